This design comes from an exercise in tuning for small area on the open sky130 flow, not from production work. Where RTL was checked, it was by simulation tests only, not by an equivalence proof against the original. Order is by start time. A run may have started before the one above it ended, and the first run may already hold edits. Some runs may be left out. An edit can pass the tests and still lose a function that they never use. Function not checked in run 2: the RTL went through the layout flow alone. Power and IR drop assume default switching activity.

==> flow/design.v <==
`timescale 1ns / 1ps
module Oled_C(input basys_clock, input [12:0] pixel_index, input [3:0] song_state, output reg [15:0] oled_colour
    );
    wire [6:0] x;
    wire [6:0] y;
    pix_convert convert0 (pixel_index, x, y);
    always @ (posedge basys_clock) begin
        if ( y == 11 && ((x>=1 && x<=3) || (x == 6 || x == 10) || (x>=13 && x<=15) || (x>=18 && x<=21) || (x>=24 && x<=26)
             || (x>=30 && x<=32) || (x==36||x==37) || (x==41) || (x==53 || x== 57) || (x==61 || x==62) || (x>=66 && x<=68)
             || (x==73 || x==74) || (x==78 || x==81))) begin
            oled_colour <= 16'b 11111_111111_11111;
          end
        else if (y == 12 && ((x==2) || (x==6||x==7) || (x==9 || x==10) || (x==13 || x==16) || (x==18) || (x==24 || x==27) 
             || (x==31) || (x==35 || x==38) || (x==41) || (x==53 || x==54) || (x==56 || x==57) || (x==60 || x==63) || 
             (x==66 || x==69) || (x==72 || x==75) || (x==78 || x==81))) begin
             oled_colour <= 16'b 11111_111111_11111;
            end
        else if (y == 13 && ((x==2) || (x==6||x==8||x==10) || (x>=13 && x<=15) || (x>=18 && x<=20) || (x>=24 && x<=26) 
             || (x==31) || (x>=35 && x<=38) || (x==41) || (x==53 || x==55 || x==57) || (x>=60 && x<=63) || 
             (x>=66 && x<=68) || (x==72) || (x>=78 && x<=81))) begin
             oled_colour <= 16'b 11111_111111_11111;
            end
        else if (y == 14 && ((x==2) || (x==6||x==10) || (x==13) || (x==18) || (x==24 || x==26) 
             || (x==31) || (x==35 || x==38) || (x==41) || (x==53 || x==57) || (x==60 || x==63) || 
             (x==66 || x==68) || (x==72 || x==75) || (x==78 || x==81))) begin
             oled_colour <= 16'b 11111_111111_11111;
            end  
        else if (y == 15 && ((x>=1 && x<=3) || (x==6||x==10) || (x==13) || (x>=18 && x<=21) || (x==24 || x==27) 
             || (x>=30 && x<=32) || (x==35 || x==38) || (x>=41 && x<=44) || (x==53 || x==57) || (x==60 || x==63) || 
             (x==66 || x==69) || (x==73 || x==74) || (x==78 || x==81))) begin
             oled_colour <= 16'b 11111_111111_11111;
           end 
        else if (y == 26 && ((x>=1 && x<=4) || (x==7 || x==10) || (x>=13 && x<=15) || (x>=23 && x<=26) || (x==29)
             || (x>=35 && x<=37) || (x>=41 && x<=43) || (x>=46 && x<=49))) begin
             oled_colour <= 16'b 11111_111111_11111;
            end
        else if (y == 27 && ((x==1) || (x==7 || x==10) || (x==13 || x==16) || (x== 23) 
             || (x==29) || (x==36) || (x==40)
             || (x==46))) begin
              oled_colour <= 16'b 11111_111111_11111;
            end
        else if (y == 28 && ((x>=1 && x<=3) || (x==7 || x==10) || (x>=13 && x<=15) || (x>=23 && x<=25) || 
             (x==29) || (x==36) || (x>=41 && x<=42) || (x>=46 && x<=48))) begin
             oled_colour <= 16'b 11111_111111_11111;
            end
        else if (y == 29 && ((x==1) || (x==7 || x==10) || (x==13 || x==15) || (x==23) 
              || (x==29) || (x==36) || (x==43)
              || (x==46))) begin
              oled_colour <= 16'b 11111_111111_11111;
             end
        else if (y == 30 && ((x==1) || (x==8 || x==9) || (x==13 || x==16) || (x>=23 && x<=26) 
              || (x>=29 && x<=32) || (x>=35 && x<=37) || (x>=40 && x<=42)
              || (x>=46 && x<=49))) begin
              oled_colour <= 16'b 11111_111111_11111;
              end
        else if (y == 42 && ((x==2 || x==3) || (x>=7 && x<=9) || (x>=13 && x<=16) || (x>=25 && x<=29) || (x==33 || x==34)
             || (x==47) || (x==51 || x==52) || (x==56 || x==60))) begin
             oled_colour <= 16'b 11111_111111_11111;
            end
        else if (y == 43 && ((x==1 || x==4) || (x==7 || x==10) || (x==13) || (x==27) || (x==32 || x==35) || (x==47)
             || (x==50 || x== 53) || (x==56 || x==60))) begin
             oled_colour <= 16'b 11111_111111_11111;
            end
        else if (y == 44 && ((x==1 || x==4) || (x==7 || x==10) || (x>=13 && x<=15) || (x==27) || (x==32 || x==35) || (x==47)
              || (x==50 || x== 53) || (x>=57 && x<=59))) begin
              oled_colour <= 16'b 11111_111111_11111;
             end
        else if (y == 45 && ((x==1 || x==4) || (x==7 || x==10) || (x==13) || (x==27) || (x==32 || x==35) || (x==44) || (x==47)
              || (x==50 || x== 53) || (x==58))) begin
              oled_colour <= 16'b 11111_111111_11111;
             end
        else if (y == 46 && ((x==2 || x==3) || (x>=7 && x<=9) || (x>=13 && x<=16) || (x==27) || (x==33 || x==34)
             || (x==45 || x==46) || (x==51 || x==52) || (x==58))) begin
             oled_colour <= 16'b 11111_111111_11111;
            end
        else if (y == 58 && ((x==1 || x==4) || (x>=7 && x<=10) || (x==13 || x==17) || (x>=20 && x<=23) || (x>=26 && x<=28) 
             || (x==39 || x== 40) || (x==45 || x==46) || (x==50 || x==53) || (x==56 || x==59) || (x==63 || x==64))) begin
             oled_colour <= 16'b 11111_111111_11111;
            end
        else if (y == 59 && ((x==1 || x==2 || x==4) || (x==7) || (x==13 || x==17) || (x==20) || (x==26 || x==29) 
             || (x==38) || (x==44 || x==47) || (x==50 || x==51 || x==53) || (x==56 || x==57 || x==59) || (x==62 || x==65))) begin
             oled_colour <= 16'b 11111_111111_11111;
            end
        else if (y == 60 && ((x==1 || x==3 || x==4) || (x>=7 && x<=9) || (x==14 || x==16) || (x>=20 && x<=22) 
             || (x>=26 && x<=28) || (x==38 || x==40 || x==41) || (x==44 || x==47) || (x==50 || x==52 || x==53) ||
             (x==56 || x==58 || x==59) || (x>= 62 && x<=65))) begin
             oled_colour <= 16'b 11111_111111_11111;        
            end
        else if (y == 61 && ((x==1 || x==4) || (x==7) || (x==14 || x==16) || (x==20) 
              || (x==26 || x==28) || (x==38 || x==41) || (x==44 || x==47) || (x==50 || x==53) ||
              (x==56 || x==59) || (x== 62 || x==65)|| (x==67 || x==69 || x==71 || x==73 || x== 75 || x==77))) begin
              oled_colour <= 16'b 11111_111111_11111;        
             end
        else if (y == 62 && ((x==1 || x==4) || (x>=7 && x<=10) || (x==15) || (x>=20 && x<=23) || (x==26 || x==29) 
              || (x==39 || x== 40) || (x==45 || x==46) || (x==50 || x==53) || (x==56 || x==59) || (x==62 || x==65))) begin
              oled_colour <= 16'b 11111_111111_11111;
             end
        else if (song_state == 0 || song_state == 1 && (y==11) && ((x>=88 && x<=92))) 
              oled_colour <= 16'b 11111_111111_11111;
        else if (song_state == 0 || song_state == 1 && (y==12) && ((x>=87 && x<=92))) 
              oled_colour <= 16'b 11111_111111_11111;
        else if (song_state == 0 || song_state == 1 && (y==13) && ((x>=86 && x<=92))) 
              oled_colour <= 16'b 11111_111111_11111;
        else if (song_state == 0 || song_state == 1 && (y==14) && ((x>=87 && x<=92))) 
              oled_colour <= 16'b 11111_111111_11111;
        else if (song_state == 0 || song_state == 1 && (y==15) && ((x>=88 && x<=92))) 
              oled_colour <= 16'b 11111_111111_11111;
        else if (song_state == 2 && (y==26) && ((x>=56 && x<=60))) 
              oled_colour <= 16'b 11111_111111_11111;
        else if (song_state == 2 && (y==27) && ((x>=55 && x<=60))) 
              oled_colour <= 16'b 11111_111111_11111;
        else if (song_state == 2 && (y==28) && ((x>=54 && x<=60))) 
              oled_colour <= 16'b 11111_111111_11111;
        else if (song_state == 2 && (y==29) && ((x>=55 && x<=60))) 
              oled_colour <= 16'b 11111_111111_11111;  
        else if (song_state == 2 && (y==30) && ((x>=56 && x<=60))) 
              oled_colour <= 16'b 11111_111111_11111;
        else if (song_state == 3 && (y==42) && ((x>=66 && x<=70))) 
               oled_colour <= 16'b 11111_111111_11111;
        else if (song_state == 3 && (y==43) && ((x>=65 && x<=70))) 
               oled_colour <= 16'b 11111_111111_11111;
        else if (song_state == 3 && (y==44) && ((x>=64 && x<=70))) 
               oled_colour <= 16'b 11111_111111_11111;
        else if (song_state == 3 && (y==45) && ((x>=65 && x<=70))) 
               oled_colour <= 16'b 11111_111111_11111;  
        else if (song_state == 3 && (y==46) && ((x>=66 && x<=70))) 
               oled_colour <= 16'b 11111_111111_11111;     
        else if (song_state == 4 && (y==58) && ((x>=84 && x<=88))) 
               oled_colour <= 16'b 11111_111111_11111;
        else if (song_state == 4 && (y==59) && ((x>=83 && x<=88))) 
               oled_colour <= 16'b 11111_111111_11111;
        else if (song_state == 4 && (y==60) && ((x>=82 && x<=88))) 
               oled_colour <= 16'b 11111_111111_11111;
        else if (song_state == 4 && (y==61) && ((x>=83 && x<=88))) 
               oled_colour <= 16'b 11111_111111_11111;
        else if (song_state == 4 && (y==62) && ((x>=84 && x<=88))) 
               oled_colour <= 16'b 11111_111111_11111;
        else
            oled_colour <= 16'b 00000_000000_00000;
    end
endmodule
`timescale 1ns / 1ps
module a_440hz(
    input basys_clock,
    input rst,
    output reg clk_440hz
    );
    reg [31:0] count;
        always @ (posedge basys_clock)
        begin
            if (rst) begin
                count <= 0;
                clk_440hz <= 0;
            end else begin
            count <= (count == 114) ? 0 : count + 1;
            clk_440hz <= (count == 0) ? ~clk_440hz : clk_440hz;
            end
        end
 endmodule
`timescale 1ns / 1ps
module b_494hz(
    input basys_clock,
    input rst,
    output reg clk_659hz
    );
    reg [31:0] count;
        always @ (posedge basys_clock)
        begin
            if (rst) begin
                count <= 0;
                clk_659hz <= 0;
            end else begin
            count <= (count == 101) ? 0 : count + 1;
            clk_659hz <= (count == 0) ? ~clk_659hz : clk_659hz;
            end
        end
 endmodule
`timescale 1ns / 1ps
module cH_523hz(
    input basys_clock,
    input rst,
    output reg clk_523hz
    );
    reg [31:0] count;
        always @ (posedge basys_clock)
        begin
            if (rst) begin
                count <= 0;
                clk_523hz <= 0;
            end else begin
            count <= (count == 96) ? 0 : count + 1;
            clk_523hz <= (count == 0) ? ~clk_523hz : clk_523hz;
            end
        end
 endmodule
`timescale 1ns / 1ps
module c_256hz(
    input basys_clock,
    input rst,
    output reg clk_659hz
    );
    reg [31:0] count;
        always @ (posedge basys_clock)
        begin
            if (rst) begin
                count <= 0;
                clk_659hz <= 0;
            end else begin
            count <= (count == 195) ? 0 : count + 1;
            clk_659hz <= (count == 0) ? ~clk_659hz : clk_659hz;
            end
        end
 endmodule
`timescale 1ns / 1ps
module dH_587hz(
    input basys_clock,
    input rst,
    output reg clk_587hz
    );
    reg [31:0] count;
        always @ (posedge basys_clock)
        begin
            if (rst) begin
                count <= 0;
                clk_587hz <= 0;
            end else begin
            count <= (count == 85) ? 0 : count + 1;
            clk_587hz <= (count == 0) ? ~clk_587hz : clk_587hz;
            end
        end
 endmodule
`timescale 1ns / 1ps
module debouncer_v1(
    input btnC,
    input clk_oled,
    input rst,
    output reset
    );
    wire dff_1_out;
    wire dff_2_out;
    dff dff0 (clk_oled, rst, btnC, dff_1_out);
    dff dff1 (clk_oled, rst, dff_1_out, dff_2_out);
    assign reset = dff_1_out & ~dff_2_out;
endmodule
`timescale 1ns / 1ps
module dff(
    input DFF_CLOCK, rst, D,
    output reg Q
    );
    always @ (posedge DFF_CLOCK)
    begin
        if (rst)
            Q <= 0;
        else
            Q <= D;
    end
endmodule
`timescale 1ns / 1ps
module dsharp(
    input basys_clock,
    input rst,
    output reg clk_622hz
    );
    reg [31:0] count;
        always @ (posedge basys_clock)
        begin
            if (rst) begin
                count <= 0;
                clk_622hz <= 0;
            end else begin
            count <= (count == 80) ? 0 : count + 1;
            clk_622hz <= (count == 0) ? ~clk_622hz : clk_622hz;
            end
        end
 endmodule
`timescale 1ns / 1ps
module eH_659hz(
    input basys_clock,
    input rst,
    output reg clk_659hz
    );
    reg [31:0] count;
        always @ (posedge basys_clock)
        begin
            if (rst) begin
                count <= 0;
                clk_659hz <= 0;
            end else begin
            count <= (count == 76) ? 0 : count + 1;
            clk_659hz <= (count == 0) ? ~clk_659hz : clk_659hz;
            end
        end
 endmodule
`timescale 1ns / 1ps
module e_329hz(
    input basys_clock,
    input rst,
    output reg clk_329hz
    );
    reg [31:0] count;
        always @ (posedge basys_clock)
        begin
            if (rst) begin
                count <= 0;
                clk_329hz <= 0;
            end else begin
            count <= (count == 152) ? 0 : count + 1;
            clk_329hz <= (count == 0) ? ~clk_329hz : clk_329hz;
            end
        end
 endmodule
`timescale 1ns / 1ps
module fH_698hz(
    input basys_clock,
    input rst,
    output reg clk_698hz
    );
    reg [31:0] count;
        always @ (posedge basys_clock)
        begin
            if (rst) begin
                count <= 0;
                clk_698hz <= 0;
            end else begin
            count <= (count == 72) ? 0 : count + 1;
            clk_698hz <= (count == 0) ? ~clk_698hz : clk_698hz;
            end
        end
 endmodule
`timescale 1ns / 1ps
module f_349hz(
    input basys_clock,
    input rst,
    output reg clk_349hz
    );
    reg [31:0] count;
        always @ (posedge basys_clock)
        begin
            if (rst) begin
                count <= 0;
                clk_349hz <= 0;
            end else begin
            count <= (count == 143) ? 0 : count + 1;
            clk_349hz <= (count == 0) ? ~clk_349hz : clk_349hz;
            end
        end
 endmodule
`timescale 1ns / 1ps
module gH_784hz(
    input basys_clock,
    input rst,
    output reg clk_523hz
    );
    reg [31:0] count;
        always @ (posedge basys_clock)
        begin
            if (rst) begin
                count <= 0;
                clk_523hz <= 0;
            end else begin
            count <= (count == 64) ? 0 : count + 1;
            clk_523hz <= (count == 0) ? ~clk_523hz : clk_523hz;
            end
        end
 endmodule
`timescale 1ns / 1ps
module gS_415hz(
    input basys_clock,
    input rst,
    output reg clk_415hz
    );
    reg [31:0] count;
        always @ (posedge basys_clock)
        begin
            if (rst) begin
                count <= 0;
                clk_415hz <= 0;
            end else begin
            count <= (count == 120) ? 0 : count + 1;
            clk_415hz <= (count == 0) ? ~clk_415hz : clk_415hz;
            end
        end
 endmodule
`timescale 1ns / 1ps
module g_392hz(
    input basys_clock,
    input rst,
    output reg clk_392hz
    );
    reg [31:0] count;
        always @ (posedge basys_clock)
        begin
            if (rst) begin
                count <= 0;
                clk_392hz <= 0;
            end else begin
            count <= (count == 128) ? 0 : count + 1;
            clk_392hz <= (count == 0) ? ~clk_392hz : clk_392hz;
            end
        end
 endmodule
`timescale 1ns / 1ps
module note (input basys_clock, input [31:0] note0, input [31:0] note1, input [31:0] note2, 
input [31:0] note3, input [3:0] song_state, output reg [31:0] note_out);
    always @ (posedge basys_clock) begin
    if (song_state == 1)
        note_out <= note0;
    else if (song_state == 2)
        note_out <= note1;
    else if (song_state == 3)
        note_out <= note2;
    else if (song_state == 4)
        note_out <= note3;
    else
        note_out <= 0;
    end
endmodule
`timescale 1ns / 1ps
module pix_convert(
    input [12:0]pix_index,
    output [6:0]x,
    output [6:0]y
    );
    assign x = (pix_index % 96);
    assign y = (pix_index / 96);
endmodule
`timescale 1ns / 1ps
module segment_control_music(input basys_clock, input rst, input [31:0] note, output reg [6:0] seg, output reg [3:0] an
    );
    reg [9:0] counter;
    always @ (posedge basys_clock) begin
        counter <= rst ? 10'd0 : counter + 1;
        if (counter [9:8] == 1) begin
            an <= 4'b 0111;
            case(note)   
                "a": seg <= 7'b 0001000;
                "cH": seg <= 7'b 1000110;
                "eH": seg <= 7'b 0000110;
                "fH": seg <= 7'b 0001110;
                "f": seg <= 7'b 0001110;
                "gS": seg <= 7'b 1000010;
                "dH": seg <= 7'b 0100001;
                "g" : seg <= 7'b 1000010;
                "gH" : seg <= 7'b 1000010;
                "b" : seg <= 7'b 0000011;
                "c" : seg <= 7'b 1000110;
                "e": seg <= 7'b 0000110;
                "eS": seg <= 7'b 0000110;
                default: seg <= 7'b 1111111;    
            endcase
         end
         else begin
            an <= 4'b 1011;
            case(note)
                "a": seg <= 7'b 1111111;
                "cH": seg <= 7'b 0001001;
                "eH": seg <= 7'b 0001001;
                "fH": seg <= 7'b 0001001;
                "f": seg <= 7'b 1111111;
                "gS": seg <= 7'b 0010010;
                "dH": seg <= 7'b 0001001;
                "g" : seg <= 7'b 1111111;
                "gH" : seg <= 7'b 0001001;
                "b" : seg <= 7'b 1111111;
                "c" : seg <= 7'b 1111111;
                "e" : seg <= 7'b 1111111;
                "eS": seg <= 7'b 0010010;                
                default: seg <= 7'b 1111111;
            endcase
      end
    end
endmodule
`timescale 1ns / 1ps
module song_fur_elise (input basys_clock, input rst, input button, input [3:0] song_state, output reg speaker, output reg [31:0] note
    );
   wire eH,dH,b,cH,a,c,e,eS;
   cH_523hz  tone1 (basys_clock, rst, cH);
   a_440hz  tone3 (basys_clock, rst, a);
   c_256hz  tone4 (basys_clock, rst, c);
   eH_659hz tone5 (basys_clock, rst, eH);
   dH_587hz tone6 (basys_clock, rst, dH);
   e_329hz tone7 (basys_clock, rst, e);
   b_494hz ton8 (basys_clock, rst, b);
   dsharp tone9(basys_clock, rst, eS);
   parameter integer basys_freq = 100_000;
   parameter integer delay_500ms = basys_freq * 0.5;
   parameter integer delay_350ms = basys_freq * 0.35;
   parameter integer delay_150ms = basys_freq * 0.15;
   parameter integer delay_650ms = basys_freq * 0.65;
   parameter integer delay_break = basys_freq * 0.1;
   reg [31:0] counter;
   reg counter_clear;
   reg past_500ms;
   reg past_350ms;
   reg past_150ms;
   reg past_650ms;
   reg past_break;
   reg [31:0] state;
   always @ (posedge basys_clock) begin
    speaker <= (state=="t1" || state=="t3" || state=="t5") 
                                 ? eH :  
                                 (state=="t2" || state=="t4" ) ? eS :
                                 (state == "t7") ? dH :                                                 
                                 (state=="t6" || state=="t13" || state=="t16") ? b :                                
                                 (state=="t8" || state=="t17") ? cH :    
                                 (state=="t9" || state=="t12" || state =="t15") ? a :   
                                 (state=="t10") ? c :                                                                                                               
                                 (state=="t11" || state=="t14") ? e : 0;
    note <= (state=="t1" || state=="t3" || state=="t5") 
              ? "eH" :  
              (state=="t2" || state=="t4") ? "eS" :
              (state=="t7")? "dH" :                                                 
              (state=="t6" || state=="t13" || state=="t16") ? "b" :                                
              (state=="t8" || state=="t17") ? "cH" :    
              (state=="t9" || state=="t12" || state =="t15") ? "a" :   
              (state=="t10") ? "c" :                                                                                                               
              (state=="t11" || state=="t14") ? "e" : 0;
    if (counter_clear) begin
        counter <= 0;
        counter_clear <= 0;
        past_500ms <= 0;
        past_350ms <= 0;
        past_150ms <= 0;
        past_650ms <= 0;
        past_break <= 0;
     end
    else begin
        counter <= counter + 1;
        if (counter == delay_500ms) 
            past_500ms <= 1;
        if (counter == delay_350ms)
            past_350ms <= 1;
        if (counter == delay_150ms)
            past_150ms <= 1;
        if (counter == delay_650ms)
            past_650ms <= 1;
        if (counter == delay_break)
            past_break <= 1;
    end
    case(state)
    "ini" : begin counter_clear <= 1; 
                    if (button == 1 && song_state == 2) begin
                        state <= "t1";
                    end
             end
             "t1" : begin 
                    if (past_350ms) begin
                        counter_clear <= 1;
                        state <= "b1";
                     end
             end
             "b1" : begin
                    if (past_break) begin
                        counter_clear <= 1;
                        state <= "t2";
                    end
             end
             "t2" :begin
                    if (past_350ms) begin
                        counter_clear <= 1;
                        state <= "b2";
                    end
             end
             "b2" : begin
                     if (past_break) begin
                         counter_clear <= 1;
                         state <= "t3";
                     end
             end
             "t3" : begin
                      if (past_350ms) begin
                          counter_clear <= 1;
                          state <= "b3";
                      end
             end
             "b3" : begin
                     if (past_break) begin
                         counter_clear <= 1;
                         state <= "t4";
                     end
             end
             "t4" : begin
                      if (past_350ms) begin
                          counter_clear <= 1;
                          state <= "b4";
                      end
              end
              "b4" : begin
                       if (past_break) begin
                           counter_clear <= 1;
                           state <= "t5";
                       end
               end
               "t5" : begin
                        if (past_350ms) begin
                           counter_clear <= 1;
                           state <= "b5";
                        end
                end
                "b5" : begin
                         if (past_break) begin
                             counter_clear <= 1;
                             state <= "t6";
                         end
                end
                "t6" : begin
                          if (past_350ms) begin
                              counter_clear <= 1;
                              state <= "b6";
                          end
                 end
                 "b6" : begin
                           if (past_break) begin
                               counter_clear <= 1;
                               state <= "t7";
                           end
                 end
                 "t7" : begin
                            if (past_350ms) begin
                                counter_clear <= 1;
                                state <= "b7";
                            end
                  end
                  "b7" : begin
                            if (past_break) begin
                                counter_clear <= 1;
                                state <= "t8";
                         end
                  end
                  "t8" : begin
                            if (past_350ms) begin
                                counter_clear <= 1;
                                state <= "b8";
                            end
                   end
                   "b8" : begin
                             if (past_break) begin
                                 counter_clear <= 1;
                                 state <= "t9";
                              end
                   end
                   "t9" : begin
                              if (past_break) begin
                                  counter_clear <= 1;
                                  state <= "b9";
                               end
                    end
                    "b9" : begin
                              if (past_500ms) begin
                                  counter_clear <= 1;
                                  state <= "t10";
                              end
                     end
                     "t10" : begin
                               if (past_350ms) begin
                                   counter_clear <= 1;
                                   state
                                    <= "b10";
                                end
                      end
                      "b10" : begin
                                 if (past_break) begin
                                     counter_clear <= 1;
                                     state <= "t11";
                                 end
                       end
                       "t11" : begin
                                  if (past_350ms) begin
                                      counter_clear <= 1;
                                      state <= "b11";
                                   end
                       end
                       "b11" : begin
                                   if (past_break) begin
                                      counter_clear <= 1;
                                      state <= "t12";
                                   end
                       end
                       "t12" : begin
                                   if (past_350ms) begin
                                     counter_clear <= 1;
                                     state <= "b12";
                                   end                                                                                                   
                        end
                        "b12" : begin
                                  if (past_break) begin
                                      counter_clear <= 1;
                                      state <= "t13";
                                  end
                         end
                         "t13" : begin
                                   if (past_650ms) begin
                                       counter_clear <= 1;
                                       state <= "b13";
                                   end                                                                                                   
                         end
                         "b13" : begin
                                    if (past_break) begin
                                        counter_clear <= 1;
                                        state <= "t14";
                                    end
                         end
                          "t14" : begin
                                    if (past_350ms) begin
                                        counter_clear <= 1;
                                        state <= "b14";
                                    end                                                                                                   
                          end
                         "b14" : begin
                                   if (past_break) begin
                                       counter_clear <= 1;
                                       state <= "t15";
                                   end
                          end 
                         "t15" : begin
                                    if (past_350ms) begin
                                    counter_clear <= 1;
                                    state <= "b15";
                                    end                                                                                                   
                                 end
                         "b15" : begin
                                    if (past_break) begin
                                        counter_clear <= 1;
                                        state <= "t16";
                                    end
                                 end
                         "t16" : begin
                                     if (past_350ms) begin
                                         counter_clear <= 1;
                                         state <= "b16";
                                     end                                                                                                   
                                 end
                         "b16" : begin
                                     if (past_break) begin
                                        counter_clear <= 1;
                                        state <= "t17";
                                     end
                                 end
                         "t17" : begin
                                     if (past_350ms) begin
                                        counter_clear <= 1;
                                        state <= "b17";
                                 end                                                                                                   
                            end      
                        "b17" : begin
                                      if (past_break) begin
                                        counter_clear <= 1;
                                        state <= "ini";
                               end                                                                                                   
                        end    
    endcase
    if (rst) begin
        counter <= 0;
        counter_clear <= 0;
        past_500ms <= 0;
        past_350ms <= 0;
        past_150ms <= 0;
        past_650ms <= 0;
        past_break <= 0;
        state <= "ini";
    end        
 end
endmodule
`timescale 1ns / 1ps
module song_imperial_march (input basys_clock, input rst, input button, input [3:0] song_state, output reg speaker, output reg [31:0] note
    );
   wire a, cH, eH, fH, f, gS;
   a_440hz   tone0 (basys_clock, rst, a);
   cH_523hz  tone1 (basys_clock, rst, cH);
   eH_659hz  tone2 (basys_clock, rst, eH);
   fH_698hz  tone3 (basys_clock, rst, fH);
   f_349hz   tone4 (basys_clock, rst, f);
   gS_415hz  tone5 (basys_clock, rst, gS);
   parameter integer basys_freq = 100_000;
   parameter integer delay_500ms = basys_freq * 0.5;
   parameter integer delay_350ms = basys_freq * 0.35;
   parameter integer delay_150ms = basys_freq * 0.15;
   parameter integer delay_650ms = basys_freq * 0.65;
   parameter integer delay_break = basys_freq * 0.1;
   reg [31:0] counter;
   reg counter_clear;
   reg past_500ms;
   reg past_350ms;
   reg past_150ms;
   reg past_650ms;
   reg past_break;
   reg [31:0] state;
   always @ (posedge basys_clock) begin
    speaker <= (state=="t1" || state=="t2" || state=="t3" || state=="t6" || state=="t9" || state=="t18") 
                                 ? a :  
                                 (state=="t4" || state=="t7" || state=="t16") ? f :                                                 
                                 (state=="t5" || state=="t8" || state=="t14" || state=="t17") ? cH :                                
                                 (state=="t10" || state=="t11" || state=="t12") ? eH :                                              
                                 (state=="t13") ? fH :                                                                              
                                 (state=="t15") ? gS : 0;
     note <= (state=="t1" || state=="t2" || state=="t3" || state=="t6" || state=="t9" || state=="t18") 
                                      ? "a" :  
                                      (state=="t4" || state=="t7" || state=="t16") ? "f" :                                                 
                                      (state=="t5" || state=="t8" || state=="t14" || state=="t17") ? "cH" :                                
                                      (state=="t10" || state=="t11" || state=="t12") ? "eH" :                                              
                                      (state=="t13") ? "fH" :                                                                              
                                      (state=="t15") ? "gS" : 0;
    if (counter_clear) begin
        counter <= 0;
        counter_clear <= 0;
        past_500ms <= 0;
        past_350ms <= 0;
        past_150ms <= 0;
        past_650ms <= 0;
        past_break <= 0;
     end
    else begin
        counter <= counter + 1;
        if (counter == delay_500ms) 
            past_500ms <= 1;
        if (counter == delay_350ms)
            past_350ms <= 1;
        if (counter == delay_150ms)
            past_150ms <= 1;
        if (counter == delay_650ms)
            past_650ms <= 1;
        if (counter == delay_break)
            past_break <= 1;
    end
    case(state)
        "ini" : begin counter_clear <= 1; 
                if (button == 1 && song_state == 1) begin
                    state <= "t1";
                end
         end
         "t1" : begin 
                if (past_500ms) begin
                    counter_clear <= 1;
                    state <= "b1";
                 end
         end
         "b1" : begin
                if (past_break) begin
                    counter_clear <= 1;
                    state <= "t2";
                end
         end
         "t2" :begin
                if (past_500ms) begin
                    counter_clear <= 1;
                    state <= "b2";
                end
         end
         "b2" : begin
                 if (past_break) begin
                     counter_clear <= 1;
                     state <= "t3";
                 end
         end
         "t3" : begin
                  if (past_500ms) begin
                      counter_clear <= 1;
                      state <= "b3";
                  end
         end
         "b3" : begin
                 if (past_break) begin
                     counter_clear <= 1;
                     state <= "t4";
                 end
         end
         "t4" : begin
                  if (past_350ms) begin
                      counter_clear <= 1;
                      state <= "b4";
                  end
          end
          "b4" : begin
                   if (past_break) begin
                       counter_clear <= 1;
                       state <= "t5";
                   end
           end
           "t5" : begin
                    if (past_150ms) begin
                       counter_clear <= 1;
                       state <= "b5";
                    end
            end
            "b5" : begin
                     if (past_break) begin
                         counter_clear <= 1;
                         state <= "t6";
                     end
            end
            "t6" : begin
                      if (past_500ms) begin
                          counter_clear <= 1;
                          state <= "b6";
                      end
             end
             "b6" : begin
                       if (past_break) begin
                           counter_clear <= 1;
                           state <= "t7";
                       end
             end
             "t7" : begin
                        if (past_350ms) begin
                            counter_clear <= 1;
                            state <= "b7";
                        end
              end
              "b7" : begin
                        if (past_break) begin
                            counter_clear <= 1;
                            state <= "t8";
                     end
              end
              "t8" : begin
                        if (past_150ms) begin
                            counter_clear <= 1;
                            state <= "b8";
                        end
               end
               "b8" : begin
                         if (past_break) begin
                             counter_clear <= 1;
                             state <= "t9";
                          end
               end
               "t9" : begin
                          if (past_650ms) begin
                              counter_clear <= 1;
                              state <= "b9";
                           end
                end
                "b9" : begin
                          if (past_650ms) begin
                              counter_clear <= 1;
                              state <= "t10";
                          end
                 end
                 "t10" : begin
                           if (past_500ms) begin
                               counter_clear <= 1;
                               state <= "b10";
                            end
                  end
                  "b10" : begin
                             if (past_break) begin
                                 counter_clear <= 1;
                                 state <= "t11";
                             end
                   end
                   "t11" : begin
                              if (past_500ms) begin
                                  counter_clear <= 1;
                                  state <= "b11";
                               end
                   end
                   "b11" : begin
                               if (past_break) begin
                                  counter_clear <= 1;
                                  state <= "t12";
                               end
                   end
                   "t12" : begin
                               if (past_500ms) begin
                                 counter_clear <= 1;
                                 state <= "b12";
                               end                                                                                                   
                    end
                    "b12" : begin
                              if (past_break) begin
                                  counter_clear <= 1;
                                  state <= "t13";
                              end
                     end
                     "t13" : begin
                               if (past_350ms) begin
                                   counter_clear <= 1;
                                   state <= "b13";
                               end                                                                                                   
                     end
                     "b13" : begin
                                if (past_break) begin
                                    counter_clear <= 1;
                                    state <= "t14";
                                end
                     end
                      "t14" : begin
                                if (past_150ms) begin
                                    counter_clear <= 1;
                                    state <= "b14";
                                end                                                                                                   
                      end
                     "b14" : begin
                               if (past_break) begin
                                   counter_clear <= 1;
                                   state <= "t15";
                               end
                      end 
                      "t15" : begin
                                if (past_500ms) begin
                                    counter_clear <= 1;
                                    state <= "b15";
                                end                                                                                                   
                       end
                      "b15" : begin
                                if (past_break) begin
                                    counter_clear <= 1;
                                    state <= "t16";
                                end
                       end
                      "t16" : begin
                                if (past_350ms) begin
                                    counter_clear <= 1;
                                    state <= "b16";
                                end                                                                                                   
                       end
                      "b16" : begin
                                if (past_break) begin
                                    counter_clear <= 1;
                                    state <= "t17";
                                end
                       end
                      "t17" : begin
                                if (past_150ms) begin
                                    counter_clear <= 1;
                                    state <= "b17";
                                end                                                                                                   
                       end
                      "b17" : begin
                                 if (past_break) begin
                                     counter_clear <= 1;
                                     state <= "t18";
                                 end
                       end
                      "t18" : begin
                                if (past_650ms) begin
                                    counter_clear <= 1;
                                    state <= "ini";
                                end                                                                                                   
                       end
                  endcase
    if (rst) begin
        counter <= 0;
        counter_clear <= 0;
        past_500ms <= 0;
        past_350ms <= 0;
        past_150ms <= 0;
        past_650ms <= 0;
        past_break <= 0;
        state <= "ini";
    end
 end
endmodule
`timescale 1ns / 1ps
module song_never_gonna_give_you_up (input basys_clock, input rst, input button, input [3:0] song_state, output reg speaker, output reg [31:0] note
    );
   wire cH,dH,g,eH,gH,fH;
   cH_523hz  tone1 (basys_clock, rst, cH);
   fH_698hz   tone2 (basys_clock, rst, fH);
   g_392hz  tone3 (basys_clock, rst, g);
   gH_784hz  tone4 (basys_clock, rst, gH);
   eH_659hz tone5 (basys_clock, rst, eH);
   dH_587hz tone6 (basys_clock, rst, dH);
   parameter integer basys_freq = 100_000;
   parameter integer delay_500ms = basys_freq * 0.5;
   parameter integer delay_350ms = basys_freq * 0.35;
   parameter integer delay_150ms = basys_freq * 0.15;
   parameter integer delay_650ms = basys_freq * 0.65;
   parameter integer delay_break = basys_freq * 0.1;
   reg [31:0] counter;
   reg counter_clear;
   reg past_500ms;
   reg past_350ms;
   reg past_150ms;
   reg past_650ms;
   reg past_break;
   reg [31:0] state;
   always @ (posedge basys_clock) begin
    speaker <= (state=="t1" || state=="t9" || state=="t14") 
                                 ? cH :  
                                 (state=="t2" || state=="t4" || state=="t10" || state=="t12" || state=="t13") ? dH :                                                 
                                 (state=="t3" || state=="t11" ) ? g :                                
                                 (state=="t5" || state=="t8") ? eH :                                              
                                 (state=="t6") ? gH :                                                                              
                                 (state=="t7") ? fH: 0;
     note <= (state=="t1" || state=="t9" || state=="t14") 
      ? "cH" :  
      (state=="t2" || state=="t4" || state=="t10" || state=="t12" || state=="t13") ? "dH" :                                                 
      (state=="t3" || state=="t11") ? "g" :                                
      (state=="t5" || state=="t8") ? "eH" :                                              
      (state=="t6") ? "gH" :                                                                              
      (state=="t7") ? "fH" : 0;
    if (counter_clear) begin
        counter <= 0;
        counter_clear <= 0;
        past_500ms <= 0;
        past_350ms <= 0;
        past_150ms <= 0;
        past_650ms <= 0;
        past_break <= 0;
     end
    else begin
        counter <= counter + 1;
        if (counter == delay_500ms) 
            past_500ms <= 1;
        if (counter == delay_350ms)
            past_350ms <= 1;
        if (counter == delay_150ms)
            past_150ms <= 1;
        if (counter == delay_650ms)
            past_650ms <= 1;
        if (counter == delay_break)
            past_break <= 1;
    end
    case(state)
    "ini" : begin counter_clear <= 1; 
                    if (button == 1 && song_state == 4) begin
                        state <= "t1";
                    end
             end
             "t1" : begin 
                    if (past_650ms) begin
                        counter_clear <= 1;
                        state <= "b1";
                     end
             end
             "b1" : begin
                    if (past_break) begin
                        counter_clear <= 1;
                        state <= "t2";
                    end
             end
             "t2" :begin
                    if (past_650ms) begin
                        counter_clear <= 1;
                        state <= "b2";
                    end
             end
             "b2" : begin
                     if (past_break) begin
                         counter_clear <= 1;
                         state <= "t3";
                     end
             end
             "t3" : begin
                      if (past_500ms) begin
                          counter_clear <= 1;
                          state <= "b3";
                      end
             end
             "b3" : begin
                     if (past_break) begin
                         counter_clear <= 1;
                         state <= "t4";
                     end
             end
             "t4" : begin
                      if (past_650ms) begin
                          counter_clear <= 1;
                          state <= "b4";
                      end
              end
              "b4" : begin
                       if (past_break) begin
                           counter_clear <= 1;
                           state <= "t5";
                       end
               end
               "t5" : begin
                        if (past_650ms) begin
                           counter_clear <= 1;
                           state <= "b5";
                        end
                end
                "b5" : begin
                         if (past_break) begin
                             counter_clear <= 1;
                             state <= "t6";
                         end
                end
                "t6" : begin
                          if (past_150ms) begin
                              counter_clear <= 1;
                              state <= "b6";
                          end
                 end
                 "b6" : begin
                           if (past_break) begin
                               counter_clear <= 1;
                               state <= "t7";
                           end
                 end
                 "t7" : begin
                            if (past_150ms) begin
                                counter_clear <= 1;
                                state <= "b7";
                            end
                  end
                  "b7" : begin
                            if (past_break) begin
                                counter_clear <= 1;
                                state <= "t8";
                         end
                  end
                  "t8" : begin
                            if (past_150ms) begin
                                counter_clear <= 1;
                                state <= "b8";
                            end
                   end
                   "b8" : begin
                             if (past_break) begin
                                 counter_clear <= 1;
                                 state <= "t9";
                              end
                   end
                   "t9" : begin
                              if (past_650ms) begin
                                  counter_clear <= 1;
                                  state <= "b9";
                               end
                    end
                    "b9" : begin
                              if (past_650ms) begin
                                  counter_clear <= 1;
                                  state <= "t10";
                              end
                     end
                     "t10" : begin
                               if (past_650ms) begin
                                   counter_clear <= 1;
                                   state <= "b10";
                                end
                      end
                      "b10" : begin
                                 if (past_break) begin
                                     counter_clear <= 1;
                                     state <= "t11";
                                 end
                       end
                       "t11" : begin
                                  if (past_350ms) begin
                                      counter_clear <= 1;
                                      state <= "b11";
                                   end
                       end
                       "b11" : begin
                                   if (past_break) begin
                                      counter_clear <= 1;
                                      state <= "t12";
                                   end
                       end
                       "t12" : begin
                                   if (past_350ms) begin
                                     counter_clear <= 1;
                                     state <= "b12";
                                   end                                                                                                   
                        end
                        "b12" : begin
                                  if (past_break) begin
                                      counter_clear <= 1;
                                      state <= "t13";
                                  end
                         end
                         "t13" : begin
                                   if (past_350ms) begin
                                       counter_clear <= 1;
                                       state <= "b13";
                                   end                                                                                                   
                         end
                         "b13" : begin
                                    if (past_350ms) begin
                                        counter_clear <= 1;
                                        state <= "t14";
                                    end
                         end
                          "t14" : begin
                                    if (past_350ms) begin
                                        counter_clear <= 1;
                                        state <= "b14";
                                    end                                                                                                   
                          end
                         "b14" : begin
                                   if (past_break) begin
                                       counter_clear <= 1;
                                       state <= "ini";
                                   end
                          end 
    endcase
    if (rst) begin
        counter <= 0;
        counter_clear <= 0;
        past_500ms <= 0;
        past_350ms <= 0;
        past_150ms <= 0;
        past_650ms <= 0;
        past_break <= 0;
        state <= "ini";
    end        
 end
endmodule
module song_ode_to_joy (input basys_clock, input rst, input button, input [3:0] song_state, output reg speaker, output reg [31:0] note
    );
   wire cH, dH, eH, fH, gH ;
   cH_523hz  tone1 (basys_clock, rst, cH);
   dH_587hz  tone0 (basys_clock, rst, dH);
   eH_659hz  tone2 (basys_clock, rst, eH);
   fH_698hz  tone3 (basys_clock, rst, fH);
   gH_784hz  tone4 (basys_clock, rst, gH);
   parameter integer basys_freq = 100_000;
   parameter integer delay_500ms = basys_freq * 0.5;
   parameter integer delay_350ms = basys_freq * 0.35;
   parameter integer delay_150ms = basys_freq * 0.15;
   parameter integer delay_650ms = basys_freq * 0.65;
   parameter integer delay_break = basys_freq * 0.1;
   reg [31:0] counter;
   reg counter_clear;
   reg past_500ms;
   reg past_350ms;
   reg past_150ms;
   reg past_650ms;
   reg past_break;
   reg [31:0] state;
   always @ (posedge basys_clock) begin
    speaker <= (state=="t1" || state=="t2" || state=="t7" || state=="t12" || state=="t13") 
          ? eH :  
          (state=="t3" || state=="t6") ? fH :                                                 
          (state=="t5" || state=="t4") ? gH :                                
          (state=="t8" || state=="t11" || state=="t14" || state=="t15") ? dH :                                              
          (state=="t9"  || state=="t10") ? cH : 0;
    note <= (state=="t1" || state=="t2" || state=="t7" || state=="t12" || state=="t13") 
               ? "eH" :  
               (state=="t3" || state=="t6") ? "fH" :                                                 
               (state=="t5" || state=="t4") ? "gH" :                                
               (state=="t8" || state=="t11" || state=="t14" || state=="t15") ? "dH" :                                              
               (state=="t9"  || state=="t10") ? "cH" : 0;
    if (counter_clear) begin
        counter <= 0;
        counter_clear <= 0;
        past_500ms <= 0;
        past_350ms <= 0;
        past_150ms <= 0;
        past_650ms <= 0;
        past_break <= 0;
     end
    else begin
        counter <= counter + 1;
        if (counter == delay_500ms) 
            past_500ms <= 1;
        if (counter == delay_350ms)
            past_350ms <= 1;
        if (counter == delay_150ms)
            past_150ms <= 1;
        if (counter == delay_650ms)
            past_650ms <= 1;
        if (counter == delay_break)
            past_break <= 1;
    end
    case(state)
        "ini" : begin counter_clear <= 1; 
                if (button == 1 && song_state == 3) begin
                    state <= "t1";
                end
         end
         "t1" : begin 
                if (past_500ms) begin
                    counter_clear <= 1;
                    state <= "b1";
                 end
         end
         "b1" : begin
                if (past_break) begin
                    counter_clear <= 1;
                    state <= "t2";
                end
         end
         "t2" :begin
                if (past_500ms) begin
                    counter_clear <= 1;
                    state <= "b2";
                end
         end
         "b2" : begin
                 if (past_break) begin
                     counter_clear <= 1;
                     state <= "t3";
                 end
         end
         "t3" : begin
                  if (past_500ms) begin
                      counter_clear <= 1;
                      state <= "b3";
                  end
         end
         "b3" : begin
                 if (past_break) begin
                     counter_clear <= 1;
                     state <= "t4";
                 end
         end
         "t4" : begin
                  if (past_500ms) begin
                      counter_clear <= 1;
                      state <= "b4";
                  end
          end
          "b4" : begin
                   if (past_break) begin
                       counter_clear <= 1;
                       state <= "t5";
                   end
           end
           "t5" : begin
                    if (past_500ms) begin
                       counter_clear <= 1;
                       state <= "b5";
                    end
            end
            "b5" : begin
                     if (past_break) begin
                         counter_clear <= 1;
                         state <= "t6";
                     end
            end
            "t6" : begin
                      if (past_500ms) begin
                          counter_clear <= 1;
                          state <= "b6";
                      end
             end
             "b6" : begin
                       if (past_break) begin
                           counter_clear <= 1;
                           state <= "t7";
                       end
             end
             "t7" : begin
                        if (past_500ms) begin
                            counter_clear <= 1;
                            state <= "b7";
                        end
              end
              "b7" : begin
                        if (past_break) begin
                            counter_clear <= 1;
                            state <= "t8";
                     end
              end
              "t8" : begin
                        if (past_500ms) begin
                            counter_clear <= 1;
                            state <= "b8";
                        end
               end
               "b8" : begin
                         if (past_break) begin
                             counter_clear <= 1;
                             state <= "t9";
                          end
               end
               "t9" : begin
                          if (past_500ms) begin
                              counter_clear <= 1;
                              state <= "b9";
                           end
                end
                "b9" : begin
                          if (past_break) begin
                              counter_clear <= 1;
                              state <= "t10";
                          end
                 end
                 "t10" : begin
                           if (past_500ms) begin
                               counter_clear <= 1;
                               state <= "b10";
                            end
                  end
                  "b10" : begin
                             if (past_break) begin
                                 counter_clear <= 1;
                                 state <= "t11";
                             end
                   end
                   "t11" : begin
                              if (past_500ms) begin
                                  counter_clear <= 1;
                                  state <= "b11";
                               end
                   end
                   "b11" : begin
                               if (past_break) begin
                                  counter_clear <= 1;
                                  state <= "t12";
                               end
                   end
                   "t12" : begin
                               if (past_500ms) begin
                                 counter_clear <= 1;
                                 state <= "b12";
                               end                                                                                                   
                    end
                    "b12" : begin
                              if (past_break) begin
                                  counter_clear <= 1;
                                  state <= "t13";
                              end
                     end
                     "t13" : begin
                               if (past_500ms) begin
                                   counter_clear <= 1;
                                   state <= "b13";
                               end                                                                                                   
                     end
                     "b13" : begin
                                if (past_350ms) begin
                                    counter_clear <= 1;
                                    state <= "t14";
                                end
                     end
                      "t14" : begin
                                if (past_500ms) begin
                                    counter_clear <= 1;
                                    state <= "b14";
                                end                                                                                                   
                      end
                     "b14" : begin
                               if (past_350ms) begin
                                   counter_clear <= 1;
                                   state <= "t15";
                               end
                      end 
                      "t15" : begin
                                if (past_500ms) begin
                                    counter_clear <= 1;
                                    state <= "b15";
                                end                                                                                                   
                       end
                      "b15" : begin
                                if (past_break) begin
                                    counter_clear <= 1;
                                    state <= "ini";
                                end
                       end
                  endcase
    if (rst) begin
        counter <= 0;
        counter_clear <= 0;
        past_500ms <= 0;
        past_350ms <= 0;
        past_150ms <= 0;
        past_650ms <= 0;
        past_break <= 0;
        state <= "ini";
    end
 end
endmodule
`timescale 1ns / 1ps
module song_state_update(input [2:0] app_state,input basys_clock, input rst, input btnL, btnR,  output reg [3:0] song_state
    );
    wire R_pressed, L_pressed;
    debouncer_v1 d1 (btnR, basys_clock, rst, R_pressed);
    debouncer_v1 d2 (btnL, basys_clock, rst, L_pressed);
    always @ (posedge basys_clock) begin
       if (rst)
           song_state <= 1;
       else if (app_state == 2) begin
           if (song_state == 5)
                    song_state <= 1;
           else if (song_state == 0)
                    song_state <= 4;
           if (R_pressed)
                song_state <= song_state + 1;
            else if (L_pressed) 
                song_state <= song_state - 1;
       end
    end   
endmodule
`timescale 1ns / 1ps
module speaker(input [2:0] app_state, input basys_clock, input rst, input [3:0] speakers, input [3:0] song_state, output reg speaker
    );
    always @ (posedge basys_clock) begin
        if (rst)
            speaker <= 0;
        else if (app_state == 2) begin
            if (song_state == 1)
              speaker <= speakers[0];
            else if (song_state == 2)
              speaker <= speakers[1];
            else if (song_state == 3)
              speaker <= speakers[2];
            else if (song_state == 4)
              speaker <= speakers[3];
            else
              speaker <= 0;
        end      
    end
endmodule
`timescale 1ns / 1ps
module Music_App(
    input [12:0] pixel_index,
    input [2:0] app_state,
    input basys_clock,
    input rst,
    input btnC, btnL, btnR,
    output AIN,
    output [6:0] seg, 
    output [3:0] an,
    output [15:0] oled_color,
    output reg [3:0] led
    );
        wire send_pix;
        wire [15:0] pixel_data;
        wire fb;
        wire samp_pix;
        wire [3:0] song_state;    
    wire [31:0] note0; wire [3:0] speaker;
    wire [31:0] note1; 
    wire [31:0] note2; 
    wire [31:0] note3; 
    wire [31:0] note_out;
    speaker speaker_start (app_state, basys_clock, rst, speaker, song_state, AIN);
    note note_start (basys_clock, note0, note1, note2, note3, song_state, note_out);
    song_imperial_march song0 (basys_clock, rst, btnC, song_state, speaker[0], note0);
    segment_control_music control0(basys_clock, rst, note_out, seg,an);
    song_never_gonna_give_you_up song3(basys_clock, rst, btnC, song_state, speaker[3], note3);
    song_fur_elise song1(basys_clock, rst, btnC, song_state, speaker[1], note1);
    song_ode_to_joy song2 (basys_clock, rst, btnC, song_state, speaker[2], note2);
    Oled_C colour0 (basys_clock, pixel_index, song_state, oled_color);
    song_state_update update0 (app_state, basys_clock, rst, btnL, btnR, song_state);
    always @ (posedge basys_clock) begin
       if (song_state == 1)
           led[0] <= 1;
       else
           led[0] <= 0;
       if (song_state == 2)
          led[1] <= 1;
       else 
          led[1] <= 0;   
       if (song_state == 3)
          led[2] <= 1;
       else 
          led[2] <= 0; 
       if (song_state == 4)
          led[3] <= 1;
       else 
          led[3] <= 0;
    end
endmodule
==> flow/run.sh <==
#!/bin/bash
# synth_recipe.tcl (not shown) runs the flow's synth.tcl, then flattens the netlist and writes it again
# the make line also repeats each setting of config.mk as NAME=value (left out here)
make -C /OpenROAD-flow-scripts/flow DESIGN_CONFIG=/design/flow/config.mk WORK_HOME=/design/flow/orfs CLKGATE_MAP_FILE= SYNTH_SCRIPT=/design/flow/synth_recipe.tcl finish
==> flow/config.mk <==
export PLATFORM = sky130hd
export DESIGN_NAME = Music_App
export DESIGN_NICKNAME = Music_App
export VERILOG_FILES = /design/flow/design.v
export SDC_FILE = /design/flow/constraint.sdc
export NUM_CORES = 4
export LEC_CHECK = 0
export CAP_MARGIN = 20
export CORE_MARGIN = 2
export CORE_UTILIZATION = 40
export SLEW_MARGIN = 20
==> flow/constraint.sdc <==
create_clock -name core_clock -period 10.0 [get_ports {basys_clock}]
set_input_delay 2.0000 -clock core_clock [delete_from_list [all_inputs] [get_ports {basys_clock}]]
set_output_delay 2.0000 -clock core_clock [all_outputs]
set_load 0.01 [all_outputs]
==> load_flow_metrics.sql, run 1 <==
INSERT INTO impl_metrics (metric_group, metric, value, unit) VALUES
('outcome', 'status', 'no timing/DRC/antenna violations', ''),
('place', 'hpwl', '86700', 'um'),
('final_layout', 'layout.cells.most_common_list', '1292 x sky130_fd_sc_hd__nor2_1, 1110 x sky130_fd_sc_hd__dfxtp_1, 611 x sky130_fd_sc_hd__nand2_1, 593 x sky130_fd_sc_hd__xor2_1, 420 x sky130_fd_sc_hd__nand3_1', ''),
('global_route', 'number_of_antenna_violations_at_the_first_check_in_global_routing', '2', ''),
('power_and_ir_drop', 'combinationalPowerShare', '11.4', '%'),
('power_and_ir_drop', 'sw_frac_of_total', '26.3', '%'),
('place', 'routabilityCongestion', '0.951', ''),
('route', 'firstDrtPassIters', '6', ''),
('clock_tree', 'cts_tree', 'done', ''),
('final_layout', 'antenna_cells_inserted', '0', ''),
('critical_path', 'startpoint_type', 'input port', ''),
('floorplanning', 'pin_count', '53', ''),
('power_and_ir_drop', 'power_density', '173', 'nW/um2'),
('route', 'wirelength', '127000', 'um'),
('floorplanning', 'rows', '135', ''),
('power_and_ir_drop', 'cell_internal_pwr', '7.71', 'mW'),
('job', 'cap_violations', '0', ''),
('clock_tree', 'cts-buffers-inserted', '119', ''),
('critical_path', 'critPathCaptureType', 'flop', ''),
('clock_tree', 'clk_root_buffer_cell', 'sky130_fd_sc_hd__clkbuf_16', ''),
('power_and_ir_drop', 'p_sw', '2.75', 'mW'),
('synthesis', 'postSynthRegisterBits', '1110', ''),
('power_and_ir_drop', 'total_leakage_power', '22.0', 'nW'),
('sta', 'fmax', '134', 'MHz'),
('synthesis', 'synthesis.area_per_instance', '8.00', 'um2'),
('clock_tree', 'cts.sinks', '1110', ''),
('clock_tree', 'path_clk_slew', '0.07', 'ns'),
('critical_path', 'cp_data_arrival_time', '8.05', 'ns'),
('sta', 'layout_min_cycle_time', '7.44', 'ns'),
('synthesis', 'yosysWarningCount', '44', ''),
('sta', 'tightestPinTransition', '1.07', 'ns'),
('hold_path', 'hold-path-endpoint', 'note_start.note_out[5]', ''),
('clock_tree', 'cts_resized', '0', ''),
('floorplanning', 'die_height', '374', 'um'),
('global_route', 'grt_pass1_vias', '42400', ''),
('critical_path', 'rr_worst_depth', '13', ''),
('synthesis', 'synth_flop_cell', 'sky130_fd_sc_hd__dfxtp_1', ''),
('clock_tree', 'cts_hold_buffers', '0', ''),
('sta', 'post-route-period-util', '74.4', '%'),
('global_route', 'grt.overflow.total', '0', ''),
('route', 'drt_iter0_markers', '3425', ''),
('synthesis', 'syn_inst', '6847', ''),
('synthesis', 'netlist-cell-type-count', '111', ''),
('hold_path', 'hold_path_startpoint', 'song0.note[5]', ''),
('route', 'route.vias.total', '46100', ''),
('clock_tree', 'cts_setup_buffers', '0', ''),
('clock_tree', 'cts_htree_levels', '3', ''),
('final_layout', 'num-nets-final', '6854', ''),
('place', 'detailedPlace.worstSlack', '1.95', 'ns'),
('sta', 'report.final.setup_viol', '0', ''),
('power_and_ir_drop', 'vdd_drop_max', '0.138', 'mV'),
('sta', 'grt_setup_unrepaired', 'false', ''),
('place', 'placedCellCount', '8422', ''),
('critical_path', 'timing.critical_path.fanout_max', '26', ''),
('sta', 'worst_slack', '2.56', 'ns'),
('hold_path', 'path_category_of_the_worst_min_delay_check', 'flop to flop', ''),
('global_route', 'grt_first_pass_wirelength', '214000', 'um'),
('floorplanning', 'floorplan.die.width', '374', 'um'),
('power_and_ir_drop', 'power.share.clock', '43.6', '%'),
('synthesis', 'ys_seq_area_share', '40.6', '%'),
('critical_path', 'rrSetupSlack', '5.89', 'ns'),
('synthesis', 'syn-cell-area', '54800', 'um2'),
('place', 'io_buffers', '50', ''),
('route', 'wl_per_cell', '14.7', 'um'),
('place', 'placement.cell_area', '56500', 'um2'),
('synthesis', 'postSynth.asyncResetShare', '0', '%'),
('global_route', 'grt_util_all_layers', '17.7', '%'),
('critical_path', 'timing.rr.end', 'song3.state[12]', ''),
('global_route', 'largest_net_degree_at_the_start_of_global_routing', '59', ''),
('route', 'detail_route.vias_per_cell', '5.33', ''),
('synthesis', 'synth-edff-count', '0', '');
## metal layers
layer  global-route usage (%)  vias to the layer above  wire [um]  share of wire [%]
met5                        0                        -          0                  0
met4                     6.27                        0       3960                3.1
met3                     2.71                      243       5650                4.4
met2                     28.2                      931      56000                 44
met1                     24.4                    21400      61900                 49
li1                         -                    23500          -                  -
## power groups by stage
| stage | Sequential [mW] | Combinational, mW | Clock [mW] |
|---|---|---|---|
| after global placement | 4.80 | 1.18 | 0 |
| after CTS | 4.71 | 1.19 | 4.72 |
| after floorplan | 4.74 | 0.928 | 0 |
| after detailed placement | 4.80 | 1.18 | 0 |
| final | 4.71 | 1.19 | 4.57 |
| after global routing | 4.73 | 1.32 | 4.91 |
## per-stage QoR
stage	util [%]	hold slack, ns
after floorplan	-	0.401
after global placement	41.7	0.412
after detailed placement	41.7	0.417
after CTS	44.7	0.432
after global routing	44.7	0.466
final	44.7	0.429
## cell families after synthesis
kind of cell,Yosys count,synth area share [%]
XOR/XNOR,820,13.2
flip-flops,1110,40.6
AO/OA/AOI/OAI,860,10.2
buffers and inverters,478,3.56
AND/OR/NAND/NOR,3494,30.7
multiplexers,14,0.269
other,1,0.00684
adder cells (fa/ha/maj),70,1.60
## final cells by class
| cell class | count | area (um2) |
|---|---|---|
| clock buffers | 181 | 3550 |
| clock inverters | 40 | 561 |
| fillers | 13400 | 75000 |
| inverters | 196 | 736 |
| multi-input cells | 5260 | 30600 |
| flip-flops and latches | 1110 | 22200 |
| well taps | 1781 | 2230 |
| repair buffers | 76 | 694 |
## critical path, stage by stage
cell and delay [ns]:
sky130_fd_sc_hd__clkdlybuf4s50_1 0.87, sky130_fd_sc_hd__ha_1 0.59, sky130_fd_sc_hd__nand3b_1 0.59, sky130_fd_sc_hd__nand2_1 0.53, sky130_fd_sc_hd__a22o_1 0.21, sky130_fd_sc_hd__a2bb2oi_1 0.33, sky130_fd_sc_hd__o22ai_2 0.20, sky130_fd_sc_hd__o21ai_2 0.59
sky130_fd_sc_hd__xnor2_1 0.47, sky130_fd_sc_hd__nor2_1 0.28, sky130_fd_sc_hd__a22oi_2 0.28, sky130_fd_sc_hd__a31oi_1 0.16, sky130_fd_sc_hd__a2111oi_2 0.39, sky130_fd_sc_hd__nand4_1 0.15, sky130_fd_sc_hd__nor3_1 0.28, sky130_fd_sc_hd__nand4_1 0.12
## worst max-delay path by stage
stage / start / to / slack (ns) / depth (start not counted)
floorplan: pixel_index[11] / colour0.oled_colour[14] / 4.25 / 19
global placement: pixel_index[12] / colour0.oled_colour[14] / 1.91 / 16
detailed placement: pixel_index[12] / colour0.oled_colour[14] / 1.95 / 16
CTS: pixel_index[12] / colour0.oled_colour[14] / 2.74 / 16
global route: pixel_index[12] / colour0.oled_colour[14] / 2.18 / 16
finish: pixel_index[12] / colour0.oled_colour[14] / 2.56 / 16
## cells in the mapped netlist, types with 10 or more instances
cell / instances / area share (%)
sky130_fd_sc_hd__nor4b_1: 37 / 0.59
sky130_fd_sc_hd__a21o_1: 17 / 0.23
sky130_fd_sc_hd__a41oi_1: 12 / 0.19
sky130_fd_sc_hd__buf_4: 19 / 0.26
sky130_fd_sc_hd__and4_1: 47 / 0.75
sky130_fd_sc_hd__a211o_1: 14 / 0.22
sky130_fd_sc_hd__o21ai_0: 257 / 2.3
sky130_fd_sc_hd__nand3b_1: 17 / 0.23
sky130_fd_sc_hd__o211ai_1: 15 / 0.21
sky130_fd_sc_hd__a211oi_1: 19 / 0.26
sky130_fd_sc_hd__clkbuf_1: 188 / 1.3
sky130_fd_sc_hd__nand2_1: 611 / 4.2
sky130_fd_sc_hd__a21oi_1: 225 / 2.1
sky130_fd_sc_hd__nor3_1: 144 / 1.3
sky130_fd_sc_hd__nand2b_1: 49 / 0.56
sky130_fd_sc_hd__o32ai_1: 10 / 0.16
sky130_fd_sc_hd__xnor2_1: 225 / 3.6
sky130_fd_sc_hd__a221o_1: 11 / 0.20
sky130_fd_sc_hd__nor2b_1: 57 / 0.65
sky130_fd_sc_hd__a31oi_1: 32 / 0.37
sky130_fd_sc_hd__ha_1: 70 / 1.6
sky130_fd_sc_hd__nor2_1: 1292 / 8.9
sky130_fd_sc_hd__o21a_1: 16 / 0.22
sky130_fd_sc_hd__mux2i_1: 11 / 0.20
sky130_fd_sc_hd__or2_2: 28 / 0.32
sky130_fd_sc_hd__a31o_2: 14 / 0.22
sky130_fd_sc_hd__or3_1: 130 / 1.5
sky130_fd_sc_hd__dfxtp_1: 1110 / 41
sky130_fd_sc_hd__nor4_1: 193 / 2.2
sky130_fd_sc_hd__o22ai_1: 35 / 0.40
sky130_fd_sc_hd__inv_1: 192 / 1.3
sky130_fd_sc_hd__nand4_1: 183 / 2.1
sky130_fd_sc_hd__and2_1: 43 / 0.49
sky130_fd_sc_hd__xor2_1: 593 / 9.5
sky130_fd_sc_hd__and3_1: 186 / 2.1
sky130_fd_sc_hd__a41o_1: 12 / 0.22
sky130_fd_sc_hd__nor3b_1: 13 / 0.18
sky130_fd_sc_hd__a22oi_1: 26 / 0.36
sky130_fd_sc_hd__nand3_1: 420 / 3.8
sky130_fd_sc_hd__buf_2: 13 / 0.12
sky130_fd_sc_hd__buf_1: 53 / 0.36
==> run 2, diff against run 1 <==
==> flow/design.v (replaced) <==
module Music_App(
    input [12:0] pixel_index,
    input [2:0] app_state,
    input basys_clock,
    input rst,
    input btnC, btnL, btnR,
    output AIN,
    output [6:0] seg,
    output [3:0] an,
    output [15:0] oled_color,
    output reg [3:0] led
    );
    wire clk = basys_clock;
    wire app2 = (app_state == 3'd2);
    reg r1, r2, l1, l2;
    reg [3:0] song_state;
    always @(posedge clk) begin
        r1 <= rst ? 1'b0 : btnR;  r2 <= r1;
        l1 <= rst ? 1'b0 : btnL;  l2 <= l1;
    end
    wire R_pressed = r1 & ~r2, L_pressed = l1 & ~l2;
    always @(posedge clk) begin
        if (rst) song_state <= 4'd1;
        else if (app2) begin
            if (R_pressed) song_state <= song_state + 4'd1;
            else if (L_pressed) song_state <= song_state - 4'd1;
            else if (song_state == 4'd5) song_state <= 4'd1;
            else if (song_state == 4'd0) song_state <= 4'd4;
        end
    end
    wire [3:0] ssel = {song_state == 4'd4, song_state == 4'd3, song_state == 4'd2, song_state == 4'd1};
    always @(posedge clk) led <= ssel;
    reg btnd;
    always @(posedge clk) btnd <= rst ? 1'b0 : btnC;
    reg [9:0] B;
    always @(posedge clk) B <= rst ? 10'h3ff : B + 10'd1;
    wire [9:0] U = B - 10'd1;
    reg [2:0] R5;
    wire R5_w = ((R5 & 3'd3) == 3'd2);
    always @(posedge clk) R5 <= rst ? 3'd7 : {R5[1:0], R5[2] ^ R5[0] ^ R5_w};
    reg [4:0] R23;
    wire R23_w = ((R23 & 5'd15) == 5'd12);
    always @(posedge clk) R23 <= rst ? 5'd22 : {R23[3:0], R23[4] ^ R23[1] ^ R23_w};
    reg [3:0] R13;
    wire R13_w = ((R13 & 4'd7) == 4'd5);
    always @(posedge clk) R13 <= rst ? 4'd14 : {R13[2:0], R13[3] ^ R13[0] ^ R13_w};
    reg [6:0] R97;
    wire R97_w = ((R97 & 7'd59) == 7'd18);
    always @(posedge clk) R97 <= rst ? 7'd105 : {R97[5:0], R97[6] ^ R97[0] ^ R97_w};
    reg [6:0] R73;
    wire R73_w = ((R73 & 7'd47) == 7'd15);
    always @(posedge clk) R73 <= rst ? 7'd47 : {R73[5:0], R73[6] ^ R73[0] ^ R73_w};
    reg [5:0] R43;
    wire R43_w = ((R43 & 6'd39) == 6'd0);
    always @(posedge clk) R43 <= rst ? 6'd4 : {R43[4:0], R43[5] ^ R43[4] ^ R43_w};
    reg [4:0] R17;
    wire R17_w = ((R17 & 5'd7) == 5'd0);
    always @(posedge clk) R17 <= rst ? 5'd4 : {R17[3:0], R17[4] ^ R17[1] ^ R17_w};
    reg [3:0] R9;
    wire R9_w = ((R9 & 4'd9) == 4'd0);
    always @(posedge clk) R9 <= rst ? 4'd1 : {R9[2:0], R9[3] ^ R9[2] ^ R9_w};
    wire m3 = (R9 == 4'd7) | (R9 == 4'd12) | (R9 == 4'd2);
    reg [3:0] R9h;
    wire R9h_w = ((R9h & 4'd9) == 4'd0);
    always @(posedge clk) R9h <= rst ? 4'd2 : R9_w ? {R9h[2:0], R9h[3] ^ R9h[2] ^ R9h_w} : R9h;
    reg [2:0] R7;
    wire R7_w = ((R7 & 3'd6) == 3'd0);
    always @(posedge clk) R7 <= rst ? 3'd4 : {R7[1:0], R7[2] ^ R7[0]};
    reg [2:0] R7h;
    wire R7h_w = ((R7h & 3'd6) == 3'd0);
    always @(posedge clk) R7h <= rst ? 3'd1 : R7_w ? {R7h[1:0], R7h[2] ^ R7h[0]} : R7h;
    reg [3:0] R11;
    wire R11_w = ((R11 & 4'd6) == 4'd0);
    always @(posedge clk) R11 <= rst ? 4'd12 : {R11[2:0], R11[3] ^ R11[0] ^ R11_w};
    reg [3:0] R11h;
    wire R11h_w = ((R11h & 4'd6) == 4'd0);
    always @(posedge clk) R11h <= rst ? 4'd9 : R11_w ? {R11h[2:0], R11h[3] ^ R11h[0] ^ R11h_w} : R11h;
    reg TD_a;
    always @(posedge clk) TD_a <= rst ? 1'b0 : TD_a ^ (R5_w & R23_w);
    reg TD_gH;
    always @(posedge clk) TD_gH <= rst ? 1'b0 : TD_gH ^ (R5_w & R13_w);
    reg TD_cH;
    always @(posedge clk) TD_cH <= rst ? 1'b0 : TD_cH ^ (R97_w);
    reg TD_fH;
    always @(posedge clk) TD_fH <= rst ? 1'b0 : TD_fH ^ (R73_w);
    reg TD_dH;
    always @(posedge clk) TD_dH <= rst ? 1'b0 : TD_dH ^ (~B[0] & R43_w);
    reg TD_g;
    always @(posedge clk) TD_g <= rst ? 1'b0 : TD_g ^ (m3 & R43_w);
    reg TD_eS;
    always @(posedge clk) TD_eS <= rst ? 1'b0 : TD_eS ^ (R9_w & R9h_w);
    reg TD_f;
    always @(posedge clk) TD_f <= rst ? 1'b0 : TD_f ^ ((B[3:0] == 4'd0) & R9_w);
    reg TD_e;
    always @(posedge clk) TD_e <= rst ? 1'b0 : TD_e ^ (R9_w & R17_w);
    reg TD_b;
    always @(posedge clk) TD_b <= rst ? 1'b0 : TD_b ^ (~B[0] & m3 & R17_w);
    reg TD_c;
    always @(posedge clk) TD_c <= rst ? 1'b0 : TD_c ^ ((B[1:0] == 2'd0) & R7_w & R7h_w);
    reg TD_eH;
    always @(posedge clk) TD_eH <= rst ? 1'b0 : TD_eH ^ (R7_w & R11_w);
    reg TD_gS;
    always @(posedge clk) TD_gS <= rst ? 1'b0 : TD_gS ^ (R11_w & R11h_w);
    reg [4:0] i1;
    reg [15:0] c1_q;
    wire [15:0] c1 = c1_q ^ 16'h5555;
    wire n1_0 = (i1==5'd1)|(i1==5'd2)|(i1==5'd4)|(i1==5'd5)|(i1==5'd6)|(i1==5'd13)|(i1==5'd16)|(i1==5'd18)|(i1==5'd20)|(i1==5'd23)|(i1==5'd26)|(i1==5'd29);
    wire n1_1 = (i1==5'd1)|(i1==5'd2)|(i1==5'd5)|(i1==5'd8)|(i1==5'd9)|(i1==5'd11)|(i1==5'd14)|(i1==5'd21);
    wire n1_2 = (i1==5'd4)|(i1==5'd10)|(i1==5'd11)|(i1==5'd20)|(i1==5'd23);
    wire n1_3 = 1'b0;
    wire [3:0] n1 = {n1_3, n1_2, n1_1, n1_0};
    wire k1_0 = (i1==5'd8)|(i1==5'd9)|(i1==5'd14)|(i1==5'd21);
    wire k1_1 = (i1==5'd4)|(i1==5'd10)|(i1==5'd20)|(i1==5'd23);
    wire k1_2 = (i1==5'd0)|(i1==5'd1)|(i1==5'd2)|(i1==5'd3)|(i1==5'd5)|(i1==5'd6)|(i1==5'd7)|(i1==5'd11)|(i1==5'd12)|(i1==5'd13)|(i1==5'd15)|(i1==5'd17)|(i1==5'd18)|(i1==5'd19)|(i1==5'd22)|(i1==5'd24)|(i1==5'd25)|(i1==5'd26)|(i1==5'd27)|(i1==5'd28)|(i1==5'd30)|(i1==5'd31);
    wire k1_3 = (i1==5'd16)|(i1==5'd29);
    wire [3:0] k1 = {k1_3, k1_2, k1_1, k1_0};
    wire idle1 = ((i1 & 5'd21) == 5'd17);
    wire term1 = (k1[0] & ((c1 & 16'h3d7f) == 16'h2023)) | (k1[1] & ((c1 & 16'h77ef) == 16'h300d)) | (k1[2] & ((c1 & 16'hfff9) == 16'h4879)) | (k1[3] & ((c1 & 16'hffff) == 16'he277));
    wire inil1 = idle1 | (((i1 & 5'd26) == 5'd24) & term1);
    wire start1 = btnd & led[0];
    always @(posedge clk) begin
        c1_q <= ((idle1 | term1) ? 16'h0000 : {c1[14:0], ~(c1[15] ^ c1[14] ^ c1[12] ^ c1[3])}) ^ 16'h5555;
        if (rst) i1 <= 5'd27;
        else if (inil1) i1 <= start1 ? 5'd6 : 5'd27;
        else if (term1) i1 <= {i1[3:0], i1[4] ^ i1[1]};
    end
    wire [3:0] disp1 = (idle1 | term1) ? 4'd0 : n1;
    reg [4:0] i2;
    reg [15:0] c2_q;
    wire [15:0] c2 = c2_q ^ 16'h5555;
    wire n2_0 = (i2==5'd7)|(i2==5'd11)|(i2==5'd12)|(i2==5'd14)|(i2==5'd17)|(i2==5'd19)|(i2==5'd23)|(i2==5'd27)|(i2==5'd29)|(i2==5'd30);
    wire n2_1 = (i2==5'd6)|(i2==5'd7)|(i2==5'd11)|(i2==5'd12)|(i2==5'd13)|(i2==5'd14)|(i2==5'd22)|(i2==5'd24)|(i2==5'd27)|(i2==5'd28);
    wire n2_2 = (i2==5'd12)|(i2==5'd23)|(i2==5'd25)|(i2==5'd29)|(i2==5'd31);
    wire n2_3 = (i2==5'd6)|(i2==5'd7)|(i2==5'd22)|(i2==5'd23)|(i2==5'd25)|(i2==5'd28)|(i2==5'd29)|(i2==5'd31);
    wire [3:0] n2 = {n2_3, n2_2, n2_1, n2_0};
    wire k2_0 = (i2==5'd7);
    wire k2_1 = (i2==5'd15);
    wire k2_2 = (i2==5'd17);
    wire k2_3 = (i2==5'd0)|(i2==5'd1)|(i2==5'd2)|(i2==5'd4)|(i2==5'd5)|(i2==5'd6)|(i2==5'd8)|(i2==5'd9)|(i2==5'd10)|(i2==5'd11)|(i2==5'd12)|(i2==5'd13)|(i2==5'd14)|(i2==5'd16)|(i2==5'd18)|(i2==5'd19)|(i2==5'd20)|(i2==5'd21)|(i2==5'd22)|(i2==5'd23)|(i2==5'd24)|(i2==5'd25)|(i2==5'd26)|(i2==5'd27)|(i2==5'd29)|(i2==5'd30)|(i2==5'd31);
    wire k2_4 = (i2==5'd3);
    wire k2_5 = (i2==5'd28);
    wire [5:0] k2 = {k2_5, k2_4, k2_3, k2_2, k2_1, k2_0};
    wire idle2 = ((i2 & 5'd7) == 5'd2);
    wire term2 = (k2[0] & ((c2 & 16'h0001) == 16'h0001)) | (k2[1] & ((c2 & 16'ha8ff) == 16'ha039)) | (k2[2] & ((c2 & 16'hc37f) == 16'h8065)) | (k2[3] & ((c2 & 16'h77ef) == 16'h300d)) | (k2[4] & ((c2 & 16'he7ff) == 16'h421e)) | (k2[5] & ((c2 & 16'hffff) == 16'he277));
    wire inil2 = idle2;
    wire start2 = btnd & led[1];
    always @(posedge clk) begin
        c2_q <= ((idle2 | term2) ? 16'h0000 : {c2[14:0], ~(c2[15] ^ c2[14] ^ c2[12] ^ c2[3])}) ^ 16'h5555;
        if (rst) i2 <= 5'd26;
        else if (inil2) i2 <= start2 ? 5'd11 : 5'd26;
        else if (term2) i2 <= {i2[3:0], i2[4] ^ i2[1]};
    end
    wire [3:0] disp2 = (idle2 | term2) ? 4'd0 : n2;
    reg [3:0] i3;
    reg [15:0] c3_q;
    wire [15:0] c3 = c3_q ^ 16'h5555;
    wire n3_0 = (i3==4'd1)|(i3==4'd2)|(i3==4'd4)|(i3==4'd5)|(i3==4'd7)|(i3==4'd8)|(i3==4'd11)|(i3==4'd12)|(i3==4'd13)|(i3==4'd14)|(i3==4'd15);
    wire n3_1 = (i3==4'd1)|(i3==4'd2)|(i3==4'd7)|(i3==4'd8)|(i3==4'd9)|(i3==4'd10)|(i3==4'd11)|(i3==4'd12)|(i3==4'd13)|(i3==4'd14)|(i3==4'd15);
    wire n3_2 = (i3==4'd3)|(i3==4'd6)|(i3==4'd8)|(i3==4'd11)|(i3==4'd14)|(i3==4'd15);
    wire n3_3 = (i3==4'd4)|(i3==4'd5);
    wire [3:0] n3 = {n3_3, n3_2, n3_1, n3_0};
    wire k3_0 = (i3==4'd0)|(i3==4'd1)|(i3==4'd2)|(i3==4'd3)|(i3==4'd4)|(i3==4'd5)|(i3==4'd6)|(i3==4'd7)|(i3==4'd8)|(i3==4'd9)|(i3==4'd10)|(i3==4'd11)|(i3==4'd12)|(i3==4'd13)|(i3==4'd14)|(i3==4'd15);
    wire [0:0] k3 = {k3_0};
    wire idle3 = (i3 == 4'd0);
    wire term3 = (k3[0] & ((c3 & 16'hfff9) == 16'h4879));
    wire inil3 = idle3;
    wire start3 = btnd & led[2];
    always @(posedge clk) begin
        c3_q <= ((idle3 | term3) ? 16'h0000 : {c3[14:0], ~(c3[15] ^ c3[14] ^ c3[12] ^ c3[3])}) ^ 16'h5555;
        if (rst) i3 <= 4'd0;
        else if (inil3) i3 <= start3 ? 4'd1 : 4'd0;
        else if (term3) i3 <= (i3 == 4'd15) ? 4'd0 : i3 + 4'd1;
    end
    wire [3:0] disp3 = (idle3 | term3) ? 4'd0 : n3;
    reg [3:0] i4;
    reg [15:0] c4_q;
    wire [15:0] c4 = c4_q ^ 16'h5555;
    wire n4_0 = (i4==4'd2)|(i4==4'd3)|(i4==4'd5)|(i4==4'd6)|(i4==4'd9)|(i4==4'd13)|(i4==4'd14)|(i4==4'd15);
    wire n4_1 = (i4==4'd1)|(i4==4'd2)|(i4==4'd3)|(i4==4'd4)|(i4==4'd5)|(i4==4'd6)|(i4==4'd9)|(i4==4'd11)|(i4==4'd14)|(i4==4'd15);
    wire n4_2 = (i4==4'd2)|(i4==4'd3)|(i4==4'd6)|(i4==4'd9)|(i4==4'd10)|(i4==4'd15);
    wire n4_3 = (i4==4'd7)|(i4==4'd12)|(i4==4'd13);
    wire [3:0] n4 = {n4_3, n4_2, n4_1, n4_0};
    wire k4_0 = (i4==4'd5)|(i4==4'd10)|(i4==4'd13);
    wire k4_1 = (i4==4'd2)|(i4==4'd4)|(i4==4'd9)|(i4==4'd12);
    wire k4_2 = (i4==4'd7);
    wire k4_3 = (i4==4'd0)|(i4==4'd1)|(i4==4'd3)|(i4==4'd6)|(i4==4'd8)|(i4==4'd11)|(i4==4'd14)|(i4==4'd15);
    wire [3:0] k4 = {k4_3, k4_2, k4_1, k4_0};
    wire idle4 = ((i4 & 4'd7) == 4'd0);
    wire term4 = (k4[0] & ((c4 & 16'h3d7f) == 16'h2023)) | (k4[1] & ((c4 & 16'h77ef) == 16'h300d)) | (k4[2] & ((c4 & 16'hfff9) == 16'h4879)) | (k4[3] & ((c4 & 16'hffff) == 16'he277));
    wire inil4 = idle4;
    wire start4 = btnd & led[3];
    always @(posedge clk) begin
        c4_q <= ((idle4 | term4) ? 16'h0000 : {c4[14:0], ~(c4[15] ^ c4[14] ^ c4[12] ^ c4[3])}) ^ 16'h5555;
        if (rst) i4 <= 4'd8;
        else if (inil4) i4 <= start4 ? 4'd1 : 4'd8;
        else if (term4) i4 <= {i4[2:0], i4[3] ^ i4[0]};
    end
    wire [3:0] disp4 = (idle4 | term4) ? 4'd0 : n4;
    wire [3:0] nsel = ({4{ssel[0]}} & disp1) | ({4{ssel[1]}} & disp2) | ({4{ssel[2]}} & disp3) | ({4{ssel[3]}} & disp4);
    wire tsel = ((nsel == 4'd1) & TD_a) | ((nsel == 4'd2) & TD_cH) | ((nsel == 4'd3) & TD_eH) | ((nsel == 4'd4) & TD_fH) | ((nsel == 4'd5) & TD_f) | ((nsel == 4'd6) & TD_gS) | ((nsel == 4'd7) & TD_dH) | ((nsel == 4'd8) & TD_g) | ((nsel == 4'd9) & TD_gH) | ((nsel == 4'd10) & TD_b) | ((nsel == 4'd11) & TD_c) | ((nsel == 4'd12) & TD_e) | ((nsel == 4'd13) & TD_eS);
    reg AIN_r;
    always @(posedge clk) AIN_r <= rst ? 1'b0 : app2 ? tsel : AIN_r;
    assign AIN = AIN_r;
    reg [3:0] note_out, note_d;
    always @(posedge clk) begin note_out <= nsel; note_d <= note_out; end
    wire dsel = ~B[9] & B[8];
    wire [4:0] sk = {dsel, note_d};
    wire seg_0 = ~((sk == 5'b1_0001) | (sk == 5'b1_0010) | (sk == 5'b1_0011) | (sk == 5'b1_0100) | (sk == 5'b1_0101) | (sk == 5'b1_0110) | (sk == 5'b0_0110) | (sk == 5'b1_1000) | (sk == 5'b1_1001) | (sk == 5'b1_1011) | (sk == 5'b1_1100) | (sk == 5'b1_1101) | (sk == 5'b0_1101));
    wire seg_1 = ~((sk == 5'b1_0001) | (sk == 5'b0_0010) | (sk == 5'b0_0011) | (sk == 5'b0_0100) | (sk == 5'b1_0111) | (sk == 5'b0_0111) | (sk == 5'b0_1001));
    wire seg_2 = ~((sk == 5'b1_0001) | (sk == 5'b0_0010) | (sk == 5'b0_0011) | (sk == 5'b0_0100) | (sk == 5'b1_0110) | (sk == 5'b0_0110) | (sk == 5'b1_0111) | (sk == 5'b0_0111) | (sk == 5'b1_1000) | (sk == 5'b1_1001) | (sk == 5'b0_1001) | (sk == 5'b1_1010) | (sk == 5'b0_1101));
    wire seg_3 = ~((sk == 5'b1_0010) | (sk == 5'b1_0011) | (sk == 5'b1_0110) | (sk == 5'b0_0110) | (sk == 5'b1_0111) | (sk == 5'b1_1000) | (sk == 5'b1_1001) | (sk == 5'b1_1010) | (sk == 5'b1_1011) | (sk == 5'b1_1100) | (sk == 5'b1_1101) | (sk == 5'b0_1101));
    wire seg_4 = ~((sk == 5'b1_0001) | (sk == 5'b1_0010) | (sk == 5'b0_0010) | (sk == 5'b1_0011) | (sk == 5'b0_0011) | (sk == 5'b1_0100) | (sk == 5'b0_0100) | (sk == 5'b1_0101) | (sk == 5'b1_0110) | (sk == 5'b1_0111) | (sk == 5'b0_0111) | (sk == 5'b1_1000) | (sk == 5'b1_1001) | (sk == 5'b0_1001) | (sk == 5'b1_1010) | (sk == 5'b1_1011) | (sk == 5'b1_1100) | (sk == 5'b1_1101));
    wire seg_5 = ~((sk == 5'b1_0001) | (sk == 5'b1_0010) | (sk == 5'b0_0010) | (sk == 5'b1_0011) | (sk == 5'b0_0011) | (sk == 5'b1_0100) | (sk == 5'b0_0100) | (sk == 5'b1_0101) | (sk == 5'b1_0110) | (sk == 5'b0_0110) | (sk == 5'b0_0111) | (sk == 5'b1_1000) | (sk == 5'b1_1001) | (sk == 5'b0_1001) | (sk == 5'b1_1010) | (sk == 5'b1_1011) | (sk == 5'b1_1100) | (sk == 5'b1_1101) | (sk == 5'b0_1101));
    wire seg_6 = ~((sk == 5'b1_0001) | (sk == 5'b0_0010) | (sk == 5'b1_0011) | (sk == 5'b0_0011) | (sk == 5'b1_0100) | (sk == 5'b0_0100) | (sk == 5'b1_0101) | (sk == 5'b0_0110) | (sk == 5'b1_0111) | (sk == 5'b0_0111) | (sk == 5'b0_1001) | (sk == 5'b1_1010) | (sk == 5'b1_1100) | (sk == 5'b1_1101) | (sk == 5'b0_1101));
    wire [6:0] seg_c = {seg_6, seg_5, seg_4, seg_3, seg_2, seg_1, seg_0};
    assign seg = seg_c;
    assign an = {~dsel, dsel, 2'b11};
    wire [7:0] q = pixel_index[12:5];
    wire [4:0] r = pixel_index[4:0];
    wire [31:0] T33 = 32'hc73ce44e;
    wire [31:0] T34 = 32'h62200231;
    wire [31:0] T35 = 32'h0002461c;
    wire [31:0] A35 = 32'h1f000000;
    wire [31:0] T36 = 32'h890526c4;
    wire [31:0] T37 = 32'h93600248;
    wire [31:0] T38 = 32'h00024924;
    wire [31:0] A38 = 32'h1f800000;
    wire [31:0] T39 = 32'h871ce544;
    wire [31:0] T40 = 32'hf2a00278;
    wire [31:0] T41 = 32'h0003c11c;
    wire [31:0] A41 = 32'h1fc00000;
    wire [31:0] T42 = 32'h85042444;
    wire [31:0] T43 = 32'h92200248;
    wire [31:0] T44 = 32'h00024914;
    wire [31:0] A44 = 32'h1f800000;
    wire [31:0] T45 = 32'hc93c244e;
    wire [31:0] T46 = 32'h92201e49;
    wire [31:0] T47 = 32'h00024624;
    wire [31:0] A47 = 32'h1f000000;
    wire [31:0] T78 = 32'h2780e49e;
    wire [31:0] T79 = 32'h0003ce38;
    wire [31:0] A79 = 32'h1f000000;
    wire [31:0] T81 = 32'h20812482;
    wire [31:0] T82 = 32'h00004110;
    wire [31:0] A82 = 32'h1f800000;
    wire [31:0] T84 = 32'h2380e48e;
    wire [31:0] T85 = 32'h0001c610;
    wire [31:0] A85 = 32'h1fc00000;
    wire [31:0] T87 = 32'h2080a482;
    wire [31:0] T88 = 32'h00004810;
    wire [31:0] A88 = 32'h1f800000;
    wire [31:0] T90 = 32'he7812302;
    wire [31:0] T91 = 32'h0003c739;
    wire [31:0] A91 = 32'h1f000000;
    wire [31:0] T126 = 32'h3e01e38c;
    wire [31:0] T127 = 32'h11188006;
    wire [31:0] A128 = 32'h0000007c;
    wire [31:0] T129 = 32'h08002492;
    wire [31:0] T130 = 32'h11248009;
    wire [31:0] A131 = 32'h0000007e;
    wire [31:0] T132 = 32'h0800e492;
    wire [31:0] T133 = 32'h0e248009;
    wire [31:0] A134 = 32'h0000007f;
    wire [31:0] T135 = 32'h08002492;
    wire [31:0] T136 = 32'h04249009;
    wire [31:0] A137 = 32'h0000007e;
    wire [31:0] T138 = 32'h0801e38c;
    wire [31:0] T139 = 32'h04186006;
    wire [31:0] A140 = 32'h0000007c;
    wire [31:0] T174 = 32'h1cf22792;
    wire [31:0] T175 = 32'h89246180;
    wire [31:0] T176 = 32'h00000001;
    wire [31:0] A176 = 32'h01f00000;
    wire [31:0] T177 = 32'h24122096;
    wire [31:0] T178 = 32'h4b2c9040;
    wire [31:0] T179 = 32'h00000002;
    wire [31:0] A179 = 32'h01f80000;
    wire [31:0] T180 = 32'h1c71439a;
    wire [31:0] T181 = 32'hcd349340;
    wire [31:0] T182 = 32'h00000003;
    wire [31:0] A182 = 32'h01fc0000;
    wire [31:0] T183 = 32'h14114092;
    wire [31:0] T184 = 32'h49249240;
    wire [31:0] T185 = 32'h00002aaa;
    wire [31:0] A185 = 32'h01f80000;
    wire [31:0] T186 = 32'h24f08792;
    wire [31:0] T187 = 32'h49246180;
    wire [31:0] T188 = 32'h00000002;
    wire [31:0] A188 = 32'h01f00000;
    wire txt = ((q == 8'd33) & T33[r]) | ((q == 8'd34) & T34[r]) | ((q == 8'd35) & T35[r]) | ((q == 8'd36) & T36[r]) | ((q == 8'd37) & T37[r]) | ((q == 8'd38) & T38[r]) | ((q == 8'd39) & T39[r]) | ((q == 8'd40) & T40[r]) | ((q == 8'd41) & T41[r]) | ((q == 8'd42) & T42[r]) | ((q == 8'd43) & T43[r]) | ((q == 8'd44) & T44[r]) | ((q == 8'd45) & T45[r]) | ((q == 8'd46) & T46[r]) | ((q == 8'd47) & T47[r]) | ((q == 8'd78) & T78[r]) | ((q == 8'd79) & T79[r]) | ((q == 8'd81) & T81[r]) | ((q == 8'd82) & T82[r]) | ((q == 8'd84) & T84[r]) | ((q == 8'd85) & T85[r]) | ((q == 8'd87) & T87[r]) | ((q == 8'd88) & T88[r]) | ((q == 8'd90) & T90[r]) | ((q == 8'd91) & T91[r]) | ((q == 8'd126) & T126[r]) | ((q == 8'd127) & T127[r]) | ((q == 8'd129) & T129[r]) | ((q == 8'd130) & T130[r]) | ((q == 8'd132) & T132[r]) | ((q == 8'd133) & T133[r]) | ((q == 8'd135) & T135[r]) | ((q == 8'd136) & T136[r]) | ((q == 8'd138) & T138[r]) | ((q == 8'd139) & T139[r]) | ((q == 8'd174) & T174[r]) | ((q == 8'd175) & T175[r]) | ((q == 8'd176) & T176[r]) | ((q == 8'd177) & T177[r]) | ((q == 8'd178) & T178[r]) | ((q == 8'd179) & T179[r]) | ((q == 8'd180) & T180[r]) | ((q == 8'd181) & T181[r]) | ((q == 8'd182) & T182[r]) | ((q == 8'd183) & T183[r]) | ((q == 8'd184) & T184[r]) | ((q == 8'd185) & T185[r]) | ((q == 8'd186) & T186[r]) | ((q == 8'd187) & T187[r]) | ((q == 8'd188) & T188[r]);
    wire arr1 = ((q == 8'd35) & A35[r]) | ((q == 8'd38) & A38[r]) | ((q == 8'd41) & A41[r]) | ((q == 8'd44) & A44[r]) | ((q == 8'd47) & A47[r]);
    wire arr2 = ((q == 8'd79) & A79[r]) | ((q == 8'd82) & A82[r]) | ((q == 8'd85) & A85[r]) | ((q == 8'd88) & A88[r]) | ((q == 8'd91) & A91[r]);
    wire arr3 = ((q == 8'd128) & A128[r]) | ((q == 8'd131) & A131[r]) | ((q == 8'd134) & A134[r]) | ((q == 8'd137) & A137[r]) | ((q == 8'd140) & A140[r]);
    wire arr4 = ((q == 8'd176) & A176[r]) | ((q == 8'd179) & A179[r]) | ((q == 8'd182) & A182[r]) | ((q == 8'd185) & A185[r]) | ((q == 8'd188) & A188[r]);
    wire pix_w = txt | ss0 | (arr1 & ssel[0]) | (arr2 & ssel[1]) | (arr3 & ssel[2]) | (arr4 & ssel[3]);
    wire ss0 = (song_state == 4'd0);
    reg pix_q;
    always @(posedge clk) pix_q <= pix_w;
    assign oled_color = {16{pix_q}};
endmodule
==> flow/flow/run.sh (new file) <==
#!/bin/bash
# Own layout flow: the standard layout (standard.sh) with three changes:
#  - synthesis maps the combinational logic with an area-oriented ABC script
#    (mysynth.tcl, abc_area_map.script) and leaves adders to ABC instead of
#    extracting half/full adder cells first; registers are untouched;
#  - port buffers use the smallest buffer cell;
#  - clock tree: settings in cts.args, without dummy loads.
# Every tool's output goes to a log file in the work folder.
set -euo pipefail
W=$(pwd)
export MY_ABC_SCRIPT=$W/flow/abc_area_map.script
ARGS=(SYNTH_SCRIPT=$W/flow/mysynth.tcl ADDER_MAP_FILE=
      "BUFFER_PORTS_ARGS=-buffer_cell sky130_fd_sc_hd__buf_1"
      "CTS_ARGS=$(cat $W/flow/cts.args)")
bash standard.sh "${ARGS[@]}" synth > synth.log 2>&1
grep -q "abc (area mapping)" orfs/logs/*/Music_App/base/1_2_yosys.log
bash standard.sh "${ARGS[@]}" > layout.log 2>&1
test -f out/final.def
==> flow/flow/abc_area_map.script (new file) <==
strash
&get -n
&deepsyn -J 300 -T 900
&put
dch -f
amap
topo
==> flow/flow/cts.args (new file) <==
-sink_clustering_enable -repair_clock_nets -dont_use_dummy_load -buf_list sky130_fd_sc_hd__clkbuf_4 sky130_fd_sc_hd__clkbuf_8
==> flow/flow/mysynth.tcl (new file) <==
# The standard flow's synthesis script (synth_recipe.tcl) with one change: the ABC mapping
# of the combinational logic uses an area-oriented script (abc_area_map.script
# beside this file) instead of ORFS's. Registers are mapped before ABC runs, so
# they are the same as the standard synthesis's.
proc synth {args} { yosys synth -nofsm -noshare {*}$args }

proc abc {args} {
  set i [lsearch -exact $args -script]
  if { $i >= 0 } {
    set args [lreplace $args [expr {$i + 1}] [expr {$i + 1}] $::env(MY_ABC_SCRIPT)]
  }
  set j [lsearch -exact $args -D]
  if { $j >= 0 } {
    set args [lreplace $args $j [expr {$j + 1}]]
  }
  puts "abc (area mapping): $args"
  yosys abc {*}$args
}
source $::env(SCRIPTS_DIR)/synth.tcl
# left out here: clear keep_hierarchy, flatten, clean up, hide names made inside functions, write 1_2_yosys.v
==> flow/standard.sh (new file) <==
#!/bin/bash
# synth_recipe.tcl (not shown) runs the flow's synth.tcl, then flattens the netlist and writes it again
# the make line also repeats each setting of config.mk as NAME=value (left out here)
make -C /OpenROAD-flow-scripts/flow DESIGN_CONFIG=/design/flow/config.mk WORK_HOME=/design/flow/orfs CLKGATE_MAP_FILE= SYNTH_SCRIPT=/design/flow/synth_recipe.tcl "${@:-finish}"
removed: flow/run.sh
==> load_flow_metrics.sql, run 2 <==
INSERT INTO impl_metrics (metric_group, metric, value, unit) VALUES
('synthesis', 'most_frequent_cells_after_synthesis', '258 x sky130_fd_sc_hd__nor2_1, 187 x sky130_fd_sc_hd__dfxtp_1, 128 x sky130_fd_sc_hd__clkinv_1, 95 x sky130_fd_sc_hd__nand2_1, 58 x sky130_fd_sc_hd__o21ai_0', ''),
('floorplanning', 'starting_utilization_of_the_core_area', '41.0', '%'),
('outcome', 'toolErrorMsg', '[ERROR STA-0564] clock_tree_synthesis positional arguments not supported.', ''),
('synthesis', 'postSynthRegisterBits', '187', ''),
('place', 'hpwl', '17500', 'um'),
('synthesis', 'yosysTopAreaCellShare', '43.3', '%'),
('place', 'routabilityCongestion', '1.03', ''),
('place', 'io_buffers', '50', ''),
('synthesis', 'yosysWarningCount', '1', ''),
('synthesis', 'ys_seq_area_share', '43.3', '%'),
('synthesis', 'yosys.cell_count.top_type', 'sky130_fd_sc_hd__nor2_1', ''),
('synthesis', 'synthesis.area_per_instance', '7.54', 'um2'),
('synthesis', 'synth_flop_cell', 'sky130_fd_sc_hd__dfxtp_1', ''),
('floorplanning', 'die_height', '151', 'um'),
('outcome', 'outcome.stop_stage', '4_1_cts', ''),
('synthesis', 'syn_inst', '1145', ''),
('synthesis', 'largest_cells_by_area_after_synthesis', 'sky130_fd_sc_hd__dfxtp_1 43%, sky130_fd_sc_hd__nor2_1 11%, sky130_fd_sc_hd__clkinv_1 5.6%, sky130_fd_sc_hd__nand2_1 4.1%, sky130_fd_sc_hd__o21ai_0 3.4%', ''),
('synthesis', 'synth-edff-count', '0', ''),
('floorplanning', 'rows', '53', ''),
('synthesis', 'netlist-cell-type-count', '57', ''),
('synthesis', 'postSynth.asyncResetShare', '0', '%'),
('synthesis', 'synth.largest_area_cell', 'sky130_fd_sc_hd__dfxtp_1', ''),
('floorplanning', 'floorplan.die.width', '151', 'um'),
('floorplanning', 'pin_count', '53', ''),
('synthesis', 'syn-cell-area', '8640', 'um2'),
('outcome', 'status', 'aborted with a tool error', '');
run 2: changes by cell type after synthesis, moves of 225 or more:
cell                      delta
sky130_fd_sc_hd__nor2_1   -1034
sky130_fd_sc_hd__nand2_1   -516
sky130_fd_sc_hd__xor2_1    -593
sky130_fd_sc_hd__nand3_1   -398
sky130_fd_sc_hd__dfxtp_1   -923
sky130_fd_sc_hd__xnor2_1   -225
run 2: how the worst max path moves through the flow:
stage | from | endpoint | slack, ns | depth (start not counted)
global placement | pixel_index[2] | pix_q | 4.56 | 16
floorplan | pixel_index[3] | pix_q | 5.86 | 14
detailed placement | pixel_index[2] | pix_q | 4.56 | 16
run 2: kinds of logic after synthesis:
group	after synthesis	share of synthesized area (%)
other	1	0.0434
and+or+nand+nor	552	29.0
DFF	187	43.3
AOI/OAI and AO/OA	251	19.8
buffers and inverters	154	7.82
run 2: power by group through the flow:
| stage | clock network, mW | registers (mW) | logic [mW] |
|---|---|---|---|
| after detailed placement | 0 | 0.849 | 0.372 |
| after global placement | 0 | 0.849 | 0.380 |
| after floorplan | 0 | 0.839 | 0.274 |
run 2: metrics by stage:
stage	power (mW)	setup WS (ns)	hold WS, ns	cells	area [um2]
3_3_place_gp	1.23	4.56	0.315	1450	9020
3_5_place_dp	1.22	4.56	0.312	1450	9020
2_1_floorplan	1.11	5.86	0.310	1146	8640

==> what the ideal ports hide <==
How much do the figures lean on ideal ports? The routed layout below was timed once more, with nothing changed but the port constraints. Step 1, drivers: a clkbuf_16 drives basys_clock and a buf_2 each remaining input, both assumed. Step 2 adds t to the input delays and takes it off the output delays; t is the mean of the earliest and latest rising clock arrival at the registers after step 1. Input paths then give back, and output paths get back, about the clock's delay inside the block. a / b / c = no drivers / after step 1 / after step 2; a / b = the first two.
run: run 1
t (ns): 0.794
setup slack, ns: 2.555 / 2.606 / 1.811
latest minus earliest clock arrival (ns): 0.027 / 0.027
pins driven straight from the clock port: 1
After both steps run 1 still meets setup and hold. The setup slack of run 1 moves by +0.051 ns with the drivers and by -0.744 ns with both steps.
